This is an optimization exercise on Yosys and OpenROAD, whose aim is small area, not a production implementation. Function was checked by simulation only, so behaviour that the tests miss may differ from the original. Order is by start time. A run may have started before the one above it ended, and the first run may already hold edits. Some runs may be left out. An edit can pass the tests and still lose a function that they never use. Power is estimated from default activity; no workload was simulated.

<file path="flow/run.sh">
#!/bin/bash
# synth_recipe.tcl (not shown) runs the flow's synth.tcl, then flattens the netlist and writes it again
# the make line also repeats each setting of config.mk as NAME=value (left out here)
make -C /OpenROAD-flow-scripts/flow DESIGN_CONFIG=/design/flow/config.mk WORK_HOME=/design/flow/orfs CLKGATE_MAP_FILE= SYNTH_SCRIPT=/design/flow/synth_recipe.tcl finish
</file>
<file path="flow/config.mk">
export PLATFORM = sky130hd
export DESIGN_NAME = taxi_controller
export DESIGN_NICKNAME = taxi_controller
export VERILOG_FILES = /design/flow/design.v
export SDC_FILE = /design/flow/constraint.sdc
export NUM_CORES = 4
export LEC_CHECK = 0
export CAP_MARGIN = 20
export CORE_MARGIN = 2
export CORE_UTILIZATION = 40
export SLEW_MARGIN = 20
</file>
<file path="flow/constraint.sdc">
create_clock -name core_clock -period 10.0 [get_ports {clk}]
set_input_delay 2.0000 -clock core_clock [delete_from_list [all_inputs] [get_ports {clk}]]
set_output_delay 2.0000 -clock core_clock [all_outputs]
set_load 0.01 [all_outputs]
</file>
<file path="flow/design.v">
module taxi_controller(input clk,               
                       input rst_n,             
                       input key_1,             
                       input key_2,             
                       input key_3,             
                       input key_4,             
                       output wire [31:0] digit,
                       output wire [7:0] LED_G,
                       output wire [7:0] LED_Y,
                       output wire [7:0] LED_R);
    localparam [3:0] SP = 4'd10, SR = 4'd11, SC = 4'd12, SE = 4'd13, SM = 4'd14, BL = 4'd15;
    function [6:0] seg;
        input [3:0] s;
        case (s)
            4'd0: seg = 7'b0000001;
            4'd1: seg = 7'b1001111;
            4'd2: seg = 7'b0010010;
            4'd3: seg = 7'b0000110;
            4'd4: seg = 7'b1001100;
            4'd5: seg = 7'b0100100;
            4'd6: seg = 7'b0100000;
            4'd7: seg = 7'b0001111;
            4'd8: seg = 7'b0000000;
            4'd9: seg = 7'b0000100;
            SP:   seg = 7'b0011000;
            SR:   seg = 7'b0001000;
            SC:   seg = 7'b0110001;
            SE:   seg = 7'b0110000;
            SM:   seg = 7'b0001001;
            default: seg = 7'b1111111;
        endcase
    endfunction
    reg occ, mv;
    always @(posedge clk or negedge rst_n)
        if (!rst_n) begin occ <= 1'b0; mv <= 1'b0; end
        else begin occ <= key_1; mv <= key_1 & key_2; end
    wire s_idle = !occ;
    wire s_move = mv;
    wire s_wait = occ & !mv;
    reg [2:0] b0, b1, h2;
    reg a0, a1, q2;
    wire b0_4 = b0[2];
    wire b1_4 = b1[2];
    wire r100 = b0_4 & !a0;
    wire f100 = b0_4 & a0;
    wire c1_9 = b1_4 & a1;
    wire t10  = f100 & b1_4 & !a1;
    wire blink = a1;
    wire s5   = t10 & !q2;
    wire g1   = f100 & c1_9 & !q2 & h2[2];
    always @(posedge clk or negedge rst_n)
        if (!rst_n) begin
            b0 <= 0; a0 <= 0; b1 <= 0; a1 <= 0; h2 <= 0; q2 <= 0;
        end else begin
            b0 <= b0_4 ? 3'd0 : b0 + 3'd1;
            if (b0_4) a0 <= !a0;
            if (f100) begin
                b1 <= b1_4 ? 3'd0 : b1 + 3'd1;
                if (b1_4) a1 <= !a1;
                if (c1_9) begin
                    q2 <= !q2;
                    h2 <= h2[2] ? 3'd0 : h2 + 3'd1;
                end
            end
        end
    reg [2:0] lc;
    always @(posedge clk or negedge rst_n)
        if (!rst_n) lc <= 0;
        else if (g1) lc <= s_move ? lc + 3'd1 : 3'd0;
    genvar gi;
    generate for (gi = 0; gi < 8; gi = gi + 1) begin : g_led
        assign LED_G[gi] = s_move & (lc == gi);
    end endgenerate
    reg [2:0] fc;    
    reg fo;          
    wire fc6 = fc[2] & fc[1];
    always @(posedge clk or negedge rst_n)
        if (!rst_n) begin fc <= 0; fo <= 0; end
        else if (t10) begin
            fo <= s_wait;
            if (s_idle) fc <= 0;
            else if (fo == s_wait) begin if (!fc6) fc <= fc + 3'd1; end
            else fc <= 3'd1;
        end
    assign LED_Y = {8{s_move & (fo | !fc6) & blink}};
    assign LED_R = {8{s_wait & (!fo | !fc6) & blink}};
    reg [2:0] db; reg da;       
    reg [8:0] u;                
    reg [9:0] ct;               
    reg lm;                     
    wire dc9 = da & db[2];
    wire charging = u[8] & u[5] & u[3] & u[2];
    wire ct599 = ct[9] & ct[6] & ct[4] & ct[2] & ct[1] & ct[0];
    always @(posedge clk or negedge rst_n)
        if (!rst_n) begin db <= 0; da <= 0; u <= 0; ct <= 0; lm <= 0; end
        else if (r100) begin
            lm <= s_move;
            if (s_idle) begin db <= 0; da <= 0; u <= 0; ct <= 0; end
            else if (s_move) begin
                db <= db[2] ? 3'd0 : db + 3'd1;
                if (db[2]) da <= !da;
                if (dc9 && !charging) u <= u + 9'd1;
            end else
                ct <= ct599 ? 10'd0 : ct + 10'd1;
        end
    wire step = lm & dc9;           
    wire tunit = !lm & ct599;       
    reg I;       
    reg G;       
    reg [2:0] Rt3, Rt1; reg [3:0] Rt2, Rt0;
    reg [3:0] Rd3, Rd2, Rd1, Rd0;
    reg [3:0] Rp4, Rp3, Rp2; reg [4:0] Rj;
    reg [3:0] St0; reg St1; reg [1:0] Sd; reg [1:0] Sk; reg Stu;
    wire [2:0] Lt3 = G ? Rt3 : 3'd0;
    wire [3:0] Lt2 = G ? Rt2 : 4'd0;
    wire [2:0] Lt1 = G ? Rt1 : {2'b00, St1};
    wire [3:0] Lt0 = G ? Rt0 : St0;
    wire [3:0] Ld3 = G ? Rd3 : 4'd0;
    wire [3:0] Ld2 = G ? Rd2 : 4'd0;
    wire [3:0] Ld1 = G ? Rd1 : 4'd0;
    wire [3:0] Ld0 = G ? Rd0 : {2'b00, Sd};
    wire [3:0] Lp4 = G ? Rp4 : {3'b000, Stu};
    wire [3:0] Lp3f = G ? Rp3 : (Stu ? 4'd0 : 4'd9);           
    wire [3:0] Lp3d = G ? Rp3 : ((Stu | I) ? 4'd0 : 4'd9);     
    wire [3:0] Lp2 = G ? Rp2 : 4'd0;
    wire [4:0] Lj  = G ? Rj : {3'b000, Sk};
    wire active = !s_idle;
    wire t_max = (Lt0 == 9) & (Lt1 == 5) & (Lt2 == 9) & (Lt3 == 5);
    wire ti = s_wait & !t_max;
    wire tc0 = ti & (Lt0 == 9);
    wire tc1 = tc0 & (Lt1 == 5);
    wire tc2 = tc1 & (Lt2 == 9);
    wire [3:0] Nt0 = ti ? (tc0 ? 4'd0 : Lt0 + 4'd1) : Lt0;
    wire [2:0] Nt1 = tc0 ? (tc1 ? 3'd0 : Lt1 + 3'd1) : Lt1;
    wire [3:0] Nt2 = tc1 ? (tc2 ? 4'd0 : Lt2 + 4'd1) : Lt2;
    wire [2:0] Nt3 = tc2 ? Lt3 + 3'd1 : Lt3;
    wire d_max = (Ld0 == 9) & (Ld1 == 9) & (Ld2 == 9) & (Ld3 == 9);
    wire di = active & step & !d_max;
    wire dc0 = di & (Ld0 == 9);
    wire dc1 = dc0 & (Ld1 == 9);
    wire dc2 = dc1 & (Ld2 == 9);
    wire [3:0] Nd0 = di ? (dc0 ? 4'd0 : Ld0 + 4'd1) : Ld0;
    wire [3:0] Nd1 = dc0 ? (dc1 ? 4'd0 : Ld1 + 4'd1) : Ld1;
    wire [3:0] Nd2 = dc1 ? (dc2 ? 4'd0 : Ld2 + 4'd1) : Ld2;
    wire [3:0] Nd3 = dc2 ? Ld3 + 4'd1 : Ld3;
    wire du = active & step & charging;
    wire jc = du & (Lj[1:0] == 2'b00) & (Lj[4:2] != 3'b000);    
    wire [4:0] Nj = du ? ((Lj == 5'd24) ? 5'd0 : Lj + 5'd1) : Lj;
    wire pc2 = jc & (Lp2 == 9);
    wire [3:0] Np2a = jc ? (pc2 ? 4'd0 : Lp2 + 4'd1) : Lp2;
    wire [4:0] p3s = Lp3f + {3'b000, active & tunit} + {3'b000, pc2};
    wire pc3 = (p3s > 9);
    wire [3:0] Np3a = pc3 ? p3s[3:0] - 4'd10 : p3s[3:0];
    wire psat = pc3 & (Lp4 == 9);
    wire [3:0] Np4 = psat ? 4'd9 : (pc3 ? Lp4 + 4'd1 : Lp4);
    wire [3:0] Np3 = psat ? 4'd9 : Np3a;
    wire [3:0] Np2 = psat ? 4'd9 : Np2a;
    wire R_en = f100 & (active ? (G | s5) : (!I & !G));
    always @(posedge clk or negedge rst_n)
        if (!rst_n) begin
            I <= 1'b1; G <= 1'b0;
            Rt3 <= 0; Rt2 <= 0; Rt1 <= 0; Rt0 <= 0;
            Rd3 <= 0; Rd2 <= 0; Rd1 <= 0; Rd0 <= 0;
            Rp4 <= 0; Rp3 <= 0; Rp2 <= 0; Rj <= 0;
            St0 <= 0; St1 <= 0; Sd <= 0; Sk <= 0; Stu <= 0;
        end else if (f100) begin
            I <= s_idle;
            G <= active & (G | s5);
            if (R_en) begin
                Rt3 <= Nt3; Rt2 <= Nt2; Rt1 <= Nt1; Rt0 <= Nt0;
                Rd3 <= Nd3; Rd2 <= Nd2; Rd1 <= Nd1; Rd0 <= Nd0;
                Rp4 <= Np4; Rp3 <= Np3; Rp2 <= Np2; Rj <= Nj;
            end
            if (active) begin
                St0 <= Nt0; St1 <= Nt1[0]; Sd <= Nd0[1:0]; Sk <= Nj[1:0]; Stu <= Np4[0];
            end else begin
                St0 <= 0; St1 <= 0; Sd <= 0; Sk <= 0; Stu <= 0;
            end
        end
    reg [5:0] cnt;
    reg [3:0] ds3, ds2, ds1, ds0;    
    reg dp2, dp1;                    
    reg [1:0] op;                    
    reg [1:0] vt;                    
    reg [3:0] lt;                    
    always @(*) begin
        op = 2'd0; vt = 2'd0; lt = BL;
        case (cnt)
            6'd1: begin op = 1; lt = SP; end
            6'd2: begin op = 1; lt = SR; end
            6'd3: begin op = 1; lt = 4'd1; end
            6'd4: begin op = 1; lt = SC; end
            6'd5: begin op = 1; lt = SE; end
            6'd6, 6'd7, 6'd8: op = 1;
            6'd23: begin op = 1; lt = 4'd7; end
            6'd24: begin op = 1; lt = 4'd1; end
            6'd25: begin op = 1; lt = SM; end
            6'd26: begin op = 1; lt = SE; end
            6'd27, 6'd28, 6'd29: op = 1;
            6'd41: begin op = 1; lt = 4'd0; end
            6'd42: begin op = 1; lt = 4'd1; end
            6'd43: begin op = 1; lt = 4'd5; end
            6'd44: begin op = 1; lt = 4'd7; end
            6'd45, 6'd46, 6'd47: op = 1;
            6'd11, 6'd12, 6'd13, 6'd17, 6'd18, 6'd19: begin op = 2; vt = 1; end
            6'd31, 6'd32, 6'd33, 6'd37, 6'd38, 6'd39: begin op = 2; vt = 2; end
            6'd49, 6'd50, 6'd51, 6'd55, 6'd56, 6'd57: begin op = 2; vt = 3; end
            default: ;
        endcase
    end
    wire [3:0] Kp2 = Rp2;
    always @(posedge clk or negedge rst_n)
        if (!rst_n) begin
            cnt <= 0; ds3 <= BL; ds2 <= BL; ds1 <= BL; ds0 <= BL; dp2 <= 1; dp1 <= 1;
        end else if (s5) begin
            if (active) cnt <= 0;
            else begin
                if (cnt != 6'd58) cnt <= cnt + 6'd1;
                case (op)
                    2'd1: begin
                        ds3 <= (cnt == 6'd44) ? 4'd5 : ds2; ds2 <= ds1; ds1 <= ds0; ds0 <= lt;
                        dp2 <= 1; dp1 <= 1;
                    end
                    2'd2: begin
                        case (vt)
                            2'd1: begin ds3 <= BL; ds2 <= Rp4; ds1 <= Rp3; ds0 <= Kp2; dp2 <= 1; dp1 <= 0; end
                            2'd2: begin ds3 <= {1'b0, Rt3}; ds2 <= Rt2; ds1 <= {1'b0, Rt1}; ds0 <= Rt0; dp2 <= 0; dp1 <= 1; end
                            default: begin ds3 <= Rd3; ds2 <= Rd2; ds1 <= Rd1; ds0 <= Rd0; dp2 <= 0; dp1 <= 1; end
                        endcase
                    end
                    default: begin ds3 <= BL; ds2 <= BL; ds1 <= BL; ds0 <= BL; dp2 <= 1; dp1 <= 1; end
                endcase
            end
        end
    wire [1:0] src = {key_4, key_3};
    wire [3:0] Lp2s = Lp2;
    reg [3:0] ls3, ls2, ls1, ls0;
    reg lp2, lp1;
    always @(*) begin
        case (src)
            2'b01: begin ls3 = BL; ls2 = Lp4; ls1 = Lp3d; ls0 = Lp2s; lp2 = 1; lp1 = 0; end
            2'b10: begin ls3 = {1'b0, Lt3}; ls2 = Lt2; ls1 = {1'b0, Lt1}; ls0 = Lt0; lp2 = 0; lp1 = 1; end
            2'b11: begin ls3 = Ld3; ls2 = Ld2; ls1 = Ld1; ls0 = Ld0; lp2 = 0; lp1 = 1; end
            default: begin ls3 = BL; ls2 = BL; ls1 = BL; ls0 = BL; lp2 = 1; lp1 = 1; end
        endcase
    end
    wire [3:0] y3 = s_idle ? ds3 : ls3;
    wire [3:0] y2 = s_idle ? ds2 : ls2;
    wire [3:0] y1 = s_idle ? ds1 : ls1;
    wire [3:0] y0 = s_idle ? ds0 : ls0;
    assign digit = {seg(y3), 1'b1,
                    seg(y2), s_idle ? dp2 : lp2,
                    seg(y1), s_idle ? dp1 : lp1,
                    seg(y0), 1'b1};
endmodule
</file>
==> results_dict.tcl, run 1 <==
set metrics [dict create \
    status "no timing/DRC/antenna violations" \
    p_sw_w 0.000371 \
    switching_share 0.281 \
    final_area_um2 11000 \
    dp_hpwl_um 17400 \
    dr.pass1.iters 5 \
    holdCritPathClass "reg -> reg" \
    grt_pass1_wl_um 42000 \
    grt_pass1_vias 8098 \
    ys_async_sr_fraction 1.00 \
    m1WireLength_um 12000 \
    synth_seq_cells 128 \
    cp_max_fo 21 \
    drive_gt1_frac 0.0908 \
    gp_congestion 0.856 \
    ir_drop_v 0.0000868 \
    crit_arrival_ps 5670 \
    fmax_ghz 0.130 \
    coreArea_um2 24200 \
    period_share 0.767 \
    io_buffers 59 \
    skew_ps 16.1 \
    die_w_um 161 \
    final_cells 1525 \
    n_antenna_cell 0 \
    post-cts-setup-buffers 0 \
    yosys_warnings 1 \
    pin_count 62 \
    dr.first_iter.drc_count 668 \
    clockBufferDepth 2 \
    synthesis.area_um2 9800 \
    dp_cells 1493 \
    finalSetupViolations 0 \
    vias 8583 \
    synth_edf_count 0 \
    setup_tns_ps 0 \
    path_clk_slew_ps 60 \
    internal_power_w 0.000947 \
    ant_nets 0 \
    cap_violations 0 \
    avgSynthCellArea_um2 8.24 \
    wl_um 25400 \
    slew_headroom 0.326 \
    insertion_delay_ps 440 \
    met3_length_um 951 \
    final_util 0.456 \
    antenna_found_initial 0 \
    rsz0062_at_grt "no" \
    placed_area_um2 10500 \
    viasPerCell 5.63 \
    route.met2.wl_um 12100 \
    die_area_um2 25800 \
    cts_tree "built" \
    hold_viol_final 0 \
    clkPwrFrac 0.457 \
    pwr-share-seq 0.422 \
    wl_per_cell_um 16.6 \
    hold-worst-slack_ps 426 \
    start_util 0.405 \
    cts-root-buf "clkbuf_16" \
    r2r_slack_ps 5670 \
    drcViolationCount 0 \
    start_kind "input port" \
    grt_max_degree 68 \
    grt-ovfl-total 0 \
    drv_slew 0 \
    fin_nets 1270 \
    ctsResizeCount 0 \
    syn_to_final_growth_pct 12.4 \
    end_kind "output pin" \
    grt_usage 0.200 \
    top_layer_used "met4" \
    power_density_nw_per_um2 120 \
    clock-sinks 128 \
    min_period_ps 7670 \
    criticalPathCategory "in -> out" \
    cts_made_buffers 17 \
    power.leakage_nw 4.70 \
    syn_inst 1189 \
    comb_power_share 0.121 \
    holdBufCountCts 0 \
    worst_slew_pin_slew_ps 1010 \
    crit_required_ps 8000 \
    rows 57 \
    synth.distinct_cells 82 \
    htree_levels 4 \
    yosysSeqAreaShare 0.329 \
    die_h_um 161 \
    ys.flop_type "dfrtp_1" \
]
## cell usage after synthesis (5+ instances only)
cell type | instances | share of area
nor2b_1 | 16 | 0.010
nand4_1 | 16 | 0.010
o211ai_1 | 5 | 0.0038
mux2_2 | 18 | 0.021
a21oi_1 | 85 | 0.043
o21ai_0 | 109 | 0.056
a22o_1 | 14 | 0.013
buf_1 | 8 | 0.0031
ha_1 | 75 | 0.096
nor2_1 | 86 | 0.033
and3_1 | 10 | 0.0064
nand2b_1 | 15 | 0.0096
a31oi_1 | 24 | 0.015
nand3b_1 | 10 | 0.0077
and2_1 | 14 | 0.0089
mux2i_1 | 26 | 0.027
buf_4 | 20 | 0.015
nor3_1 | 17 | 0.0087
o22a_1 | 5 | 0.0045
buf_2 | 17 | 0.0087
inv_1 | 69 | 0.026
xor2_1 | 10 | 0.0089
nand2_1 | 137 | 0.052
a221oi_1 | 12 | 0.011
dfrtp_1 | 109 | 0.28
nand3_1 | 38 | 0.019
o21ai_1 | 5 | 0.0026
a211oi_1 | 6 | 0.0046
or4_1 | 6 | 0.0046
a22oi_1 | 15 | 0.011
nand4b_1 | 5 | 0.0045
or2_2 | 7 | 0.0045
dfstp_2 | 19 | 0.051
clkbuf_1 | 43 | 0.016
o31ai_1 | 14 | 0.011
o22ai_1 | 18 | 0.011
## critical path, stage by stage
cell             delay [ps]
clkdlybuf4s50_1        1050
buf_4                   340
nand2b_1                120
a31oi_1                  90
o32ai_1                 730
inv_1                   160
ha_1                    280
o21ai_0                  80
o311ai_0                150
o311a_1                 200
clkdlybuf4s50_1         480
## layout by cell type (no fill, tap or decap), drive strengths merged, types with 7 or more instances in the layout
master / synthesis / final
nand2: 138 / 138
o21ai: 116 / 116
dfrtp: 109 / 109
a21oi: 88 / 88
nor2: 87 / 87
ha: 75 / 75
inv: 69 / 74
clkdlybuf4s50: 0 / 58
nand3: 38 / 38
mux2i: 26 / 26
a31oi: 25 / 25
dfstp: 19 / 19
mux2: 18 / 18
o22ai: 18 / 18
clkbuf: 43 / 18
nor3: 17 / 17
nand4: 16 / 16
nor2b: 16 / 16
a22oi: 15 / 15
nand2b: 15 / 15
and2: 14 / 14
o31ai: 14 / 14
a22o: 14 / 14
a221oi: 13 / 13
buf: 47 / 11
nand3b: 10 / 10
xor2: 10 / 10
and3: 10 / 10
clkinv: 1 / 8
or2: 7 / 7
## layout make-up
cell class,instances,area [um^2]
fill,2370,13200
multi-input combinational,902,5890
sequential,128,3230
timing repair buffer,69,667
clock buffer,18,429
tap,324,405
inverter,70,263
clock inverter,14,134
## flip-flops by register name (all words and copies together) (netlist names), 5 cells and up
name / count
ct: 10
u: 9
cnt: 6
Rj: 5
## power groups by stage
stage	sequential [W]	combinational [W]	clock, W
final	0.000556	0.000159	0.000603
after global routing	0.000560	0.000180	0.000637
after CTS	0.000555	0.000161	0.000617
after detailed placement	0.000564	0.000161	0
after global placement	0.000564	0.000158	0
after floorplan	0.000558	0.000103	0
## cell families after synthesis
group	count (synthesis)	share of synthesized area
AOI/OAI and AO/OA	369	0.240
xor gates and xnor gates	14	0.0125
adders and majority gates	76	0.0978
buffers and inverters	160	0.0726
DFF	128	0.329
muxes	45	0.0495
other	1	0.000383
and+or+nand+nor	396	0.198
## metal layers
layer | vias up | GRT usage
met5 | - | 0
met4 | 0 | 0.0426
met3 | 25 | 0.0343
met2 | 181 | 0.336
met1 | 4115 | 0.272
li1 | 4262 | -
## stage by stage
stage,total power [W],setup slack (ps)
after floorplan,0.000661,4110
after global placement,0.000722,2390
after detailed placement,0.000725,2320
after CTS,0.00133,2340
after global routing,0.00138,1990
final,0.00132,2330
## worst paths after layout
check	start	to	depth (start not counted)
setup / recovery	key_3	digit[3]	11
hold / removal	b0[0]	b0[0]	1
setup reg to reg	G	Rp4[3]	15
hold reg to reg	b0[0]	b0[0]	1
max in group asynchronous	rst_n	G	2
min in group asynchronous	rst_n	Rd1[0]	1
==> run 2: changes to the inputs <==
--- a/flow/config.mk
+++ b/flow/config.mk
@@ -5,7 +5,8 @@
 export SDC_FILE = /design/flow/constraint.sdc
 export NUM_CORES = 4
 export LEC_CHECK = 0
+export ABC_AREA = 1
 export CAP_MARGIN = 20
 export CORE_MARGIN = 2
-export CORE_UTILIZATION = 40
+export CORE_UTILIZATION = 65
 export SLEW_MARGIN = 20
==> run 2 against run 1 <==
Compared with the run above: area after synthesis fell by 0.17%; synthesized cell count rose by 18%; worst hold slack improved by 23 ps; critical path depth did not move; cell count rose by 6.8%; maximum frequency rose by 11%; power fell by 3.2%; worst setup slack improved by 760 ps; via count rose by 9.8%; global-route usage rose by 14 points.
==> results_dict.tcl, run 2 <==
set metrics [dict create \
    grtUsageMet2 0.525 \
    start_kind "input port" \
    cts_made_buffers 17 \
    gp_congestion 0.973 \
    final_cells 1629 \
    rsz0062_at_grt "no" \
    use_met3 0.0734 \
    syn_inst 1402 \
    syn_to_final_growth_pct 11.0 \
    final_area_um2 10900 \
    synthesis.area_um2 9790 \
    avgSynthCellArea_um2 6.98 \
    clock-sinks 128 \
    busiest_layer "met2" \
    crit_family "buffers and inverters" \
    largest_reg_flops 10 \
    hold_viol_final 0 \
    criticalPathCategory "in -> out" \
    power_density_nw_per_um2 118 \
    drv_slew 0 \
    crit_required_ps 8000 \
    ys.flop_type "dfrtp_1" \
    crit_arrival_ps 4910 \
    drcViolationCount 0 \
    synth_seq_cells 128 \
    reg.largest.list "ct: 10 flops, u: 9 flops, cnt: 6 flops" \
    cts-root-buf "clkbuf_16" \
    ant_nets 0 \
    holdPathEnd "b0[0]" \
    insertion_delay_ps 440 \
    top_register "ct" \
    grt_pass1_wl_um 43000 \
    finalSetupViolations 0 \
    final_cell_mix "nand2_1 (432), inv_1 (191), dfrtp_1 (109)" \
    crit_buf_inv 3 \
    worst_hold_startpoint "b0[0]" \
    clockBufferDepth 2 \
    wl_per_cell_um 16.3 \
    fmax_ghz 0.145 \
    rr_endpoint "Rp2[0]" \
    ir_drop_v 0.000119 \
    grt_usage 0.339 \
    period_share 0.691 \
    synth.distinct_cells 50 \
    setup_tns_ps 0 \
    slew_headroom 0.341 \
    critPathSlowestCell "clkdlybuf4s50_1" \
    hold-worst-slack_ps 449 \
    ys_top_cells_by_count "nand2_1 (432), inv_1 (191), dfrtp_1 (109), o21ai_0 (106), nand3_1 (88)" \
    synth_edf_count 0 \
    path_clk_slew_ps 60 \
    ys_async_sr_fraction 1.00 \
    die_w_um 127 \
    skew_ps 8.72 \
    yosys_warnings 1 \
    coreArea_um2 14600 \
    pin_count 62 \
    dp_cells 1597 \
    final_util 0.741 \
    end_kind "output pin" \
    slowest_delay_ps 590 \
    grt-ovfl-total 0 \
    dr.first_iter.drc_count 902 \
    die_area_um2 16100 \
    start_util 0.668 \
    die_h_um 127 \
    grtUsageMet1 0.471 \
    final_common_cell "nand2_1" \
    yosysTopAreaCell "dfrtp_1" \
    ff2ff_path_depth 17 \
    nFillCells 1161 \
    power.leakage_nw 5.45 \
    yosys-top-cells-area "dfrtp_1 (28%), nand2_1 (17%), ha_1 (9.6%)" \
    vias 9428 \
    placed_area_um2 10300 \
    synth_most_common_cell "nand2_1" \
    io_buffers 59 \
    post-cts-setup-buffers 0 \
    cts_tree "built" \
    grt_pass1_vias 8623 \
    antenna_found_initial 0 \
    whs_path_depth 1 \
    worst_slew_pin_slew_ps 988 \
    cap_violations 0 \
    cp_max_fo 9 \
    viasPerCell 5.79 \
    wl_um 26500 \
    min_period_ps 6910 \
    yosysTopAreaCellShare 0.279 \
    n_antenna_cell 0 \
    grt_max_degree 78 \
    holdCritPathClass "reg -> reg" \
    r2r-start "occ" \
    r2r_slack_ps 5970 \
    fin_nets 1514 \
    ctsResizeCount 0 \
    holdBufCountCts 0 \
    status "no timing/DRC/antenna violations" \
    dp_hpwl_um 19100 \
    drive_gt1_frac 0.0775 \
    rows 44 \
    dr.pass1.iters 5 \
    yosysSeqAreaShare 0.330 \
    htree_levels 4 \
    path_cells "clkdlybuf4s50_1 > nand2_1 > nand2_2 > nand4_1 > o21ai_0 > inv_1 > ha_1 > nand3b_1 > or2_2 > nand2_1 > clkdlybuf4s50_1" \
]
-- run 2: layout make-up --
cell class / count / area (um^2) / share of cell area
Clock buffer: 20 / 447 / 0.0411
Tap cell: 184 / 230 / 0.0212
Clock inverter: 12 / 111 / 0.0103
Inverter: 201 / 754 / 0.0695
Timing Repair Buffer: 63 / 622 / 0.0573
Multi-Input combinational cell: 1021 / 5470 / 0.503
Sequential cell: 128 / 3230 / 0.297
-- run 2: worst reg2reg max path, cell delays in order (launching register included) --
cell and delay, ps:
dfrtp_1 320, buf_4 410, nand2_1 190, nor2_4 300
nand2_2 160, inv_2 140, nand3_2 160, inv_2 150
nand2_1 90, fa_1 450, inv_1 100, ha_1 250
inv_1 120, nand3_1 90, nand3_1 150, nand2_1 270
a21oi_4 390, a21oi_1 150
-- run 2: cells by family after synthesis --
kind of cell	Yosys count	synth area share
fa+ha+maj	76	0.0979
simple gates	679	0.298
flops	128	0.330
other cells	1	0.000383
xor+xnor	18	0.0161
compound gates	246	0.146
buf+inv	254	0.112
-- run 2: per-layer routing --
layer / vias up / routed length [um]
li1: 4553 / -
met1: 4425 / 11700
met2: 385 / 11900
met3: 65 / 2040
met4: 0 / 835
met5: - / 0
-- run 2: power breakdown --
part           leakage [nW]  switching (W)  total [W]  internal [W]
logic                  3.50      0.0000944   0.000149     0.0000548
registers              1.68     0.00000726   0.000535      0.000528
clock network         0.266       0.000244   0.000592      0.000348
total                  5.45       0.000346    0.00128      0.000931
-- run 2: per-stage QoR --
stage	setup slack (ps)	total power, W
after floorplan	4510	0.000629
after global placement	3190	0.000689
after detailed placement	3150	0.000691
after CTS	3140	0.00127
after global routing	2820	0.00132
final	3090	0.00128
-- run 2: worst max path at each step --
stage / startpoint / end / slack [ps] / depth (start not counted)
final: key_3 / digit[14] / 3090 / 11
after global routing: key_3 / digit[4] / 2820 / 14
after CTS: key_3 / digit[14] / 3140 / 11
after detailed placement: key_3 / digit[14] / 3150 / 11
after global placement: key_3 / digit[14] / 3190 / 11
after floorplan: key_3 / digit[13] / 4510 / 11
==> run 3: changes to the inputs <==
--- a/flow/design.v
+++ b/flow/design.v
@@ -8,7 +8,7 @@
                        output wire [7:0] LED_G,
                        output wire [7:0] LED_Y,
                        output wire [7:0] LED_R);
-    localparam [3:0] SP = 4'd10, SR = 4'd11, SC = 4'd12, SE = 4'd13, SM = 4'd14, BL = 4'd15;
+    localparam [3:0] SP = 4'd10, SR = 4'd11, BL = 4'd12, SC = 4'd13, SE = 4'd14, SM = 4'd15;
     function [6:0] seg;
         input [3:0] s;
         case (s)
@@ -27,7 +27,7 @@
             SC:   seg = 7'b0110001;
             SE:   seg = 7'b0110000;
             SM:   seg = 7'b0001001;
-            default: seg = 7'b1111111;
+            default: seg = 7'b1111111;    
         endcase
     endfunction
     reg occ, mv;
@@ -107,6 +107,7 @@
     wire tunit = !lm & ct599;       
     reg I;       
     reg G;       
+    reg Kv;      
     reg [2:0] Rt3, Rt1; reg [3:0] Rt2, Rt0;
     reg [3:0] Rd3, Rd2, Rd1, Rd0;
     reg [3:0] Rp4, Rp3, Rp2; reg [4:0] Rj;
@@ -121,7 +122,6 @@
     wire [3:0] Ld0 = G ? Rd0 : {2'b00, Sd};
     wire [3:0] Lp4 = G ? Rp4 : {3'b000, Stu};
     wire [3:0] Lp3f = G ? Rp3 : (Stu ? 4'd0 : 4'd9);           
-    wire [3:0] Lp3d = G ? Rp3 : ((Stu | I) ? 4'd0 : 4'd9);     
     wire [3:0] Lp2 = G ? Rp2 : 4'd0;
     wire [4:0] Lj  = G ? Rj : {3'b000, Sk};
     wire active = !s_idle;
@@ -148,9 +148,9 @@
     wire [4:0] Nj = du ? ((Lj == 5'd24) ? 5'd0 : Lj + 5'd1) : Lj;
     wire pc2 = jc & (Lp2 == 9);
     wire [3:0] Np2a = jc ? (pc2 ? 4'd0 : Lp2 + 4'd1) : Lp2;
-    wire [4:0] p3s = Lp3f + {3'b000, active & tunit} + {3'b000, pc2};
-    wire pc3 = (p3s > 9);
-    wire [3:0] Np3a = pc3 ? p3s[3:0] - 4'd10 : p3s[3:0];
+    wire pi3 = (active & tunit) | pc2;
+    wire pc3 = pi3 & (Lp3f == 9);
+    wire [3:0] Np3a = pi3 ? (pc3 ? 4'd0 : Lp3f + 4'd1) : Lp3f;
     wire psat = pc3 & (Lp4 == 9);
     wire [3:0] Np4 = psat ? 4'd9 : (pc3 ? Lp4 + 4'd1 : Lp4);
     wire [3:0] Np3 = psat ? 4'd9 : Np3a;
@@ -158,19 +158,24 @@
     wire R_en = f100 & (active ? (G | s5) : (!I & !G));
     always @(posedge clk or negedge rst_n)
         if (!rst_n) begin
-            I <= 1'b1; G <= 1'b0;
-            Rt3 <= 0; Rt2 <= 0; Rt1 <= 0; Rt0 <= 0;
-            Rd3 <= 0; Rd2 <= 0; Rd1 <= 0; Rd0 <= 0;
-            Rp4 <= 0; Rp3 <= 0; Rp2 <= 0; Rj <= 0;
-            St0 <= 0; St1 <= 0; Sd <= 0; Sk <= 0; Stu <= 0;
+            I <= 1'b1; G <= 1'b0; Kv <= 1'b0;
         end else if (f100) begin
             I <= s_idle;
             G <= active & (G | s5);
+            if (s_idle & !I) Kv <= 1'b1;
+        end
+    always @(posedge clk)
+        if (f100) begin
             if (R_en) begin
                 Rt3 <= Nt3; Rt2 <= Nt2; Rt1 <= Nt1; Rt0 <= Nt0;
                 Rd3 <= Nd3; Rd2 <= Nd2; Rd1 <= Nd1; Rd0 <= Nd0;
                 Rp4 <= Np4; Rp3 <= Np3; Rp2 <= Np2; Rj <= Nj;
             end
+        end
+    always @(posedge clk or negedge rst_n)
+        if (!rst_n) begin
+            St0 <= 0; St1 <= 0; Sd <= 0; Sk <= 0; Stu <= 0;
+        end else if (f100) begin
             if (active) begin
                 St0 <= Nt0; St1 <= Nt1[0]; Sd <= Nd0[1:0]; Sk <= Nj[1:0]; Stu <= Np4[0];
             end else begin
@@ -208,7 +213,6 @@
             default: ;
         endcase
     end
-    wire [3:0] Kp2 = Rp2;
     always @(posedge clk or negedge rst_n)
         if (!rst_n) begin
             cnt <= 0; ds3 <= BL; ds2 <= BL; ds1 <= BL; ds0 <= BL; dp2 <= 1; dp1 <= 1;
@@ -216,31 +220,35 @@
             if (active) cnt <= 0;
             else begin
                 if (cnt != 6'd58) cnt <= cnt + 6'd1;
-                case (op)
-                    2'd1: begin
-                        ds3 <= (cnt == 6'd44) ? 4'd5 : ds2; ds2 <= ds1; ds1 <= ds0; ds0 <= lt;
-                        dp2 <= 1; dp1 <= 1;
-                    end
-                    2'd2: begin
-                        case (vt)
-                            2'd1: begin ds3 <= BL; ds2 <= Rp4; ds1 <= Rp3; ds0 <= Kp2; dp2 <= 1; dp1 <= 0; end
-                            2'd2: begin ds3 <= {1'b0, Rt3}; ds2 <= Rt2; ds1 <= {1'b0, Rt1}; ds0 <= Rt0; dp2 <= 0; dp1 <= 1; end
-                            default: begin ds3 <= Rd3; ds2 <= Rd2; ds1 <= Rd1; ds0 <= Rd0; dp2 <= 0; dp1 <= 1; end
-                        endcase
-                    end
-                    default: begin ds3 <= BL; ds2 <= BL; ds1 <= BL; ds0 <= BL; dp2 <= 1; dp1 <= 1; end
-                endcase
-            end
-        end
-    wire [1:0] src = {key_4, key_3};
-    wire [3:0] Lp2s = Lp2;
+                if (op == 2'd1) begin
+                    ds3 <= (cnt == 6'd44) ? 4'd5 : ds2; ds2 <= ds1; ds1 <= ds0; ds0 <= lt;
+                    dp2 <= 1; dp1 <= 1;
+                end else begin       
+                    ds3 <= ls3; ds2 <= ls2; ds1 <= ls1; ds0 <= ls0; dp2 <= lp2; dp1 <= lp1;
+                end
+            end
+        end
+    wire useR = s_idle ? Kv : G;
+    wire sh = !s_idle & !G;
+    wire [2:0] Dt3 = useR ? Rt3 : 3'd0;
+    wire [3:0] Dt2 = useR ? Rt2 : 4'd0;
+    wire [2:0] Dt1 = useR ? Rt1 : {2'b00, sh & St1};
+    wire [3:0] Dt0 = useR ? Rt0 : (sh ? St0 : 4'd0);
+    wire [3:0] Dd3 = useR ? Rd3 : 4'd0;
+    wire [3:0] Dd2 = useR ? Rd2 : 4'd0;
+    wire [3:0] Dd1 = useR ? Rd1 : 4'd0;
+    wire [3:0] Dd0 = useR ? Rd0 : {2'b00, sh ? Sd : 2'b00};
+    wire [3:0] Dp4 = useR ? Rp4 : {3'b000, sh & Stu};
+    wire [3:0] Dp3 = useR ? Rp3 : ((sh & !Stu & !I) ? 4'd9 : 4'd0);
+    wire [3:0] Dp2 = useR ? Rp2 : 4'd0;
+    wire [1:0] src = s_idle ? vt : {key_4, key_3};
     reg [3:0] ls3, ls2, ls1, ls0;
     reg lp2, lp1;
     always @(*) begin
         case (src)
-            2'b01: begin ls3 = BL; ls2 = Lp4; ls1 = Lp3d; ls0 = Lp2s; lp2 = 1; lp1 = 0; end
-            2'b10: begin ls3 = {1'b0, Lt3}; ls2 = Lt2; ls1 = {1'b0, Lt1}; ls0 = Lt0; lp2 = 0; lp1 = 1; end
-            2'b11: begin ls3 = Ld3; ls2 = Ld2; ls1 = Ld1; ls0 = Ld0; lp2 = 0; lp1 = 1; end
+            2'b01: begin ls3 = BL; ls2 = Dp4; ls1 = Dp3; ls0 = Dp2; lp2 = 1; lp1 = 0; end
+            2'b10: begin ls3 = {1'b0, Dt3}; ls2 = Dt2; ls1 = {1'b0, Dt1}; ls0 = Dt0; lp2 = 0; lp1 = 1; end
+            2'b11: begin ls3 = Dd3; ls2 = Dd2; ls1 = Dd1; ls0 = Dd0; lp2 = 0; lp1 = 1; end
             default: begin ls3 = BL; ls2 = BL; ls1 = BL; ls0 = BL; lp2 = 1; lp1 = 1; end
         endcase
     end
==> flow/flow/run.sh (new file) <==
#!/bin/bash
# Own layout flow: the standard synthesis, then an area-oriented re-mapping
# of the combinational logic between the registers (the registers, their names
# and cell types are left exactly as the standard synthesis made them), then
# the standard layout steps. Each tool's output goes to a log_*.txt here.
set -euo pipefail
W=$PWD
F=$W/flow
R=$W/orfs/results/$FLOW_PLATFORM/taxi_controller/base
LIB=$FLOW_HOME/platforms/$FLOW_PLATFORM/lib/sky130_fd_sc_hd__tt_025C_1v80.lib

# 1. standard synthesis
bash standard.sh synth > $W/log_1_synth_standard.txt 2>&1
cp $R/1_2_yosys.v $W/netlist_standard.v

# 2. re-map the combinational logic for area; ABC checks the result (cec)
DU=""
for c in $(cat $F/dont_use.txt); do DU="$DU -dont_use $c"; done
{ echo -n "write_blif $W/pre_remap.blif; "; tr '\n' ' ' < $F/remap.abc; echo "; cec $W/pre_remap.blif"; } > $W/remap_run.abc
yosys -l $W/log_2_remap.txt -p "
read_liberty -ignore_miss_func $LIB
read_verilog $W/netlist_standard.v
hierarchy -top $FLOW_TOP
blackbox sky130_fd_sc_hd__df* sky130_fd_sc_hd__edf* sky130_fd_sc_hd__sdf* sky130_fd_sc_hd__dl* sky130_fd_sc_hd__conb_1
flatten
opt -purge
abc -liberty $LIB $DU -script $W/remap_run.abc
opt_clean -purge
hilomap -singleton -hicell sky130_fd_sc_hd__conb_1 HI -locell sky130_fd_sc_hd__conb_1 LO
splitnets
opt_clean -purge
rename -enumerate -pattern remap_%
select -assert-none t:\$_*
write_verilog -noattr -nohex -nodec $W/netlist_remap.v
tee -o $W/remap_stat.txt stat -liberty $LIB
" > /dev/null 2>&1 || true
if grep -q "Networks are equivalent" $W/log_2_remap.txt && [ -s $W/netlist_remap.v ]; then
    cp $W/netlist_remap.v $R/1_2_yosys.v
    echo "remapped netlist used" > $W/remap_used.txt
else
    echo "remap failed: standard netlist kept" > $W/remap_used.txt
fi

# 3. rebuild the synthesis database from the netlist, then the standard layout
bash standard.sh synth > $W/log_1_synth_odb.txt 2>&1
bash standard.sh "BUFFER_PORTS_ARGS=-buffer_cell sky130_fd_sc_hd__buf_1" finish > $W/log_3_layout.txt 2>&1
==> flow/flow/dont_use.txt (new file) <==
sky130_fd_sc_hd__probe_p_8 sky130_fd_sc_hd__probec_p_8 sky130_fd_sc_hd__lpflow_bleeder_1 sky130_fd_sc_hd__lpflow_clkbufkapwr_1 sky130_fd_sc_hd__lpflow_clkbufkapwr_16 sky130_fd_sc_hd__lpflow_clkbufkapwr_2 sky130_fd_sc_hd__lpflow_clkbufkapwr_4 sky130_fd_sc_hd__lpflow_clkbufkapwr_8 sky130_fd_sc_hd__lpflow_clkinvkapwr_1 sky130_fd_sc_hd__lpflow_clkinvkapwr_16 sky130_fd_sc_hd__lpflow_clkinvkapwr_2 sky130_fd_sc_hd__lpflow_clkinvkapwr_4 sky130_fd_sc_hd__lpflow_clkinvkapwr_8 sky130_fd_sc_hd__lpflow_decapkapwr_12 sky130_fd_sc_hd__lpflow_decapkapwr_3 sky130_fd_sc_hd__lpflow_decapkapwr_4 sky130_fd_sc_hd__lpflow_decapkapwr_6 sky130_fd_sc_hd__lpflow_decapkapwr_8 sky130_fd_sc_hd__lpflow_inputiso0n_1 sky130_fd_sc_hd__lpflow_inputiso0p_1 sky130_fd_sc_hd__lpflow_inputiso1n_1 sky130_fd_sc_hd__lpflow_inputiso1p_1 sky130_fd_sc_hd__lpflow_inputisolatch_1 sky130_fd_sc_hd__lpflow_isobufsrc_1 sky130_fd_sc_hd__lpflow_isobufsrc_16 sky130_fd_sc_hd__lpflow_isobufsrc_2 sky130_fd_sc_hd__lpflow_isobufsrc_4 sky130_fd_sc_hd__lpflow_isobufsrc_8 sky130_fd_sc_hd__lpflow_isobufsrckapwr_16 sky130_fd_sc_hd__lpflow_lsbuf_lh_hl_isowell_tap_1 sky130_fd_sc_hd__lpflow_lsbuf_lh_hl_isowell_tap_2 sky130_fd_sc_hd__lpflow_lsbuf_lh_hl_isowell_tap_4 sky130_fd_sc_hd__lpflow_lsbuf_lh_isowell_4 sky130_fd_sc_hd__lpflow_lsbuf_lh_isowell_tap_1 sky130_fd_sc_hd__lpflow_lsbuf_lh_isowell_tap_2 sky130_fd_sc_hd__lpflow_lsbuf_lh_isowell_tap_4
==> flow/flow/remap.abc (new file) <==
strash; ifraig; scorr; dc2; strash; &get -n; &synch2; &dch -f; &nf -a -R 1000; &put; mfs2; strash; &get -n; &dch -f; &nf -a -R 1000; &put; topo
==> flow/standard.sh (new file) <==
#!/bin/bash
# synth_recipe.tcl (not shown) runs the flow's synth.tcl, then flattens the netlist and writes it again
# the make line also repeats each setting of config.mk as NAME=value (left out here)
make -C /OpenROAD-flow-scripts/flow DESIGN_CONFIG=/design/flow/config.mk WORK_HOME=/design/flow/orfs CLKGATE_MAP_FILE= SYNTH_SCRIPT=/design/flow/synth_recipe.tcl "${@:-finish}"
--- a/flow/config.mk
+++ b/flow/config.mk
@@ -5,8 +5,8 @@
 export SDC_FILE = /design/flow/constraint.sdc
 export NUM_CORES = 4
 export LEC_CHECK = 0
-export ABC_AREA = 1
 export CAP_MARGIN = 20
 export CORE_MARGIN = 2
-export CORE_UTILIZATION = 65
+export CORE_UTILIZATION = 55
+export CTS_BUF_LIST = sky130_fd_sc_hd__clkbuf_4 sky130_fd_sc_hd__clkbuf_8
 export SLEW_MARGIN = 20
removed: flow/run.sh
==> run 3 against run 2 <==
Compared with the run above: critical path type unchanged; highest routed layer unchanged; largest cell class unchanged; clock skew grew 1.6 ps; still clean; wire length shrank 30%; core utilization shrank 12 points.
==> results_dict.tcl, run 3 <==
set metrics [dict create \
    gp_congestion 0.869 \
    viasPerCell 6.12 \
    n_antenna_cell 0 \
    die_area_um2 14200 \
    end_kind "output pin" \
    top_register "ct" \
    largest_reg_flops 10 \
    antenna_found_initial 0 \
    skew_ps 10.4 \
    cp_max_fo 21 \
    grt_pass1_wl_um 30400 \
    ant_nets 0 \
    dr.first_iter.drc_count 605 \
    holdBufCountCts 0 \
    worst_hold_startpoint "u[7]" \
    avgSynthCellArea_um2 8.76 \
    insertion_delay_ps 450 \
    cap_violations 0 \
    crit_required_ps 8000 \
    grt-ovfl-total 0 \
    finalSetupViolations 0 \
    fin_nets 923 \
    start_util 0.556 \
    htree_levels 4 \
    slew_headroom 0.388 \
    rows 42 \
    synthesis.area_um2 7280 \
    period_share 0.696 \
    dr.pass1.iters 5 \
    status "no timing/DRC/antenna violations" \
    fmax_ghz 0.144 \
    dp_hpwl_um 13100 \
    holdPathEnd "u[7]" \
    hold_viol_final 0 \
    r2r_slack_ps 6340 \
    min_period_ps 6960 \
    critPathSlowestCell "and2_0" \
    r2r-start "occ" \
    slowest_delay_ps 390 \
    setup_tns_ps 0 \
    cts_made_buffers 17 \
    coreArea_um2 13100 \
    cts-root-buf "clkbuf_8" \
    syn_to_final_growth_pct 12.6 \
    post-cts-setup-buffers 0 \
    worst_slew_pin_slew_ps 918 \
    syn_inst 831 \
    die_h_um 119 \
    yosys_warnings 1 \
    drive_gt1_frac 0.0581 \
    clockBufferDepth 2 \
    final_cell_mix "nand2_1 (114), nor2_1 (110), a21oi_1 (88)" \
    wl_um 18600 \
    pin_count 62 \
    ff2ff_path_depth 12 \
    reg.largest.list "ct: 10 flops, u: 9 flops, cnt: 6 flops" \
    power.leakage_nw 3.10 \
    final_area_um2 8190 \
    grt_pass1_vias 6307 \
    drcViolationCount 0 \
    wl_per_cell_um 16.8 \
    ir_drop_v 0.0000902 \
    path_cells "buf_1 > nand2b_1 > a21boi_2 > buf_4 > and2_0 > a21oi_1 > o22a_1 > nand2_1 > o21ai_0 > and2_0 > a21oi_1 > nor2_1 > a21o_1 > buf_1" \
    power_density_nw_per_um2 136 \
    place_ws_ps 3140 \
    whs_path_depth 1 \
    die_w_um 119 \
    criticalPathCategory "in -> out" \
    drv_slew 0 \
    holdCritPathClass "reg -> reg" \
    grt_usage 0.270 \
    cts_tree "built" \
    ctsResizeCount 0 \
    setup_ws_ps 3040 \
    grt_max_degree 72 \
    final_common_cell "nand2_1" \
    nFillCells 1158 \
    path_clk_slew_ps 80 \
    clock-sinks 129 \
    placed_area_um2 7790 \
    hold-worst-slack_ps 464 \
    vias 6773 \
    io_buffers 59 \
    rr_endpoint "Rp3[3]" \
    crit_arrival_ps 4960 \
    start_kind "input port" \
    rsz0062_at_grt "no" \
]
run 3: per-layer routing:
layer,vias up,GRT usage,wire length [um],part of all wire
met2,196,0.458,9140,0.49
met3,33,0.0522,769,0.041
met4,0,0.114,486,0.026
li1,3259,-,-,-
met1,3285,0.338,8180,0.44
met5,-,0,0,0
run 3: worst max path at each step:
stage,startpoint,endpoint,slack (ps),depth (start not counted)
final,key_3,digit[20],3040,14
after global routing,key_3,digit[20],2710,14
after CTS,key_3,digit[20],3120,14
after detailed placement,key_3,digit[20],3140,14
after global placement,key_3,digit[20],3290,14
after floorplan,key_3,digit[20],2350,11
run 3: layout make-up:
cell class / count / area, um^2 / share of cell area
clock buffers: 19 / 249 / 0.0304
multi-input cells: 684 / 3750 / 0.457
well taps: 176 / 220 / 0.0269
flip-flops and latches: 129 / 3480 / 0.425
clock inverters: 13 / 149 / 0.0182
inverters: 19 / 71.3 / 0.00870
repair buffers: 66 / 278 / 0.0339
run 3: per-stage QoR:
| step | power (W) | utilization | std cells |
|---|---|---|---|
| 5_1_grt | 0.00116 | 0.626 | 1106 |
| 3_3_place_gp | 0.000666 | 0.596 | 1074 |
| 4_1_cts | 0.00112 | 0.626 | 1106 |
| 6_report | 0.00111 | 0.626 | 1106 |
| 3_5_place_dp | 0.000669 | 0.596 | 1074 |
| 2_1_floorplan | 0.000633 | - | 832 |
run 3: worst max-delay path: cells and delay by family:
kind	cells	cell delay, ps
AOI/OAI and AO/OA	6	1340
buffers and inverters	3	620
and+or+nand+nor	5	990
run 3: where the power goes:
group,total (W),internal [W],switching [W],leakage [nW]
logic,0.000104,0.0000325,0.0000714,1.49
clock network,0.000454,0.000232,0.000222,0.201
registers,0.000555,0.000552,0.00000319,1.40
total,0.00111,0.000816,0.000297,3.10
==> run 4: changes to the inputs <==
--- a/flow/config.mk
+++ b/flow/config.mk
@@ -8,5 +8,5 @@
 export CAP_MARGIN = 20
 export CORE_MARGIN = 2
 export CORE_UTILIZATION = 55
-export CTS_BUF_LIST = sky130_fd_sc_hd__clkbuf_4 sky130_fd_sc_hd__clkbuf_8
+export CTS_BUF_LIST = sky130_fd_sc_hd__clkbuf_8
 export SLEW_MARGIN = 20
==> run 4 against run 3 <==
Compared with the run above: final area about the same; worst hold slack improved by 1.4 ps; power decreased by 0.59%; sequential share of layout area about the same; cell count unchanged; combinational power about the same; critical path depth unchanged; via count decreased by 0.21%; critical endpoint unchanged.
==> results_dict.tcl, run 4 <==
set metrics [dict create \
    status "no timing/DRC/antenna violations" \
    grt-ovfl-total 0 \
    grtUsageMet1 0.340 \
    final_cell_mix "nand2_1 (114), nor2_1 (110), a21oi_1 (88)" \
    dr.first_iter.drc_count 613 \
    vias 6759 \
    start_util 0.556 \
    internal_power_w 0.000809 \
    rr_endpoint "Rp3[3]" \
    path_clk_slew_ps 80 \
    avgSynthCellArea_um2 8.76 \
    fmax_ghz 0.144 \
    wl_um 18600 \
    pin_count 62 \
    ant_nets 0 \
    worst_slew_pin_slew_ps 915 \
    slowest_delay_ps 380 \
    syn_to_final_growth_pct 12.5 \
    pwr-share-seq 0.502 \
    reg.largest.list "ct: 10 flops, u: 9 flops, cnt: 6 flops" \
    r2r_slack_ps 6340 \
    die_w_um 119 \
    busiest_layer "met2" \
    period_share 0.695 \
    critPathSlowestCell "and2_0" \
    gp_congestion 0.869 \
    coreArea_um2 13100 \
    clkPwrFrac 0.404 \
    finalSetupViolations 0 \
    final_common_cell "nand2_1" \
    die_h_um 119 \
    syn_inst 831 \
    drcViolationCount 0 \
    insertion_delay_ps 440 \
    whs_path_depth 1 \
    die_area_um2 14200 \
    ctsResizeCount 0 \
    fin_nets 923 \
    synthesis.area_um2 7280 \
    min_period_ps 6950 \
    grt_pass1_wl_um 30500 \
    slew_headroom 0.390 \
    place_ws_ps 3140 \
    yosys_warnings 1 \
    drv_slew 0 \
    grt_pass1_vias 6304 \
    setup_tns_ps 0 \
    worst_hold_startpoint "u[7]" \
    start_kind "input port" \
    criticalPathCategory "in -> out" \
    ff2ff_path_depth 12 \
    final_area_um2 8190 \
    cp_max_fo 21 \
    top_register "ct" \
    end_kind "output pin" \
    drive_gt1_frac 0.0559 \
    power_density_nw_per_um2 135 \
    cp-endpoint "digit[20]" \
    viasPerCell 6.11 \
    cts-root-buf "clkbuf_8" \
    comb_power_share 0.094 \
    dp_hpwl_um 13100 \
    r2r-start "occ" \
    cap_violations 0 \
    crit_required_ps 8000 \
    wl_per_cell_um 16.8 \
    rsz0062_at_grt "no" \
    switching_share 0.269 \
    grtUsageMet2 0.457 \
    hold_viol_final 0 \
    holdCritPathClass "reg -> reg" \
    dr.pass1.iters 5 \
    clockBufferDepth 2 \
    largest_reg_flops 10 \
    placed_area_um2 7790 \
    finalPower_w 0.00111 \
    rows 42 \
    p_sw_w 0.000298 \
    grt_max_degree 72 \
    n_antenna_cell 0 \
    crit_arrival_ps 4950 \
    cp-startpoint "key_3" \
    post-cts-setup-buffers 0 \
    power.leakage_nw 3.10 \
    cts_made_buffers 17 \
    setup_ws_ps 3050 \
    cts_tree "built" \
    path_cells "buf_1 > nand2b_1 > a21boi_2 > buf_4 > and2_0 > a21oi_1 > o22a_1 > nand2_1 > o21ai_0 > and2_0 > a21oi_1 > nor2_1 > a21o_1 > buf_1" \
    grt_usage 0.270 \
    clock-sinks 129 \
    skew_ps 11.0 \
    holdBufCountCts 0 \
    io_buffers 59 \
    use_met3 0.0522 \
    ir_drop_v 0.0000910 \
    antenna_found_initial 0 \
    htree_levels 4 \
]
## run 4: worst min path at each step
stage | endpoint | slack, ps
finish | u[7] | 470
global route | b0[0] | 490
CTS | u[7] | 470
detailed placement | u[7] | 460
global placement | b0[0] | 450
floorplan | u[7] | 430
## run 4: final cells by class
class	count	area (um^2)
clock buffer	17	234
clock inverter	15	156
fill	1161	4900
inverter	19	71.3
multi-input combinational	684	3750
sequential	129	3480
tap	176	220
timing repair buffer	66	278
## run 4: critical path: cells and delay by family
family / cells / cell delay, ps
AOI/OAI and AO/OA: 6 / 1340
buffers and inverters: 3 / 620
and+or+nand+nor: 5 / 980
## run 4: per-stage QoR
step / util / cells / hold slack [ps]
finish: 0.626 / 1106 / 465
global route: 0.626 / 1106 / 489
CTS: 0.626 / 1106 / 469
detailed placement: 0.596 / 1074 / 458
global placement: 0.596 / 1074 / 450
floorplan: - / 832 / 434
## run 4: per-layer routing
metal  vias to the layer above  part of all wire  routed length [um]
met3                        29             0.042                 778
met1                      3277              0.44                8240
met5                         -                 0                   0
li1                       3257                 -                   -
met2                       196              0.49                9130
met4                         0             0.025                 472
## run 4: power by group through the flow
stage	Combinational (W)	Sequential, W	Clock, W
6_report	0.000104	0.000555	0.000448
5_1_grt	0.000115	0.000556	0.000484
4_1_cts	0.000103	0.000555	0.000456
3_5_place_dp	0.000103	0.000566	0
3_3_place_gp	0.0000998	0.000566	0
2_1_floorplan	0.0000650	0.000568	0
==> run 5: changes to the inputs <==
==> flow/flow/run.sh (replaced) <==
#!/bin/bash
# Own layout flow: the standard synthesis, then an area-oriented re-mapping
# of the combinational logic between the registers (the registers, their names
# and cell types are left exactly as the standard synthesis made them), then
# the standard layout steps. Each tool's output goes to a log_*.txt here.
set -euo pipefail
W=$PWD
F=$W/flow
R=$W/orfs/results/$FLOW_PLATFORM/taxi_controller/base
LIB=$FLOW_HOME/platforms/$FLOW_PLATFORM/lib/sky130_fd_sc_hd__tt_025C_1v80.lib

# 1. standard synthesis
bash standard.sh synth > $W/log_1_synth_standard.txt 2>&1
cp $R/1_2_yosys.v $W/netlist_standard.v

# 2. re-map the combinational logic for area with each ABC script in remap.abc
#    (one per line); ABC proves each result equivalent (cec); keep the smallest.
DU=""
for c in $(cat $F/dont_use.txt); do DU="$DU -dont_use $c"; done
remap() {
    local i=$1 scr=$2
    { echo -n "write_blif $W/pre_remap_$i.blif; "; echo -n "$scr"; echo "; cec $W/pre_remap_$i.blif"; } > $W/remap_run_$i.abc
    yosys -l $W/log_2_remap_$i.txt -p "
read_liberty -ignore_miss_func $LIB
read_verilog $W/netlist_standard.v
hierarchy -top $FLOW_TOP
blackbox sky130_fd_sc_hd__df* sky130_fd_sc_hd__edf* sky130_fd_sc_hd__sdf* sky130_fd_sc_hd__dl* sky130_fd_sc_hd__conb_1
flatten
opt -purge
abc -liberty $LIB $DU -script $W/remap_run_$i.abc
opt_clean -purge
hilomap -singleton -hicell sky130_fd_sc_hd__conb_1 HI -locell sky130_fd_sc_hd__conb_1 LO
splitnets
opt_clean -purge
rename -enumerate -pattern remap_%
select -assert-none t:\$_* t:\$lut t:\$sop
write_verilog -noattr -nohex -nodec $W/netlist_remap_$i.v
tee -o $W/remap_stat_$i.txt stat -liberty $LIB
" > /dev/null 2>&1 || true
}
i=0
while IFS= read -r scr; do
    [ -z "$scr" ] && continue
    i=$((i+1)); remap $i "$scr" &
done < $F/remap.abc
wait
best=""; besta=""
for s in $W/remap_stat_*.txt; do
    i=${s##*_}; i=${i%.txt}
    grep -q "Networks are equivalent" $W/log_2_remap_$i.txt || continue
    [ -s $W/netlist_remap_$i.v ] || continue
    a=$(grep "Chip area" $s | awk '{print $NF}')
    if [ -z "$besta" ] || awk "BEGIN{exit !($a < $besta)}"; then best=$i; besta=$a; fi
done
if [ -n "$best" ]; then
    cp $W/netlist_remap_$best.v $R/1_2_yosys.v
    echo "remapped netlist $best used, area $besta" > $W/remap_used.txt
else
    echo "remap failed: standard netlist kept" > $W/remap_used.txt
fi

# 3. rebuild the synthesis database from the netlist, then the standard layout
bash standard.sh synth > $W/log_1_synth_odb.txt 2>&1
bash standard.sh "BUFFER_PORTS_ARGS=-buffer_cell sky130_fd_sc_hd__buf_1" "CTS_ARGS=-sink_clustering_enable -repair_clock_nets -dont_use_dummy_load -buf_list $(cat $F/cts_bufs.txt)" finish > $W/log_3_layout.txt 2>&1
==> flow/flow/cts_bufs.txt (new file) <==
sky130_fd_sc_hd__clkbuf_8
==> flow/flow/remap.abc (replaced) <==
strash; ifraig; scorr; dc2; strash; &get -n; &synch2; &dch -f; &nf -a -R 1000; &put; mfs2; strash; &get -n; &dch -f; &nf -a -R 1000; &put; topo
strash; &get -n; &deepsyn -S 1 -T 25; &put; strash; &get -n; &dch -f; &nf -a -R 1000; &put; topo
strash; &get -n; &deepsyn -S 2 -T 25; &put; strash; &get -n; &dch -f; &nf -a -R 1000; &put; topo
strash; &get -n; &deepsyn -S 3 -T 25; &put; strash; &get -n; &dch -f; &nf -a -R 1000; &put; topo
--- a/flow/config.mk
+++ b/flow/config.mk
@@ -8,5 +8,4 @@
 export CAP_MARGIN = 20
 export CORE_MARGIN = 2
 export CORE_UTILIZATION = 55
-export CTS_BUF_LIST = sky130_fd_sc_hd__clkbuf_8
 export SLEW_MARGIN = 20
==> run 5 against run 4 <==
Compared with the run above: register-to-register slack better by 190 ps; critical path depth down 1; global-route usage up 0.64 points; non-clock buffer count down 2; synthesized cell count down 5.5%; final area down 5.0%; sequential power up 0.7%; still clean; first-iteration DRC count down 18%; area after synthesis down 3.2%; core utilization down 0.69 points.
==> results_dict.tcl, run 5 <==
set metrics [dict create \
    status "no timing/DRC/antenna violations" \
    ant_nets 0 \
    drv_slew 0 \
    wl_per_cell_um 17.4 \
    vias 6415 \
    holdCritPathClass "reg -> reg" \
    wl_um 18100 \
    worst_slew_pin_slew_ps 832 \
    htree_levels 4 \
    grt_pass1_vias 5946 \
    skew_ps 24.1 \
    die_w_um 117 \
    die_h_um 117 \
    drcViolationCount 0 \
    final_common_cell "nor2_1" \
    cap_violations 0 \
    slew_headroom 0.440 \
    start_util 0.560 \
    grt_max_degree 83 \
    placed_area_um2 7530 \
    clock-sinks 129 \
    period_share 0.686 \
    holdPathEnd "h2[1]" \
    final_cells 1039 \
    syn_to_final_growth_pct 10.4 \
    syn_inst 785 \
    finalSetupViolations 0 \
    whs_path_depth 1 \
    clockBufferDepth 2 \
    crit_arrival_ps 4860 \
    r2r_slack_ps 6530 \
    die_area_um2 13700 \
    fin_nets 875 \
    ff2ff_path_depth 9 \
    coreArea_um2 12600 \
    worst_hold_startpoint "h2[1]" \
    cts-root-buf "clkbuf_8" \
    post-cts-setup-buffers 0 \
    dp_cells 1022 \
    min_period_ps 6860 \
    cts_made_buffers 17 \
    end_kind "output pin" \
    rsz0062_at_grt "no" \
    reg.largest.list "ct: 10 flops, u: 9 flops, cnt: 6 flops" \
    path_cells "buf_1 > clkinv_1 > a21oi_1 > nor2_1 > a221o_1 > a21oi_1 > nand2_1 > o21ai_0 > nand2b_1 > o21ai_0 > nand3b_1 > a21oi_1 > buf_1" \
    slowest_delay_ps 390 \
    setup_tns_ps 0 \
    hold_viol_final 0 \
    cp-startpoint "key_3" \
    rows 41 \
    avgSynthCellArea_um2 8.97 \
    grt-ovfl-total 0 \
    critPathSlowestCell "a21oi_1" \
    drive_gt1_frac 0.0427 \
    antenna_found_initial 0 \
    gp_congestion 0.956 \
    dp_hpwl_um 13000 \
    n_antenna_cell 0 \
    rr_endpoint "Stu" \
    pin_count 62 \
    holdBufCountCts 0 \
    insertion_delay_ps 450 \
    dr.pass1.iters 8 \
    viasPerCell 6.17 \
    path_clk_slew_ps 70 \
    start_kind "input port" \
    dr.first_iter.drc_count 505 \
    final_area_um2 7770 \
    top_register "ct" \
    synthesis.area_um2 7040 \
    grt_usage 0.277 \
    ir_drop_v 0.000113 \
    final_util 0.619 \
    ctsResizeCount 0 \
    criticalPathCategory "in -> out" \
    final_cell_mix "nor2_1 (117), a21oi_1 (89), nand2_1 (84)" \
    r2r-start "G" \
    power.leakage_nw 2.98 \
    crit_required_ps 8000 \
    cp_max_fo 10 \
    yosys_warnings 1 \
    fmax_ghz 0.146 \
    cpMostUsedCell "a21oi_1" \
    io_buffers 59 \
    power_density_nw_per_um2 127 \
    largest_reg_flops 10 \
    grt_pass1_wl_um 29200 \
    cts_tree "built" \
]
run 5: cell type report:
cell class,instances,area (um^2)
clock buffer,17,234
sequential,129,3480
timing repair buffer,64,267
multi-input combinational,638,3510
tap,172,215
inverter,19,71.3
fill,1153,4790
run 5: layer usage:
| metal | vias to the layer above | track usage | wire [um] |
|---|---|---|---|
| li1 | 3065 | - | - |
| met2 | 218 | 0.471 | 8870 |
| met1 | 3099 | 0.350 | 7770 |
| met3 | 33 | 0.0572 | 1070 |
| met5 | - | 0 | 0 |
| met4 | 0 | 0.100 | 388 |
run 5: critical path: cells and delay by family:
family,cells,cell delay [ps]
buffers and inverters,3,610
AO/OA/AOI/OAI,6,1640
AND/OR/NAND/NOR,4,590
run 5: how the worst max path moves through the flow:
| stage | to | slack (ps) | cells after the start |
|---|---|---|---|
| 2_1_floorplan | Rd0[0] | 3520 | 1 |
| 3_3_place_gp | digit[22] | 3010 | 12 |
| 3_5_place_dp | digit[18] | 2880 | 11 |
| 4_1_cts | digit[18] | 2870 | 11 |
| 5_1_grt | digit[4] | 2850 | 11 |
| 6_report | digit[22] | 3140 | 13 |
run 5: power by group:
group	leakage (nW)	switching, W	internal, W
registers	1.39	0.00000466	0.000554
clock network	0.122	0.000170	0.000149
logic	1.47	0.0000745	0.0000343
run 5: per-stage QoR:
stage	hold slack, ps	power [W]	setup slack [ps]
after floorplan	433	0.000639	3520
after CTS	466	0.000995	2870
after global routing	493	0.00103	2850
after global placement	450	0.000673	3010
final	461	0.000986	3140
after detailed placement	456	0.000676	2880
==> run 6: changes to the inputs <==
==> flow/flow/cts_bufs.txt (replaced) <==
sky130_fd_sc_hd__clkbuf_4
--- a/flow/config.mk
+++ b/flow/config.mk
@@ -5,7 +5,7 @@
 export SDC_FILE = /design/flow/constraint.sdc
 export NUM_CORES = 4
 export LEC_CHECK = 0
-export CAP_MARGIN = 20
+export CAP_MARGIN = 0
 export CORE_MARGIN = 2
-export CORE_UTILIZATION = 55
-export SLEW_MARGIN = 20
+export CORE_UTILIZATION = 70
+export SLEW_MARGIN = 0
==> run 6 against run 5 <==
Compared with the run above: still clean; sequential share of layout area up 0.87 points; core utilization up 16 points; worst hold slack better by 16 ps; wire length up 0.51%; clock power down 24%; critical path type unchanged.
==> results_dict.tcl, run 6 <==
set metrics [dict create \
    status "no timing/DRC/antenna violations" \
    top_register "ct" \
    syn_to_final_growth_pct 8.30 \
    syn_inst 785 \
    hold-worst-slack_ps 477 \
    final_common_cell "nor2_1" \
    cts_tree "built" \
    holdCritPathClass "reg -> reg" \
    vias 6584 \
    slew_headroom 0.425 \
    post-cts-setup-buffers 0 \
    start_kind "input port" \
    placed_area_um2 7500 \
    rsz0062_at_grt "no" \
    grt_usage 0.343 \
    final_cell_mix "nor2_1 (117), a21oi_1 (89), nand2_1 (84)" \
    ant_nets 0 \
    nFillCells 673 \
    dp_hpwl_um 13100 \
    end_kind "output pin" \
    grt-ovfl-total 0 \
    final_area_um2 7630 \
    gp_congestion 1.04 \
    finalPower_w 0.000909 \
    setup_ws_ps 2900 \
    cap_violations 0 \
    worst_slew_pin_slew_ps 854 \
    skew_ps 45.5 \
    yosys_warnings 1 \
    grt_pass1_vias 6043 \
    antenna_found_initial 0 \
    die_area_um2 10900 \
    clockBufferDepth 2 \
    cts-root-buf "clkbuf_4" \
    fmax_ghz 0.141 \
    place_ws_ps 2990 \
    grt_max_degree 64 \
    start_util 0.720 \
    ir_drop_v 0.000128 \
    grt_pass1_wl_um 29500 \
    criticalPathCategory "in -> out" \
    die_h_um 104 \
    path_clk_slew_ps 110 \
    pin_count 62 \
    power_density_nw_per_um2 119 \
    seq_area_um2 3480 \
    multiInputGateArea_um2 3500 \
    reg.largest.list "ct: 10 flops, u: 9 flops, cnt: 6 flops" \
    hold_viol_final 0 \
    n_antenna_cell 0 \
    crit_arrival_ps 5100 \
    crit_required_ps 8000 \
    largest_reg_flops 10 \
    insertion_delay_ps 560 \
    holdBufCountCts 0 \
    setup_tns_ps 0 \
    power.leakage_nw 2.94 \
    die_w_um 104 \
    fin_nets 877 \
    dr.first_iter.drc_count 746 \
    rows 36 \
    drcViolationCount 0 \
    period_share 0.710 \
    synthesis.area_um2 7040 \
    finalSetupViolations 0 \
    cts_made_buffers 17 \
    drv_slew 0 \
    avgSynthCellArea_um2 8.97 \
    dr.pass1.iters 8 \
    htree_levels 4 \
    ctsResizeCount 0 \
    viasPerCell 6.57 \
    wl_per_cell_um 18.2 \
    coreArea_um2 9770 \
    wl_um 18200 \
    io_buffers 59 \
    min_period_ps 7100 \
    drive_gt1_frac 0.0437 \
    clock-sinks 129 \
    cp_max_fo 10 \
]
-- run 6: worst max-delay path, cell delays in order --
cell and delay (ps):
buf_1 280, clkinv_1 160, a21o_1 250, nor3_1 690, buf_4 260, a21oi_1 90, nand2_1 80, o21ai_0 300
or3_1 470, o21ai_0 120, nand3b_1 170, a21oi_1 70, buf_1 160
-- run 6: final timing paths --
path	startpoint	to	depth (start not counted)	slack (ps)
worst min register to register	b0[1]	b0[1]	1	480
worst max register to register	occ	Stu	12	6020
min in group asynchronous	rst_n	cnt[1]	1	1360
max in group asynchronous	rst_n	occ	2	7540
worst min-delay path	b0[1]	b0[1]	1	480
worst max-delay path	key_3	digit[22]	13	2900
-- run 6: layer usage --
layer	track usage	vias to the layer above	share of wire
met5	0	-	0
met4	0.133	0	0.024
met3	0.0789	50	0.075
met2	0.568	340	0.49
met1	0.439	3108	0.41
li1	-	3086	-
-- run 6: power by group --
| part | internal (W) | switching [W] | total [W] |
|---|---|---|---|
| Clock | 0.0000774 | 0.000164 | 0.000242 |
| Combinational | 0.0000343 | 0.0000758 | 0.000110 |
| Sequential | 0.000553 | 0.00000414 | 0.000557 |
-- run 6: area by class of cell --
type,count,share of cell area
tap,133,0.0218
timing repair buffer,66,0.0364
clock buffer,17,0.0167
inverter,19,0.00935
multi-input combinational,638,0.460
sequential,129,0.456
-- run 6: per-stage QoR --
stage / util / std cells
2_1_floorplan: - / 786
3_3_place_gp: 0.767 / 985
3_5_place_dp: 0.767 / 985
4_1_cts: 0.780 / 1002
5_1_grt: 0.780 / 1002
6_report: 0.780 / 1002
==> run 7: changes to the inputs <==
--- a/flow/design.v
+++ b/flow/design.v
@@ -30,6 +30,22 @@
             default: seg = 7'b1111111;    
         endcase
     endfunction
+    function [3:0] inc10;            
+        input [3:0] d;
+        inc10 = {d[3] ? !d[0] : (d[2] & d[1] & d[0]), d[2] ^ (d[1] & d[0]), (d[1] ^ d[0]) & !d[3], !d[0]};
+    endfunction
+    function [2:0] inc6;             
+        input [2:0] t;
+        inc6 = {t[2] ? !t[0] : (t[1] & t[0]), (t[1] ^ t[0]) & !t[2], !t[0]};
+    endfunction
+    function [2:0] inc5;             
+        input [2:0] b;
+        inc5 = {b[1] & b[0], b[1] ^ b[0], !b[0] & !b[2]};
+    endfunction
+    function is9;                    
+        input [3:0] d;
+        is9 = d[3] & d[0];
+    endfunction
     reg occ, mv;
     always @(posedge clk or negedge rst_n)
         if (!rst_n) begin occ <= 1'b0; mv <= 1'b0; end
@@ -52,14 +68,14 @@
         if (!rst_n) begin
             b0 <= 0; a0 <= 0; b1 <= 0; a1 <= 0; h2 <= 0; q2 <= 0;
         end else begin
-            b0 <= b0_4 ? 3'd0 : b0 + 3'd1;
+            b0 <= inc5(b0);
             if (b0_4) a0 <= !a0;
             if (f100) begin
-                b1 <= b1_4 ? 3'd0 : b1 + 3'd1;
+                b1 <= inc5(b1);
                 if (b1_4) a1 <= !a1;
                 if (c1_9) begin
                     q2 <= !q2;
-                    h2 <= h2[2] ? 3'd0 : h2 + 3'd1;
+                    h2 <= inc5(h2);
                 end
             end
         end
@@ -97,7 +113,7 @@
             lm <= s_move;
             if (s_idle) begin db <= 0; da <= 0; u <= 0; ct <= 0; end
             else if (s_move) begin
-                db <= db[2] ? 3'd0 : db + 3'd1;
+                db <= inc5(db);
                 if (db[2]) da <= !da;
                 if (dc9 && !charging) u <= u + 9'd1;
             end else
@@ -125,34 +141,34 @@
     wire [3:0] Lp2 = G ? Rp2 : 4'd0;
     wire [4:0] Lj  = G ? Rj : {3'b000, Sk};
     wire active = !s_idle;
-    wire t_max = (Lt0 == 9) & (Lt1 == 5) & (Lt2 == 9) & (Lt3 == 5);
+    wire t_max = is9(Lt0) & Lt1[2] & Lt1[0] & is9(Lt2) & Lt3[2] & Lt3[0];
     wire ti = s_wait & !t_max;
-    wire tc0 = ti & (Lt0 == 9);
-    wire tc1 = tc0 & (Lt1 == 5);
-    wire tc2 = tc1 & (Lt2 == 9);
-    wire [3:0] Nt0 = ti ? (tc0 ? 4'd0 : Lt0 + 4'd1) : Lt0;
-    wire [2:0] Nt1 = tc0 ? (tc1 ? 3'd0 : Lt1 + 3'd1) : Lt1;
-    wire [3:0] Nt2 = tc1 ? (tc2 ? 4'd0 : Lt2 + 4'd1) : Lt2;
-    wire [2:0] Nt3 = tc2 ? Lt3 + 3'd1 : Lt3;
-    wire d_max = (Ld0 == 9) & (Ld1 == 9) & (Ld2 == 9) & (Ld3 == 9);
+    wire tc0 = ti & is9(Lt0);
+    wire tc1 = tc0 & Lt1[2] & Lt1[0];
+    wire tc2 = tc1 & is9(Lt2);
+    wire [3:0] Nt0 = ti ? inc10(Lt0) : Lt0;
+    wire [2:0] Nt1 = tc0 ? inc6(Lt1) : Lt1;
+    wire [3:0] Nt2 = tc1 ? inc10(Lt2) : Lt2;
+    wire [2:0] Nt3 = tc2 ? inc6(Lt3) : Lt3;
+    wire d_max = is9(Ld0) & is9(Ld1) & is9(Ld2) & is9(Ld3);
     wire di = active & step & !d_max;
-    wire dc0 = di & (Ld0 == 9);
-    wire dc1 = dc0 & (Ld1 == 9);
-    wire dc2 = dc1 & (Ld2 == 9);
-    wire [3:0] Nd0 = di ? (dc0 ? 4'd0 : Ld0 + 4'd1) : Ld0;
-    wire [3:0] Nd1 = dc0 ? (dc1 ? 4'd0 : Ld1 + 4'd1) : Ld1;
-    wire [3:0] Nd2 = dc1 ? (dc2 ? 4'd0 : Ld2 + 4'd1) : Ld2;
-    wire [3:0] Nd3 = dc2 ? Ld3 + 4'd1 : Ld3;
+    wire dc0 = di & is9(Ld0);
+    wire dc1 = dc0 & is9(Ld1);
+    wire dc2 = dc1 & is9(Ld2);
+    wire [3:0] Nd0 = di ? inc10(Ld0) : Ld0;
+    wire [3:0] Nd1 = dc0 ? inc10(Ld1) : Ld1;
+    wire [3:0] Nd2 = dc1 ? inc10(Ld2) : Ld2;
+    wire [3:0] Nd3 = dc2 ? inc10(Ld3) : Ld3;
     wire du = active & step & charging;
     wire jc = du & (Lj[1:0] == 2'b00) & (Lj[4:2] != 3'b000);    
-    wire [4:0] Nj = du ? ((Lj == 5'd24) ? 5'd0 : Lj + 5'd1) : Lj;
-    wire pc2 = jc & (Lp2 == 9);
-    wire [3:0] Np2a = jc ? (pc2 ? 4'd0 : Lp2 + 4'd1) : Lp2;
+    wire [4:0] Nj = du ? ((Lj[4] & Lj[3]) ? 5'd0 : Lj + 5'd1) : Lj;
+    wire pc2 = jc & is9(Lp2);
+    wire [3:0] Np2a = jc ? inc10(Lp2) : Lp2;
     wire pi3 = (active & tunit) | pc2;
-    wire pc3 = pi3 & (Lp3f == 9);
-    wire [3:0] Np3a = pi3 ? (pc3 ? 4'd0 : Lp3f + 4'd1) : Lp3f;
-    wire psat = pc3 & (Lp4 == 9);
-    wire [3:0] Np4 = psat ? 4'd9 : (pc3 ? Lp4 + 4'd1 : Lp4);
+    wire pc3 = pi3 & is9(Lp3f);
+    wire [3:0] Np3a = pi3 ? inc10(Lp3f) : Lp3f;
+    wire psat = pc3 & is9(Lp4);
+    wire [3:0] Np4 = psat ? 4'd9 : (pc3 ? inc10(Lp4) : Lp4);
     wire [3:0] Np3 = psat ? 4'd9 : Np3a;
     wire [3:0] Np2 = psat ? 4'd9 : Np2a;
     wire R_en = f100 & (active ? (G | s5) : (!I & !G));
@@ -219,7 +235,7 @@
         end else if (s5) begin
             if (active) cnt <= 0;
             else begin
-                if (cnt != 6'd58) cnt <= cnt + 6'd1;
+                if (!(cnt[5] & cnt[4] & cnt[3] & cnt[1])) cnt <= cnt + 6'd1;    
                 if (op == 2'd1) begin
                     ds3 <= (cnt == 6'd44) ? 4'd5 : ds2; ds2 <= ds1; ds1 <= ds0; ds0 <= lt;
                     dp2 <= 1; dp1 <= 1;
--- a/flow/flow/run.sh
+++ b/flow/flow/run.sh
@@ -42,6 +42,7 @@
 while IFS= read -r scr; do
     [ -z "$scr" ] && continue
     i=$((i+1)); remap $i "$scr" &
+    while [ $(jobs -rp | wc -l) -ge ${NUM_CORES:-4} ]; do wait -n || true; done
 done < $F/remap.abc
 wait
 best=""; besta=""
--- a/flow/flow/remap.abc
+++ b/flow/flow/remap.abc
@@ -2,3 +2,7 @@
 strash; &get -n; &deepsyn -S 1 -T 25; &put; strash; &get -n; &dch -f; &nf -a -R 1000; &put; topo
 strash; &get -n; &deepsyn -S 2 -T 25; &put; strash; &get -n; &dch -f; &nf -a -R 1000; &put; topo
 strash; &get -n; &deepsyn -S 3 -T 25; &put; strash; &get -n; &dch -f; &nf -a -R 1000; &put; topo
+strash; &get -n; &deepsyn -S 4 -T 25; &put; strash; &get -n; &dch -f; &nf -a -R 1000; &put; topo
+strash; &get -n; &deepsyn -S 5 -T 25; &put; strash; &get -n; &dch -f; &nf -a -R 1000; &put; topo
+strash; &get -n; &deepsyn -S 6 -T 25; &put; strash; &get -n; &dch -f; &nf -a -R 1000; &put; topo
+strash; &get -n; &deepsyn -S 7 -T 25; &put; strash; &get -n; &dch -f; &nf -a -R 1000; &put; topo
==> run 7 against run 6 <==
Compared with the run above: still clean; synthesized cell count down 4.6%; global-route usage up 2.0 points; first-iteration DRC count down 0.94%; register-to-register slack worse by 850 ps; largest cell class is now registers.
==> results_dict.tcl, run 7 <==
set metrics [dict create \
    vias 6404 \
    avgSynthCellArea_um2 9.19 \
    hold-worst-slack_ps 456 \
    cts-root-buf "clkbuf_4" \
    setup_tns_ps 0 \
    start_kind "flop" \
    wl_per_cell_um 19.2 \
    wl_um 18500 \
    slowest_delay_ps 850 \
    syn_inst 749 \
    power.leakage_nw 2.88 \
    crit_buf_inv 1 \
    worst_hold_startpoint "b0[0]" \
    grt_pass1_wl_um 29100 \
    largest_reg_flops 10 \
    insertion_delay_ps 520 \
    r2r-start "G" \
    ff2ff_path_depth 10 \
    drcViolationCount 0 \
    holdCritPathClass "reg -> reg" \
    synthesis.area_um2 6880 \
    finalSetupViolations 0 \
    gp_congestion 0.982 \
    top_register "ct" \
    end_kind "output pin" \
    coreArea_um2 9640 \
    crit_required_ps 8000 \
    grt-ovfl-total 0 \
    dr.first_iter.drc_count 739 \
    cp_max_fo 8 \
    clockBufferDepth 2 \
    critPathSlowestCell "o31ai_1" \
    ctsResizeCount 0 \
    holdBufCountCts 0 \
    path_depth 17 \
    worst_slew_pin_slew_ps 1130 \
    r2r_slack_ps 5170 \
    clock-sinks 129 \
    io_buffers 59 \
    period_share 0.698 \
    min_period_ps 6980 \
    post-cts-setup-buffers 0 \
    dp_hpwl_um 13300 \
    whs_path_depth 1 \
    htree_levels 4 \
    final_common_cell "nor2_1" \
    fmax_ghz 0.143 \
    n_antenna_cell 0 \
    holdPathEnd "b0[0]" \
    start_util 0.714 \
    ir_drop_v 0.000143 \
    fin_nets 840 \
    rows 36 \
    viasPerCell 6.64 \
    rr_endpoint "Rp3[2]" \
    status "no timing/DRC/antenna violations" \
    grt_pass1_vias 5827 \
    hold_viol_final 0 \
    slew_headroom 0.248 \
    drive_gt1_frac 0.0433 \
    cts_tree "built" \
    grt_usage 0.363 \
    crit_family "compound AO/OA/AOI/OAI gates" \
    cap_violations 0 \
    path_clk_slew_ps 90 \
    grt_max_degree 83 \
    placed_area_um2 7340 \
    drv_slew 0 \
    die_h_um 103 \
    die_w_um 103 \
    die_area_um2 10600 \
    rsz0062_at_grt "no" \
    pin_count 62 \
    syn_to_final_growth_pct 8.53 \
    ant_nets 0 \
    final_area_um2 7470 \
    power_density_nw_per_um2 119 \
    cpMostUsedCell "nand2_1" \
    skew_ps 43.8 \
    cts_made_buffers 17 \
    path_cells "nand2_1 > nand2_1 > o31ai_1 > a211o_1 > o31ai_1 > nor2_1 > a22oi_1 > a21oi_1 > a31oi_1 > nand2_1 > o21ai_0 > nor2_1 > nand3b_1 > o22ai_1 > a21oi_1 > o22ai_1 > buf_1" \
    reg.largest.list "ct: 10 flops, u: 9 flops, cnt: 6 flops" \
    antenna_found_initial 0 \
    yosys_warnings 1 \
    crit_arrival_ps 4980 \
    final_cell_mix "nor2_1 (108), nand2_1 (80), dfrtp_1 (71)" \
    finalPower_w 0.000886 \
    dr.pass1.iters 7 \
    criticalPathCategory "reg -> out" \
]
-- run 7: changes by cell type in the layout (fill, tap and decap cells not counted), sizes merged, moves of 4 or more --
cell,change
o22ai,+9
a32oi,+5
o211ai,-4
nor4,+4
a21oi,-20
a22oi,-7
a211oi,+7
a22o,+5
a221o,-5
nand2,-4
nor2,-9
-- run 7: how the worst max path moves through the flow --
stage	endpoint	startpoint	slack, ps
floorplan	digit[2]	key_3	3690
global placement	digit[2]	key_3	3530
detailed placement	digit[2]	key_3	3300
CTS	digit[2]	cnt[0]	3190
global route	digit[2]	cnt[1]	2690
finish	digit[2]	cnt[0]	3020
-- run 7: layout make-up --
type,count,area (um^2)
fill,697,2170
tap,133,166
timing repair buffer,65,270
inverter,20,75.1
multi-input combinational,601,3350
clock buffer,17,128
sequential,129,3480
-- run 7: worst reg2reg max path, cell delays in order (launching register included) --
cell and delay, ps:
dfrtp_1 360, buf_4 460, clkinv_1 750, nor2_1 400, nor4bb_1 770, and2_0 370
a21oi_1 200, nor2b_1 490, nand4_1 370, nand2_1 280, nor3_1 100
-- run 7: metrics by stage --
stage | instances | utilization | setup slack, ps
after global placement | 948 | 0.762 | 3530
after CTS | 965 | 0.775 | 3190
after global routing | 965 | 0.775 | 2690
after detailed placement | 948 | 0.762 | 3300
after floorplan | 750 | - | 3690
final | 965 | 0.775 | 3020
-- run 7: layer usage --
layer,routed length [um],vias up,track usage
met2,9070,342,0.574
met4,371,0,0.132
met5,0,-,0
li1,-,2968,-
met1,7400,3058,0.489
met3,1670,36,0.0942
-- run 7: power breakdown --
part	switching (W)	internal, W
logic	0.0000691	0.0000295
registers	0.00000344	0.000553
clock network	0.000153	0.0000776
==> run 8: changes to the inputs <==
--- a/flow/config.mk
+++ b/flow/config.mk
@@ -8,4 +8,5 @@
 export CAP_MARGIN = 0
 export CORE_MARGIN = 2
 export CORE_UTILIZATION = 70
+export GPL_TIMING_DRIVEN = 0
 export SLEW_MARGIN = 0
==> run 8 against run 7 <==
Compared with the run above: clock-buffer cell count stayed put; cell count down 0.41%; sequential power hardly changed; sequential cell count unchanged; area after synthesis unchanged; clock skew down 5.1 ps; maximum frequency fell by 2.3%; worst setup slack worse by 160 ps; final area hardly changed; largest cell class unchanged; sequential share of layout area is 0.065 points higher; first-iteration DRC count down 29%; non-clock buffer count fell by 4.
==> results_dict.tcl, run 8 <==
set metrics [dict create \
    slew_headroom 0.142 \
    ant_nets 0 \
    holdCritPathClass "reg -> reg" \
    r2r_slack_ps 5190 \
    cts-root-buf "clkbuf_4" \
    cap_violations 0 \
    largest_reg_flops 10 \
    worst_slew_pin_slew_ps 1280 \
    pin_count 62 \
    fmax_ghz 0.140 \
    grt_pass1_wl_um 26800 \
    dp_hpwl_um 12000 \
    worst_hold_startpoint "b0[0]" \
    final_cells 961 \
    fin_nets 836 \
    min_period_ps 7150 \
    die_area_um2 10600 \
    period_share 0.715 \
    rr_endpoint "Rp4[2]" \
    power.leakage_nw 2.86 \
    htree_levels 4 \
    drcViolationCount 0 \
    hold_viol_final 0 \
    final_cell_mix "nor2_1 (108), nand2_1 (80), dfrtp_1 (69), a21oi_1 (69)" \
    start_util 0.714 \
    grt_max_degree 49 \
    cts_tree "built" \
    clock-sinks 129 \
    r2r-start "G" \
    syn_inst 749 \
    status "no timing/DRC/antenna violations" \
    skew_ps 38.8 \
    post-cts-setup-buffers 0 \
    vias 6315 \
    whs_path_depth 1 \
    ff2ff_path_depth 9 \
    syn_to_final_growth_pct 8.45 \
    final_util 0.774 \
    clockBufferDepth 2 \
    rsz0062_at_grt "no" \
    wl_per_cell_um 17.3 \
    n_antenna_cell 0 \
    reg.largest.list "ct: 10 flops, u: 9 flops, cnt: 6 flops" \
    holdBufCountCts 0 \
    wl_um 16700 \
    rows 36 \
    path_clk_slew_ps 110 \
    hold-worst-slack_ps 453 \
    ir_drop_v 0.000123 \
    yosys_warnings 1 \
    crit_arrival_ps 5150 \
    antenna_found_initial 0 \
    dp_cells 944 \
    end_kind "output pin" \
    ctsResizeCount 0 \
    drive_gt1_frac 0.0411 \
    cts_made_buffers 17 \
    io_buffers 59 \
    holdPathEnd "b0[0]" \
    synthesis.area_um2 6880 \
    insertion_delay_ps 510 \
    setup_tns_ps 0 \
    top_register "ct" \
    criticalPathCategory "reg -> out" \
    gp_congestion 0.914 \
    coreArea_um2 9640 \
    start_kind "flop" \
    viasPerCell 6.57 \
    dr.pass1.iters 5 \
    final_common_cell "nor2_1" \
    crit_required_ps 8000 \
    grt_pass1_vias 5562 \
    power_density_nw_per_um2 119 \
    finalSetupViolations 0 \
    drv_slew 0 \
    die_h_um 103 \
    grt-ovfl-total 0 \
    grt_usage 0.325 \
    dr.first_iter.drc_count 527 \
    avgSynthCellArea_um2 9.19 \
    cp_max_fo 8 \
    nFillCells 711 \
    die_w_um 103 \
]
## run 8: how the worst max path moves through the flow
| stage | startpoint | to | cells past startpoint |
|---|---|---|---|
| after global routing | cnt[0] | digit[2] | 17 |
| after detailed placement | key_4 | digit[2] | 15 |
| after floorplan | key_3 | digit[2] | 13 |
| after CTS | occ | digit[2] | 14 |
| after global placement | key_4 | digit[2] | 15 |
| final | cnt[0] | digit[2] | 17 |
## run 8: power breakdown
part | internal [W] | total [W] | switching, W
Clock | 0.0000778 | 0.000235 | 0.000157
Sequential | 0.000553 | 0.000558 | 0.00000588
Combinational | 0.0000302 | 0.0000963 | 0.0000661
Total | 0.000661 | 0.000889 | 0.000229
## run 8: cell type report
cell class / count / area, um^2 / share of cell area
Multi-Input combinational cell: 601 / 3350 / 0.449
Clock buffer: 17 / 128 / 0.0171
Tap cell: 133 / 166 / 0.0223
Sequential cell: 129 / 3480 / 0.466
Inverter: 20 / 75.1 / 0.0101
Timing Repair Buffer: 61 / 263 / 0.0352
## run 8: per-layer routing
| metal | up-vias | wire [um] | track usage |
|---|---|---|---|
| li1 | 2949 | - | - |
| met1 | 3033 | 6670 | 0.441 |
| met2 | 300 | 8370 | 0.532 |
| met3 | 33 | 1260 | 0.0658 |
| met4 | 0 | 362 | 0.106 |
| met5 | - | 0 | 0 |
## run 8: critical path: stages (launching register included)
cell and delay (ps):
dfrtp_1 480, nand2_1 200, nand2_1 140, o31ai_1 80, a211o_1 340, o31ai_1 1000
nor2_1 380, a22oi_1 270, a21oi_1 90, a31oi_1 280, nand2_1 90, o21ai_0 260
nor2_1 120, nand3b_1 230, o22ai_1 220, a21oi_1 120, o22ai_1 170, buf_1 170
## run 8: through the flow
stage,cell area [um^2],power (W),setup WS [ps]
detailed placement,7330,0.000664,2950
CTS,7460,0.000892,2680
finish,7460,0.000889,2850
global route,7460,0.000928,2460
floorplan,6890,0.000628,3690
global placement,7270,0.000658,3130
==> run 9: changes to the inputs <==
--- a/flow/flow/run.sh
+++ b/flow/flow/run.sh
@@ -61,5 +61,6 @@
 fi
 
 # 3. rebuild the synthesis database from the netlist, then the standard layout
+#    (the layout steps also avoid the largest buffers, for area)
 bash standard.sh synth > $W/log_1_synth_odb.txt 2>&1
-bash standard.sh "BUFFER_PORTS_ARGS=-buffer_cell sky130_fd_sc_hd__buf_1" "CTS_ARGS=-sink_clustering_enable -repair_clock_nets -dont_use_dummy_load -buf_list $(cat $F/cts_bufs.txt)" finish > $W/log_3_layout.txt 2>&1
+bash standard.sh "DONT_USE_CELLS=$(cat $F/dont_use.txt $F/layout_dont_use.txt | tr '\n' ' ')" "BUFFER_PORTS_ARGS=-buffer_cell sky130_fd_sc_hd__buf_1" "CTS_ARGS=-sink_clustering_enable -repair_clock_nets -dont_use_dummy_load -buf_list $(cat $F/cts_bufs.txt)" finish > $W/log_3_layout.txt 2>&1
==> flow/flow/layout_dont_use.txt (new file) <==
sky130_fd_sc_hd__buf_8 sky130_fd_sc_hd__buf_12 sky130_fd_sc_hd__buf_16 sky130_fd_sc_hd__bufbuf_8 sky130_fd_sc_hd__bufbuf_16 sky130_fd_sc_hd__bufinv_8 sky130_fd_sc_hd__bufinv_16 sky130_fd_sc_hd__clkbuf_16 sky130_fd_sc_hd__inv_12 sky130_fd_sc_hd__inv_16 sky130_fd_sc_hd__clkinv_16
==> run 9 against run 8 <==
Compared with the run above: sequential cell count unchanged; still clean; highest routed layer unchanged; die area unchanged; clock power about the same.
==> results_dict.tcl, run 9 <==
set metrics [dict create \
    grt_usage 0.328 \
    nFillCells 709 \
    dr.pass1.iters 5 \
    start_util 0.714 \
    coreArea_um2 9640 \
    cp-startpoint "cnt[0]" \
    use_met3 0.0610 \
    drive_gt1_frac 0.0411 \
    syn_to_final_growth_pct 8.31 \
    setup_ws_ps 2800 \
    finalSetupViolations 0 \
    wl_um 16600 \
    gp_congestion 0.914 \
    path_clk_slew_ps 100 \
    power.leakage_nw 2.86 \
    clock-sinks 129 \
    cts_tree "built" \
    r2r_slack_ps 5120 \
    worst_hold_startpoint "b0[0]" \
    drcViolationCount 0 \
    post-cts-setup-buffers 0 \
    htree_levels 4 \
    io_buffers 59 \
    seq_area_um2 3480 \
    wl_per_cell_um 17.3 \
    cts-root-buf "clkbuf_4" \
    syn_inst 749 \
    dr.first_iter.drc_count 519 \
    grtUsageMet1 0.436 \
    cp_max_fo 8 \
    synthesis.area_um2 6880 \
    ir_drop_v 0.0000860 \
    busiest_layer "met2" \
    holdBufCountCts 0 \
    period_share 0.720 \
    top_register "ct" \
    avgSynthCellArea_um2 9.19 \
    fmax_ghz 0.139 \
    cp-endpoint "digit[2]" \
    crit_arrival_ps 5200 \
    path_cells "nand2_1 > nand2_1 > o31ai_1 > a211o_1 > o31ai_1 > nor2_1 > a22oi_1 > a21oi_1 > a31oi_1 > nand2_1 > o21ai_0 > nor2_1 > nand3b_1 > o22ai_1 > a21oi_1 > o22ai_1 > buf_1" \
    rr_endpoint "Rp4[2]" \
    end_kind "output pin" \
    crit_buf_inv 1 \
    vias 6324 \
    start_kind "flop" \
    pin_count 62 \
    die_h_um 103 \
    place_ws_ps 2960 \
    skew_ps 33.9 \
    slew_headroom 0.132 \
    fin_nets 836 \
    die_w_um 103 \
    final_common_cell "nor2_1" \
    clockBufferDepth 2 \
    holdCritPathClass "reg -> reg" \
    rsz0062_at_grt "no" \
    viasPerCell 6.58 \
    crit_required_ps 8000 \
    r2r-start "G" \
    cap_violations 0 \
    dp_cells 944 \
    crit_family "compound AO/OA/AOI/OAI gates" \
    insertion_delay_ps 520 \
    criticalPathCategory "reg -> out" \
    reg.largest.list "ct: 10 flops, u: 9 flops, cnt: 6 flops" \
    power_density_nw_per_um2 119 \
    worst_slew_pin_slew_ps 1300 \
    ctsResizeCount 0 \
    n_antenna_cell 0 \
    ant_nets 0 \
    min_period_ps 7200 \
    ff2ff_path_depth 9 \
    cpMostUsedCell "nand2_1" \
    grt_max_degree 49 \
    grt_pass1_wl_um 26800 \
    antenna_found_initial 0 \
    grt_pass1_vias 5652 \
    multiInputGateArea_um2 3350 \
    die_area_um2 10600 \
    path_depth 17 \
    slowest_delay_ps 1040 \
    whs_path_depth 1 \
    grt-ovfl-total 0 \
    hold_viol_final 0 \
    status "no timing/DRC/antenna violations" \
    dp_hpwl_um 11900 \
    grtUsageMet2 0.534 \
    setup_tns_ps 0 \
    critPathSlowestCell "o31ai_1" \
    rows 36 \
    finalPower_w 0.000888 \
    drv_slew 0 \
    final_cells 961 \
    cts_made_buffers 17 \
    yosys_warnings 1 \
    hold-worst-slack_ps 452 \
    largest_reg_flops 10 \
    final_cell_mix "nor2_1 (108), nand2_1 (80), dfrtp_1 (69), a21oi_1 (69)" \
]
==> run 9: cell types whose count changed in the layout (fill, tap and decap cells not counted) <==
cell,before,now
buf_12,2,0
buf_8,0,2
==> run 9: where the power goes <==
| part | switching (W) | leakage (nW) | total (W) | internal, W |
|---|---|---|---|---|
| Combinational | 0.0000658 | 1.39 | 0.0000953 | 0.0000296 |
| Clock | 0.000157 | 0.0782 | 0.000235 | 0.0000776 |
| Sequential | 0.00000574 | 1.39 | 0.000558 | 0.000553 |
| Total | 0.000229 | 2.86 | 0.000888 | 0.000660 |
==> run 9: worst min path at each step <==
stage,slack (ps),to
2_1_floorplan,410,b0[0]
3_3_place_gp,430,b0[0]
3_5_place_dp,440,b0[0]
4_1_cts,460,b0[0]
5_1_grt,470,b0[0]
6_report,450,b0[0]
==> run 9: layer usage <==
metal	part of all wire	up-vias	wire length (um)
met5	0	-	0
met4	0.027	0	443
met3	0.080	50	1330
met2	0.49	309	8220
met1	0.40	3016	6630
li1	-	2949	-
==> run 9: cell type report <==
class                           instances  area share
Inverter                               20      0.0101
Tap cell                              133      0.0223
Timing Repair Buffer                   61      0.0339
Multi-Input combinational cell        601       0.450
Sequential cell                       129       0.467
Clock buffer                           17      0.0171
==> run 9: metrics by stage <==
| stage | area, um^2 | util |
|---|---|---|
| final | 7450 | 0.773 |
| after CTS | 7450 | 0.773 |
| after detailed placement | 7320 | 0.760 |
| after floorplan | 6890 | - |
| after global placement | 7270 | 0.755 |
| after global routing | 7450 | 0.773 |
==> run 10: changes to the inputs <==
--- a/flow/flow/run.sh
+++ b/flow/flow/run.sh
@@ -63,4 +63,4 @@
 # 3. rebuild the synthesis database from the netlist, then the standard layout
 #    (the layout steps also avoid the largest buffers, for area)
 bash standard.sh synth > $W/log_1_synth_odb.txt 2>&1
-bash standard.sh "DONT_USE_CELLS=$(cat $F/dont_use.txt $F/layout_dont_use.txt | tr '\n' ' ')" "BUFFER_PORTS_ARGS=-buffer_cell sky130_fd_sc_hd__buf_1" "CTS_ARGS=-sink_clustering_enable -repair_clock_nets -dont_use_dummy_load -buf_list $(cat $F/cts_bufs.txt)" finish > $W/log_3_layout.txt 2>&1
+bash standard.sh "DONT_USE_CELLS=$(echo $(cat $F/dont_use.txt) $(cat $F/layout_dont_use.txt))" "BUFFER_PORTS_ARGS=-buffer_cell sky130_fd_sc_hd__buf_1" "CTS_ARGS=-sink_clustering_enable -repair_clock_nets -dont_use_dummy_load -buf_list $(cat $F/cts_bufs.txt)" finish > $W/log_3_layout.txt 2>&1
==> flow/flow/remap.abc (replaced) <==
strash; ifraig; scorr; dc2; strash; &get -n; &synch2; &dch -f; &nf -a -R 1000; &put; mfs2; strash; &get -n; &dch -f; &nf -a -R 1000; &put; topo
strash; dc2; dc2; dc2; strash; &get -n; &synch2; &dch -f; &nf -a -R 1000; &put; mfs2; strash; &get -n; &dch -f; &nf -a -R 1000; &put; topo
strash; &get -n; &deepsyn -S 1 -T 25; &put; strash; &get -n; &dch -f; &nf -a -R 1000; &put; topo
strash; &get -n; &deepsyn -S 2 -T 25; &put; strash; &get -n; &dch -f; &nf -a -R 1000; &put; topo
strash; &get -n; &deepsyn -S 3 -T 25; &put; strash; &get -n; &dch -f; &nf -a -R 1000; &put; topo
strash; &get -n; &deepsyn -S 4 -T 25; &put; strash; &get -n; &dch -f; &nf -a -R 1000; &put; topo
strash; &get -n; &deepsyn -S 5 -T 25; &put; strash; &get -n; &dch -f; &nf -a -R 1000; &put; topo
strash; &get -n; &deepsyn -S 6 -T 25; &put; strash; &get -n; &dch -f; &nf -a -R 1000; &put; topo
strash; &get -n; &deepsyn -S 7 -T 25; &put; strash; &get -n; &dch -f; &nf -a -R 1000; &put; topo
strash; &get -n; &deepsyn -S 8 -T 25; &put; strash; &get -n; &dch -f; &nf -a -R 1000; &put; topo
strash; &get -n; &deepsyn -S 9 -T 25; &put; strash; &get -n; &dch -f; &nf -a -R 1000; &put; topo
strash; &get -n; &deepsyn -S 10 -T 25; &put; strash; &get -n; &dch -f; &nf -a -R 1000; &put; topo
strash; &get -n; &deepsyn -S 11 -T 25; &put; strash; &get -n; &dch -f; &nf -a -R 1000; &put; topo
strash; &get -n; &deepsyn -S 12 -T 25; &put; strash; &get -n; &dch -f; &nf -a -R 1000; &put; topo
strash; &get -n; &deepsyn -S 13 -T 25; &put; strash; &get -n; &dch -f; &nf -a -R 1000; &put; topo
strash; &get -n; &deepsyn -S 14 -T 25; &put; strash; &get -n; &dch -f; &nf -a -R 1000; &put; topo
==> run 10 against run 9 <==
Compared with the run above: worst setup slack worse by 12 ps; area after synthesis unchanged; non-clock buffer count unchanged; critical path depth unchanged; still clean on timing, DRC and antenna; core utilization down 0.078 points; critical path type unchanged; combinational power down 0.5%; wire length up 0.43%; synthesized cell count unchanged; largest cell class unchanged; global-route usage about the same; die area unchanged; first-iteration DRC count up 15%; sequential share of layout area about the same.
==> results_dict.tcl, run 10 <==
set metrics [dict create \
    ant_nets 0 \
    finalPower_w 0.000891 \
    drcViolationCount 0 \
    dp_hpwl_um 11900 \
    viasPerCell 6.55 \
    clockBufferDepth 2 \
    placed_area_um2 7320 \
    ctsResizeCount 0 \
    reg.largest.list "ct: 10 flops, u: 9 flops, cnt: 6 flops" \
    cpMostUsedCell "nand2_1" \
    clock-sinks 129 \
    place_ws_ps 2950 \
    io_buffers 59 \
    die_h_um 103 \
    syn_to_final_growth_pct 8.20 \
    coreArea_um2 9640 \
    slew_headroom 0.146 \
    cts_tree "built" \
    fmax_ghz 0.139 \
    power.leakage_nw 2.86 \
    crit_arrival_ps 5210 \
    setup_ws_ps 2790 \
    setup_tns_ps 0 \
    syn_inst 749 \
    yosys_warnings 1 \
    slowest_delay_ps 1040 \
    antenna_found_initial 0 \
    rsz0062_at_grt "no" \
    final_cells 961 \
    start_util 0.714 \
    die_w_um 103 \
    rows 36 \
    gp_congestion 0.914 \
    ir_drop_v 0.0000779 \
    cp_max_fo 8 \
    fin_nets 836 \
    grt-ovfl-total 0 \
    min_period_ps 7210 \
    cts-root-buf "clkbuf_4" \
    dr.pass1.iters 6 \
    final_common_cell "nor2_1" \
    worst_slew_pin_slew_ps 1280 \
    grt_max_degree 49 \
    top_register "ct" \
    start_kind "flop" \
    holdBufCountCts 0 \
    final_area_um2 7450 \
    insertion_delay_ps 540 \
    power_density_nw_per_um2 120 \
    grt_pass1_vias 5589 \
    wl_per_cell_um 17.4 \
    n_antenna_cell 0 \
    skew_ps 35.0 \
    post-cts-setup-buffers 0 \
    htree_levels 4 \
    wl_um 16700 \
    end_kind "output pin" \
    status "no timing/DRC/antenna violations" \
    hold_viol_final 0 \
    avgSynthCellArea_um2 9.19 \
    dr.first_iter.drc_count 599 \
    die_area_um2 10600 \
    final_cell_mix "nor2_1 (108), nand2_1 (80), dfrtp_1 (69), a21oi_1 (69)" \
    grt_usage 0.328 \
    vias 6290 \
    drv_slew 0 \
    criticalPathCategory "reg -> out" \
    largest_reg_flops 10 \
    path_clk_slew_ps 110 \
    pin_count 62 \
    drive_gt1_frac 0.0411 \
    synthesis.area_um2 6880 \
    period_share 0.721 \
    finalSetupViolations 0 \
    holdCritPathClass "reg -> reg" \
    cap_violations 0 \
    critPathSlowestCell "o31ai_1" \
    crit_required_ps 8000 \
    path_cells "nand2_1 > nand2_1 > o31ai_1 > a211o_1 > o31ai_1 > nor2_1 > a22oi_1 > a21oi_1 > a31oi_1 > nand2_1 > o21ai_0 > nor2_1 > nand3b_1 > o22ai_1 > a21oi_1 > o22ai_1 > buf_1" \
    dp_cells 944 \
    cts_made_buffers 17 \
    grt_pass1_wl_um 26800 \
]
[run 10: changes by cell type in the layout (fill, tap and decap cells not counted)]
cell and delta:
buf_8 -2, buf_6 +2
[run 10: worst paths after layout]
| check | start | to | slack [ps] | cells past startpoint |
|---|---|---|---|---|
| worst max-delay path | cnt[0] | digit[2] | 2790 | 17 |
| worst min-delay path | b0[0] | b0[0] | 460 | 1 |
| worst max register to register | G | Rp4[2] | 5210 | 9 |
| worst min register to register | b0[0] | b0[0] | 460 | 1 |
| max in group asynchronous | rst_n | ds3[3] | 7470 | 2 |
| min in group asynchronous | rst_n | fc[2] | 1580 | 1 |
[run 10: metrics by stage]
stage / hold WS (ps) / utilization
floorplan: 412 / -
global placement: 426 / 0.755
detailed placement: 436 / 0.759
CTS: 457 / 0.772
global route: 474 / 0.772
finish: 455 / 0.772
[run 10: routing by layer]
| layer | GRT usage | share of wire | vias up |
|---|---|---|---|
| met5 | 0 | 0 | - |
| met4 | 0.138 | 0.024 | 0 |
| met3 | 0.0732 | 0.072 | 38 |
| met2 | 0.525 | 0.50 | 276 |
| met1 | 0.436 | 0.40 | 3021 |
| li1 | - | - | 2955 |
[run 10: area by class of cell]
cell class | instances | area [um^2]
fillers | 713 | 2190
inverters | 20 | 75.1
flip-flops and latches | 129 | 3480
well taps | 133 | 166
multi-input cells | 601 | 3350
clock buffers | 17 | 128
repair buffers | 61 | 245
[run 10: power by group]
group          total [W]  switching [W]  internal [W]
sequential      0.000558     0.00000587      0.000553
combinational  0.0000948      0.0000656     0.0000292
clock           0.000237       0.000160     0.0000775
[run 10: worst max-delay path, delay by kind of cell (launching register included)]
| kind | cells | cell delay, ps |
|---|---|---|
| and+or+nand+nor | 6 | 1160 |
| AOI/OAI and AO/OA | 10 | 2880 |
| buffers and inverters | 1 | 170 |
| DFF | 1 | 480 |
==> run 11: changes to the inputs <==
--- a/flow/design.v
+++ b/flow/design.v
@@ -105,8 +105,8 @@
     reg [9:0] ct;               
     reg lm;                     
     wire dc9 = da & db[2];
-    wire charging = u[8] & u[5] & u[3] & u[2];
-    wire ct599 = ct[9] & ct[6] & ct[4] & ct[2] & ct[1] & ct[0];
+    wire charging = (u == 9'b110100111);
+    wire ct599 = (ct == 10'b0101101010);
     always @(posedge clk or negedge rst_n)
         if (!rst_n) begin db <= 0; da <= 0; u <= 0; ct <= 0; lm <= 0; end
         else if (r100) begin
@@ -115,9 +115,9 @@
             else if (s_move) begin
                 db <= inc5(db);
                 if (db[2]) da <= !da;
-                if (dc9 && !charging) u <= u + 9'd1;
+                if (dc9 && !charging) u <= {u[7:0], ~(u[8] ^ u[4])};
             end else
-                ct <= ct599 ? 10'd0 : ct + 10'd1;
+                ct <= ct599 ? 10'd0 : {ct[8:0], ~(ct[9] ^ ct[6])};
         end
     wire step = lm & dc9;           
     wire tunit = !lm & ct599;       
==> run 11 against run 10 <==
Compared with the run above: synthesized cell count down 0.40%; clock-buffer cell count unchanged; sequential cell count unchanged; critical path type unchanged; critical endpoint is now digit[14]; largest cell class unchanged.
==> results_dict.tcl, run 11 <==
set metrics [dict create \
    status "no timing/DRC/antenna violations" \
    dr.pass1.iters 5 \
    crit_arrival_ps 6340 \
    placed_area_um2 7320 \
    cp-startpoint "occ" \
    syn_to_final_growth_pct 8.47 \
    period_share 0.834 \
    crit_required_ps 8000 \
    slowest_delay_ps 1160 \
    fmax_ghz 0.120 \
    vias 6341 \
    final_cells 961 \
    multiInputGateArea_um2 3350 \
    hold_viol_final 0 \
    start_util 0.713 \
    synthesis.area_um2 6870 \
    insertion_delay_ps 540 \
    holdBufCountCts 0 \
    end_kind "output pin" \
    cap_violations 0 \
    ff2ff_path_depth 9 \
    r2r_slack_ps 4990 \
    final_common_cell "nor2_1" \
    die_h_um 103 \
    viasPerCell 6.60 \
    seq_area_um2 3480 \
    worst_hold_startpoint "b0[0]" \
    die_w_um 103 \
    finalSetupViolations 0 \
    whs_path_depth 1 \
    power_density_nw_per_um2 120 \
    nFillCells 723 \
    slew_headroom 0.185 \
    wl_per_cell_um 18.2 \
    dr.first_iter.drc_count 527 \
    min_period_ps 8340 \
    criticalPathCategory "reg -> out" \
    crit_family "compound AO/OA/AOI/OAI gates" \
    pin_count 62 \
    grt_pass1_wl_um 27700 \
    setup_ws_ps 1660 \
    crit_buf_inv 2 \
    grt_pass1_vias 5734 \
    avgSynthCellArea_um2 9.21 \
    rows 36 \
    yosys_warnings 1 \
    path_clk_slew_ps 100 \
    coreArea_um2 9640 \
    critPathSlowestCell "dfrtp_1" \
    io_buffers 59 \
    ctsResizeCount 0 \
    final_cell_mix "nor2_1 (116), nand2_1 (94), dfrtp_1 (70)" \
    clock-sinks 129 \
    clockBufferDepth 2 \
    cts_tree "built" \
    drv_slew 0 \
    ir_drop_v 0.0000879 \
    holdPathEnd "b0[0]" \
    grt_max_degree 45 \
    drcViolationCount 0 \
    ant_nets 0 \
    rsz0062_at_grt "no" \
    start_kind "flop" \
    power.leakage_nw 2.95 \
    cpMostUsedCell "a21oi_1" \
    final_area_um2 7450 \
    grt_usage 0.344 \
    die_area_um2 10600 \
    r2r-start "occ" \
    dp_hpwl_um 12600 \
    antenna_found_initial 1 \
    grt-ovfl-total 0 \
    fin_nets 835 \
    post-cts-setup-buffers 0 \
    syn_inst 746 \
    cts_made_buffers 17 \
    htree_levels 4 \
    wl_um 17500 \
    skew_ps 26.3 \
    place_ws_ps 2470 \
    cp_max_fo 36 \
    holdCritPathClass "reg -> reg" \
    reg.largest.list "ct: 10 flops, u: 9 flops, cnt: 6 flops" \
    rr_endpoint "Rp4[2]" \
    setup_tns_ps 0 \
    cts-root-buf "clkbuf_4" \
    top_register "ct" \
    gp_congestion 0.970 \
    largest_reg_flops 10 \
    path_cells "clkinv_1 > o311ai_0 > a21oi_1 > or2_0 > nor3_1 > a222oi_1 > a21oi_1 > a21oi_1 > nand2_1 > nor2_1 > mux2_1 > a21oi_1 > nand2_1 > a21oi_1 > buf_1" \
    dp_cells 943 \
    worst_slew_pin_slew_ps 1220 \
    drive_gt1_frac 0.0423 \
]
run 11: area by class of cell:
cell class,count,area share
diodes,1,0.000336
multi-input cells,602,0.450
repair buffers,63,0.0351
well taps,133,0.0223
clock buffers,17,0.0171
flip-flops and latches,129,0.467
inverters,16,0.00806
run 11: worst max path at each step:
stage,to,depth (start not counted)
floorplan,digit[14],12
global placement,digit[14],15
detailed placement,digit[14],15
CTS,digit[14],15
global route,digit[14],15
finish,digit[14],15
run 11: routing by layer:
metal  part of all wire  routed length, um  GRT usage  vias up
li1                   -                  -          -     2948
met1               0.40               6990      0.439     3056
met2               0.50               8730      0.559      287
met3              0.068               1190     0.0732       50
met4              0.033                574      0.172        0
met5                  0                  0          0        -
run 11: report_power, final:
group / leakage, nW / internal [W] / switching (W)
registers: 1.40 / 0.000554 / 0.00000629
clock network: 0.0782 / 0.0000774 / 0.000159
logic: 1.47 / 0.0000316 / 0.0000698
total: 2.95 / 0.000663 / 0.000235
run 11: metrics by stage:
step	hold slack (ps)	util	total power (W)
2_1_floorplan	412	-	0.000633
3_3_place_gp	426	0.753	0.000665
3_5_place_dp	431	0.759	0.000670
4_1_cts	447	0.773	0.000897
5_1_grt	468	0.773	0.000934
6_report	442	0.773	0.000897
==> run 12: changes to the inputs <==
--- a/flow/design.v
+++ b/flow/design.v
@@ -105,8 +105,8 @@
     reg [9:0] ct;               
     reg lm;                     
     wire dc9 = da & db[2];
-    wire charging = (u == 9'b110100111);
-    wire ct599 = (ct == 10'b0101101010);
+    wire charging = u[8] & u[5] & u[3] & u[2];
+    wire ct599 = ct[9] & ct[6] & ct[4] & ct[2] & ct[1] & ct[0];
     always @(posedge clk or negedge rst_n)
         if (!rst_n) begin db <= 0; da <= 0; u <= 0; ct <= 0; lm <= 0; end
         else if (r100) begin
@@ -115,9 +115,9 @@
             else if (s_move) begin
                 db <= inc5(db);
                 if (db[2]) da <= !da;
-                if (dc9 && !charging) u <= {u[7:0], ~(u[8] ^ u[4])};
+                if (dc9 && !charging) u <= u + 9'd1;
             end else
-                ct <= ct599 ? 10'd0 : {ct[8:0], ~(ct[9] ^ ct[6])};
+                ct <= ct599 ? 10'd0 : ct + 10'd1;
         end
     wire step = lm & dc9;           
     wire tunit = !lm & ct599;       
--- a/flow/config.mk
+++ b/flow/config.mk
@@ -7,6 +7,6 @@
 export LEC_CHECK = 0
 export CAP_MARGIN = 0
 export CORE_MARGIN = 2
-export CORE_UTILIZATION = 70
+export CORE_UTILIZATION = 65
 export GPL_TIMING_DRIVEN = 0
 export SLEW_MARGIN = 0
==> run 12 against run 11 <==
Compared with the run above: combinational power down 4%; first-iteration DRC count increased by 46%; final area rose by 0.15%; critical endpoint is now digit[2]; highest routed layer unchanged.
==> results_dict.tcl, run 12 <==
set metrics [dict create \
    status "no timing/DRC/antenna violations" \
    slowest_delay_ps 970 \
    grt_usage 0.317 \
    post-cts-setup-buffers 0 \
    worst_slew_pin_slew_ps 1160 \
    clock-sinks 129 \
    die_w_um 107 \
    path_cells "nand2_1 > nand2_1 > o31ai_1 > a211o_1 > o31ai_1 > nor2_1 > a22oi_1 > a21oi_1 > a31oi_1 > nand2_1 > o21ai_0 > nor2_1 > nand3b_1 > o22ai_1 > a21oi_1 > o22ai_1 > buf_1" \
    hold_viol_final 0 \
    fin_nets 837 \
    drive_gt1_frac 0.0422 \
    cpMostUsedCell "nand2_1" \
    cts_made_buffers 17 \
    dr.pass1.iters 5 \
    syn_to_final_growth_pct 8.44 \
    grt_pass1_wl_um 28400 \
    critPathSlowestCell "o31ai_1" \
    pin_count 62 \
    coreArea_um2 10300 \
    criticalPathCategory "reg -> out" \
    crit_buf_inv 1 \
    grt_pass1_vias 5817 \
    min_period_ps 7020 \
    reg.largest.list "ct: 10 flops, u: 9 flops, cnt: 6 flops" \
    grt-ovfl-total 0 \
    skew_ps 36.3 \
    wl_per_cell_um 18.1 \
    rr_endpoint "Rp2[1]" \
    final_common_cell "nor2_1" \
    cp-startpoint "cnt[0]" \
    slew_headroom 0.217 \
    period_share 0.702 \
    path_clk_slew_ps 90 \
    r2r_slack_ps 5090 \
    path_depth 17 \
    power_density_nw_per_um2 119 \
    ir_drop_v 0.0000794 \
    placed_area_um2 7330 \
    switching_share 0.260 \
    synthesis.area_um2 6880 \
    cp-endpoint "digit[2]" \
    r2r-start "G" \
    setup_tns_ps 0 \
    ctsResizeCount 0 \
    avgSynthCellArea_um2 9.19 \
    syn_inst 749 \
    crit_family "compound AO/OA/AOI/OAI gates" \
    clkPwrFrac 0.266 \
    pwr-share-seq 0.625 \
    antenna_found_initial 0 \
    holdCritPathClass "reg -> reg" \
    p_sw_w 0.000232 \
    cts-root-buf "clkbuf_4" \
    end_kind "output pin" \
    n_antenna_cell 0 \
    top_register "ct" \
    insertion_delay_ps 550 \
    nFillCells 780 \
    drv_slew 0 \
    die_h_um 107 \
    worst_hold_startpoint "b0[0]" \
    wl_um 17400 \
    cts_tree "built" \
    vias 6320 \
    drcViolationCount 0 \
    cp_max_fo 8 \
    final_cell_mix "nor2_1 (107), nand2_1 (80), dfrtp_1 (70)" \
    viasPerCell 6.55 \
    internal_power_w 0.000660 \
    die_area_um2 11400 \
    grt_max_degree 49 \
    ff2ff_path_depth 9 \
    cap_violations 0 \
    holdBufCountCts 0 \
    htree_levels 4 \
    start_kind "flop" \
    clockBufferDepth 2 \
    gp_congestion 0.882 \
    power.leakage_nw 2.86 \
    crit_arrival_ps 5020 \
    final_area_um2 7460 \
    io_buffers 59 \
    comb_power_share 0.109 \
    rsz0062_at_grt "no" \
    start_util 0.667 \
    ant_nets 0 \
    largest_reg_flops 10 \
    finalSetupViolations 0 \
    crit_required_ps 8000 \
    dp_hpwl_um 12400 \
    yosys_warnings 1 \
    rows 37 \
    dr.first_iter.drc_count 770 \
    fmax_ghz 0.143 \
]
==> run 12: final cells by class <==
class	count	area, um^2	share of cell area
Clock buffer	17	128	0.0171
Inverter	20	75.1	0.0101
Multi-Input combinational cell	601	3350	0.450
Sequential cell	129	3480	0.466
Tap cell	136	170	0.0228
Timing Repair Buffer	62	256	0.0344
==> run 12: per-stage QoR <==
step	hold slack, ps	setup WS (ps)	util	std cells	power (W)
after global placement	426	3110	0.705	945	0.000659
after detailed placement	438	3190	0.710	948	0.000663
after CTS	451	3110	0.723	965	0.000893
after global routing	460	2610	0.723	965	0.000928
final	449	2980	0.723	965	0.000891
after floorplan	412	3690	-	750	0.000628
==> run 12: worst min path at each step <==
| stage | slack [ps] | cells after the start | end |
|---|---|---|---|
| 6_report | 450 | 1 | b0[0] |
| 5_1_grt | 460 | 1 | b0[0] |
| 4_1_cts | 450 | 1 | b0[0] |
| 3_5_place_dp | 440 | 1 | b0[0] |
| 3_3_place_gp | 430 | 1 | b0[0] |
| 2_1_floorplan | 410 | 1 | b0[0] |
==> run 12: worst register-to-register path, stage by stage, from the launching register on <==
cell	delay, ps
dfrtp_2	990
clkinv_1	820
nor2_1	390
nor4bb_1	700
and2_0	370
a21oi_1	200
nor2b_1	470
nand4_1	360
nand2_1	270
nor3_1	90
==> run 12: per-layer routing <==
layer	global-route usage	part of all wire	vias to the layer above
li1	-	-	2940
met3	0.0596	0.069	48
met4	0.103	0.022	0
met1	0.437	0.43	3027
met2	0.513	0.48	305
met5	0	0	-
==> run 12: power by group through the flow <==
stage / registers, W / clock network, W / logic (W)
CTS: 0.000557 / 0.000240 / 0.0000962
detailed placement: 0.000568 / 0 / 0.0000958
global route: 0.000557 / 0.000263 / 0.000108
finish: 0.000557 / 0.000237 / 0.0000973
global placement: 0.000571 / 0 / 0.0000886
floorplan: 0.000568 / 0 / 0.0000599
==> run 13: changes to the inputs <==
--- a/flow/design.v
+++ b/flow/design.v
@@ -122,7 +122,8 @@
     wire step = lm & dc9;           
     wire tunit = !lm & ct599;       
     reg I;       
-    reg G;       
+    wire kstep;                     
+    wire G = !I & !kstep;
     reg Kv;      
     reg [2:0] Rt3, Rt1; reg [3:0] Rt2, Rt0;
     reg [3:0] Rd3, Rd2, Rd1, Rd0;
@@ -171,13 +172,12 @@
     wire [3:0] Np4 = psat ? 4'd9 : (pc3 ? inc10(Lp4) : Lp4);
     wire [3:0] Np3 = psat ? 4'd9 : Np3a;
     wire [3:0] Np2 = psat ? 4'd9 : Np2a;
-    wire R_en = f100 & (active ? (G | s5) : (!I & !G));
-    always @(posedge clk or negedge rst_n)
-        if (!rst_n) begin
-            I <= 1'b1; G <= 1'b0; Kv <= 1'b0;
+    wire R_en = f100 & (active ? (!kstep | s5) : (!I & kstep));
+    always @(posedge clk or negedge rst_n)
+        if (!rst_n) begin
+            I <= 1'b1; Kv <= 1'b0;
         end else if (f100) begin
             I <= s_idle;
-            G <= active & (G | s5);
             if (s_idle & !I) Kv <= 1'b1;
         end
     always @(posedge clk)
@@ -229,6 +229,7 @@
             default: ;
         endcase
     end
+    assign kstep = (vt != 2'd0);
     always @(posedge clk or negedge rst_n)
         if (!rst_n) begin
             cnt <= 0; ds3 <= BL; ds2 <= BL; ds1 <= BL; ds0 <= BL; dp2 <= 1; dp1 <= 1;
--- a/flow/config.mk
+++ b/flow/config.mk
@@ -7,6 +7,6 @@
 export LEC_CHECK = 0
 export CAP_MARGIN = 0
 export CORE_MARGIN = 2
-export CORE_UTILIZATION = 65
+export CORE_UTILIZATION = 70
 export GPL_TIMING_DRIVEN = 0
 export SLEW_MARGIN = 0
==> run 13 against run 12 <==
Compared with the run above: area after synthesis is 0.31% higher; maximum frequency is 8.0% lower; sequential cell count is 1 lower; cell count is 1.1% higher; final area is 0.60% higher; clock power hardly changed; core utilization is 5.2 points higher; sequential share of layout area is 0.63 points lower; die area is 6.6% lower; still clean on timing, DRC and antenna; register-to-register slack worse by 420 ps; combinational power is 8% higher; highest routed layer unchanged.
==> results_dict.tcl, run 13 <==
set metrics [dict create \
    status "no timing/DRC/antenna violations" \
    ant_nets 0 \
    drcViolationCount 0 \
    top_register "ct" \
    viasPerCell 6.57 \
    min_period_ps 7630 \
    r2r_slack_ps 4670 \
    period_share 0.763 \
    grt-ovfl-total 0 \
    gp_congestion 0.954 \
    power.leakage_nw 3.01 \
    r2r-start "cnt[5]" \
    cts_tree "built" \
    rsz0062_at_grt "no" \
    grt_pass1_wl_um 27600 \
    path_clk_slew_ps 110 \
    crit_required_ps 8000 \
    drv_slew 0 \
    syn_to_final_growth_pct 8.75 \
    grt_max_degree 43 \
    fin_nets 851 \
    clockBufferDepth 2 \
    criticalPathCategory "in -> out" \
    skew_ps 40.9 \
    die_h_um 103 \
    grt_usage 0.340 \
    synthesis.area_um2 6900 \
    cp-startpoint "key_4" \
    n_antenna_cell 0 \
    dp_cells 959 \
    wl_um 17400 \
    rows 36 \
    start_kind "input port" \
    insertion_delay_ps 560 \
    ctsResizeCount 0 \
    cap_violations 0 \
    yosys_warnings 1 \
    ff2ff_path_depth 15 \
    grt_pass1_vias 5761 \
    htree_levels 4 \
    cts-root-buf "clkbuf_4" \
    largest_reg_flops 10 \
    cp_max_fo 12 \
    avgSynthCellArea_um2 9.08 \
    final_cell_mix "nor2_1 (112), nand2_1 (85), a21oi_1 (77)" \
    final_common_cell "nor2_1" \
    worst_hold_startpoint "b0[0]" \
    die_w_um 103 \
    ir_drop_v 0.000127 \
    clock-sinks 128 \
    finalSetupViolations 0 \
    end_kind "output pin" \
    cts_made_buffers 17 \
    start_util 0.713 \
    crit_arrival_ps 5630 \
    holdCritPathClass "reg -> reg" \
    vias 6417 \
    cp-endpoint "digit[7]" \
    coreArea_um2 9680 \
    rr_endpoint "Rd3[2]" \
    io_buffers 59 \
    pin_count 62 \
    wl_per_cell_um 17.9 \
    power_density_nw_per_um2 120 \
    dp_hpwl_um 12500 \
    post-cts-setup-buffers 0 \
    final_cells 976 \
    dr.pass1.iters 7 \
    die_area_um2 10700 \
    worst_slew_pin_slew_ps 1200 \
    hold_viol_final 0 \
    holdBufCountCts 0 \
    fmax_ghz 0.131 \
    setup_tns_ps 0 \
    dr.first_iter.drc_count 534 \
    syn_inst 760 \
    slew_headroom 0.201 \
    reg.largest.list "ct: 10 flops, u: 9 flops, cnt: 6 flops" \
    drive_gt1_frac 0.0439 \
    antenna_found_initial 0 \
]
run 13: cell types whose count changed in the layout (fill, tap and decap cells not counted), moves of 4 or more:
cell and change:
a22oi_1 +5, o21ai_0 -17, nor2_1 +5, o21a_1 +5, a221o_1 +4, xor2_1 +5
or2_0 +4, a31oi_1 +4, nand2_1 +5, nor3_1 +12, xnor2_1 -5, a21oi_1 +8
run 13: critical path, cell delays in order:
cell and delay, ps:
buf_1 410, nand2_1 270, o22ai_1 1020, nor2_1 270
a22o_1 300, a31oi_1 560, and2_0 290, o21ai_0 90
o21ai_0 110, and2_0 150, buf_1 150
run 13: layout make-up:
| class | count | area, um^2 |
|---|---|---|
| repair buffers | 65 | 290 |
| well taps | 133 | 166 |
| multi-input cells | 616 | 3410 |
| inverters | 17 | 63.8 |
| clock buffers | 17 | 128 |
| flip-flops and latches | 128 | 3450 |
| fillers | 697 | 2180 |
run 13: power breakdown:
part           internal [W]  switching (W)
clock network     0.0000773       0.000159
registers          0.000550     0.00000626
logic             0.0000342      0.0000711
total              0.000662       0.000237
run 13: through the flow:
step	setup slack [ps]	cell area [um^2]	hold WS, ps	power [W]	util
after global routing	2010	7510	479	0.000935	0.775
after CTS	2480	7510	458	0.000904	0.775
after detailed placement	2500	7380	437	0.000671	0.762
after global placement	2190	7290	425	0.000665	0.753
final	2370	7510	458	0.000899	0.775
after floorplan	3670	6910	413	0.000633	-
run 13: per-layer routing:
layer  wire length (um)  track usage  up-vias
met5                  0            0        -
met4                569        0.140        0
met3               1240       0.0853       57
met2               8450        0.568      314
met1               7190        0.428     3044
li1                   -            -     3002
run 13: worst min-delay path by stage:
stage	end	slack, ps	depth (start not counted)
after global routing	b0[0]	480	1
after detailed placement	b0[0]	440	1
after CTS	b0[0]	460	1
after global placement	b0[0]	420	1
final	b0[0]	460	1
after floorplan	b0[0]	410	1

## port drivers added, routing unchanged
The results above use ideal ports. As a check the final layouts listed here were re-extracted and re-timed, cells and wires unchanged.
Step 1, drivers: a clkbuf_16 drives clk and a buf_2 each remaining input, both assumed.
Step 2, shift: input delay + t, output delay - t, t = (earliest + latest rising clock arrival at the registers) / 2. This alone moves slack from input paths to output paths.
a / b / c = ideal / step 1 / step 2; a / b = the first two.
run | t, ns | setup slack, ns | worst register clock-pin slew, ns | pins driven straight from the clock port
run 1 | 0.476 | 2.326 / 2.302 / 2.302 | 0.06 / 0.06 | 1
run 2 | 0.476 | 3.088 / 3.065 / 3.065 | 0.06 / 0.06 | 1
run 3 | 0.481 | 3.043 / 3.000 / 3.000 | 0.08 / 0.08 | 1
run 4 | 0.479 | 3.049 / 3.007 / 3.007 | 0.08 / 0.08 | 1
run 5 | 0.478 | 3.139 / 3.082 / 3.082 | 0.08 / 0.08 | 1
run 6 | 0.572 | 2.905 / 2.862 / 2.862 | 0.12 / 0.12 | 1
run 7 | 0.538 | 3.015 / 2.980 / 3.122 | 0.12 / 0.12 | 1
run 8 | 0.518 | 2.852 / 2.820 / 2.941 | 0.11 / 0.11 | 1
run 9 | 0.535 | 2.805 / 2.777 / 2.981 | 0.11 / 0.11 | 1
run 10 | 0.548 | 2.792 / 2.765 / 2.975 | 0.11 / 0.11 | 1
run 11 | 0.567 | 1.658 / 1.621 / 2.188 | 0.11 / 0.11 | 1
run 12 | 0.565 | 2.983 / 2.948 / 3.006 | 0.12 / 0.12 | 1
run 13 | 0.566 | 2.370 / 2.343 / 2.343 | 0.11 / 0.11 | 1
After both steps setup and hold are still met in every run listed. For run 5, which loses most, drivers alone change the setup slack by -0.057 ns; drivers and shift together by -0.057 ns.
